Source: an optimization exercise on an open RTL-to-GDS flow (aim: a short achievable clock period and few clock cycles). Production flows keep margins and buffers that such runs may drop.
Only simulation tests tie the RTL to the original design; equivalence was not proved.
Order is by start time. A run may have started before the one above it ended, and the first run may already hold edits.
Some runs may be left out. An edit can pass the tests and still lose a function that they never use.
Power figures rest on the tool's default switching activity, not on a simulated workload.

[flow/config.mk]
export PLATFORM = sky130hd
export DESIGN_NAME = CPU_RV32I
export DESIGN_NICKNAME = CPU_RV32I
export VERILOG_FILES = /design/flow/design.v
export SDC_FILE = /design/flow/constraint.sdc
export NUM_CORES = 4
export LEC_CHECK = 0
export CAP_MARGIN = 20
export CORE_MARGIN = 2
export CORE_UTILIZATION = 40
export SLEW_MARGIN = 20
[flow/run.sh]
#!/bin/bash
# synth_recipe.tcl (not shown) runs the flow's synth.tcl, then flattens the netlist and writes it again
# the make line also repeats each setting of config.mk as NAME=value (left out here)
make -C /OpenROAD-flow-scripts/flow DESIGN_CONFIG=/design/flow/config.mk WORK_HOME=/design/flow/orfs CLKGATE_MAP_FILE= SYNTH_SCRIPT=/design/flow/synth_recipe.tcl finish
[flow/constraint.sdc]
create_clock -name core_clock -period 8.0 [get_ports {clk}]
set_input_delay 1.6000 -clock core_clock [delete_from_list [all_inputs] [get_ports {clk}]]
set_output_delay 1.6000 -clock core_clock [all_outputs]
set_load 0.01 [all_outputs]
[flow/design.v]
`timescale 1ns / 1ps
module ControlUnit (
    input  logic        clk,
    input  logic        reset,
    input  logic [31:0] instrCode,
    output logic        PCEn,
    output logic        regFileWe,
    output logic [ 3:0] aluControl,
    output logic        aluSrcMuxSel,
    output logic        busWe,
    output logic [ 2:0] RFWDSrcMuxSel,
    output logic        branch,
    output logic        jal,
    output logic        jalr,
    output logic        transfer,
    input  logic        ready
);
    wire  [ 6:0] opcode = instrCode[6:0];
    wire  [ 3:0] operator = {instrCode[30], instrCode[14:12]};
    logic [10:0] signals;
    assign {PCEn, regFileWe, aluSrcMuxSel, busWe, RFWDSrcMuxSel, branch, jal, jalr, transfer} = signals;
    typedef enum {
        FETCH,
        DECODE,
        R_EXE,
        I_EXE,
        B_EXE,
        LU_EXE,
        AU_EXE,
        J_EXE,
        JL_EXE,
        S_EXE,
        S_MEM,
        L_EXE,
        L_MEM,
        L_WB
    } state_e;
    state_e state, next_state;
    always_ff @(posedge clk, posedge reset) begin
        if (reset) begin
            state <= FETCH;
        end else begin
            state <= next_state;
        end
    end
    always_comb begin
        next_state = state;
        case (state)
            FETCH:  next_state = DECODE;
            DECODE: begin
                case (opcode)
                    7'b0110011:  next_state = R_EXE;
                    7'b0010011:  next_state = I_EXE;
                    7'b1100011:  next_state = B_EXE;
                    7'b0110111: next_state = LU_EXE;
                    7'b0010111: next_state = AU_EXE;
                    7'b1101111:  next_state = J_EXE;
                    7'b1100111: next_state = JL_EXE;
                    7'b0100011:  next_state = S_EXE;
                    7'b0000011:  next_state = L_EXE;
                endcase
            end
            R_EXE:  next_state = FETCH;
            I_EXE:  next_state = FETCH;
            B_EXE:  next_state = FETCH;
            LU_EXE: next_state = FETCH;
            AU_EXE: next_state = FETCH;
            J_EXE:  next_state = FETCH;
            JL_EXE: next_state = FETCH;
            S_EXE:  next_state = S_MEM;
            S_MEM:  if (ready) next_state = FETCH;
            L_EXE:  next_state = L_MEM;
            L_MEM:  if (ready) next_state = L_WB;
            L_WB:   next_state = FETCH;
        endcase
    end
    always_comb begin
        signals = 11'b0;
        aluControl = 4'b0000;
        case (state)
            FETCH:  signals = 11'b1_0_0_0_000_0_0_0_0;
            DECODE: signals = 11'b0_0_0_0_000_0_0_0_0;
            R_EXE: begin
                signals = 11'b0_1_0_0_000_0_0_0_0;
                aluControl = operator;
            end
            I_EXE: begin
                signals = 11'b0_1_1_0_000_0_0_0_0;
                if (operator == 4'b1101) aluControl = operator;
                else aluControl = {1'b0, operator[2:0]};
            end
            B_EXE: begin
                signals = 11'b0_0_0_0_000_1_0_0_0;
                aluControl = operator;
            end
            LU_EXE: signals = 11'b0_1_0_0_010_0_0_0_0;
            AU_EXE: signals = 11'b0_1_0_0_011_0_0_0_0;
            J_EXE:  signals = 11'b0_1_0_0_100_0_1_0_0;
            JL_EXE: signals = 11'b0_1_0_0_100_0_1_1_0;
            S_EXE:  signals = 11'b0_0_1_0_000_0_0_0_0;
            S_MEM:  signals = 11'b0_0_1_1_000_0_0_0_1;
            L_EXE:  signals = 11'b0_0_1_0_001_0_0_0_0;
            L_MEM:  signals = 11'b0_0_1_0_001_0_0_0_1;
            L_WB:   signals = 11'b0_1_1_0_001_0_0_0_0;
        endcase
    end
endmodule
`timescale 1ns / 1ps
module DataPath (
    input  logic        clk,
    input  logic        reset,
    input  logic [31:0] instrCode,
    output logic [31:0] instrMemAddr,
    input  logic        PCEn,
    input  logic        regFileWe,
    input  logic [ 3:0] aluControl,
    input  logic        aluSrcMuxSel,
    input  logic [ 2:0] RFWDSrcMuxSel,
    input  logic        branch,
    input  logic        jal,
    input  logic        jalr,
    output logic [31:0] busAddr,
    output logic [31:0] busWData,
    input  logic [31:0] busRData
);
    logic [31:0] aluResult, ExeReg_aluResult;
    logic [31:0] RFData1, RFData2, DecReg_RFData1, DecReg_RFData2, ExeReg_RFData2;
    logic [31:0] PCSrcData, PCOutData, PC_Imm_AdderSrcMuxOut;
    logic [31:0] aluSrcMuxOut, immExt, DecReg_immExt, RFWDSrcMuxOut;
    logic [31:0] PC_4_AdderResult, PC_Imm_AdderResult, PCSrcMuxOut, ExeReg_PCSrcMuxOut;
    logic [31:0] MemAccReg_busRData;
    logic PCSrcMuxSel;
    logic btaken;
    assign instrMemAddr = PCOutData;
    assign busAddr = ExeReg_aluResult;
    assign busWData = ExeReg_RFData2;
    RegisterFile U_RegFile (
        .clk(clk),
        .we (regFileWe),
        .RA1(instrCode[19:15]),
        .RA2(instrCode[24:20]),
        .WA (instrCode[11:7]),
        .WD (RFWDSrcMuxOut),
        .RD1(RFData1),
        .RD2(RFData2)
    );
    register U_DecReg_RFRD1 (
        .clk  (clk),
        .reset(reset),
        .d    (RFData1),
        .q    (DecReg_RFData1)
    );
    register U_DecReg_RFRD2 (
        .clk  (clk),
        .reset(reset),
        .d    (RFData2),
        .q    (DecReg_RFData2)
    );
    register U_ExeReg_RFRD2 (
        .clk  (clk),
        .reset(reset),
        .d    (DecReg_RFData2),
        .q    (ExeReg_RFData2)
    );
    mux_2x1 U_AluSrcMux (
        .sel(aluSrcMuxSel),
        .x0 (DecReg_RFData2),
        .x1 (DecReg_immExt),
        .y  (aluSrcMuxOut)
    );
    register U_MemAccReg_ReadData (
        .clk  (clk),
        .reset(reset),
        .d    (busRData),
        .q    (MemAccReg_busRData)
    );
    mux_5x1 U_RFWDSrcMux (
        .sel(RFWDSrcMuxSel),
        .x0 (aluResult),
        .x1 (MemAccReg_busRData),
        .x2 (DecReg_immExt),
        .x3 (PC_Imm_AdderResult),
        .x4 (PC_4_AdderResult),
        .y  (RFWDSrcMuxOut)
    );
    alu U_ALU (
        .aluControl(aluControl),
        .a         (DecReg_RFData1),
        .b         (aluSrcMuxOut),
        .result    (aluResult),
        .btaken    (btaken)
    );
    register U_ExeReg_ALU (
        .clk  (clk),
        .reset(reset),
        .d    (aluResult),
        .q    (ExeReg_aluResult)
    );
    immExtend U_ImmExtend (
        .instrCode(instrCode),
        .immExt   (immExt)
    );
    register U_DecReg_ImmExtend (
        .clk  (clk),
        .reset(reset),
        .d    (immExt),
        .q    (DecReg_immExt)
    );
    mux_2x1 U_PC_Imm_AdderSrcMux (
        .sel(jalr),
        .x0 (PCOutData),
        .x1 (DecReg_RFData1),
        .y  (PC_Imm_AdderSrcMuxOut)
    );
    adder U_PC_Imm_Adder (
        .a(DecReg_immExt),
        .b(PC_Imm_AdderSrcMuxOut),
        .y(PC_Imm_AdderResult)
    );
    adder U_PC_4_Adder (
        .a(32'd4),
        .b(PCOutData),
        .y(PC_4_AdderResult)
    );
    assign PCSrcMuxSel = jal | (btaken & branch);
    mux_2x1 U_PCSrcMux (
        .sel(PCSrcMuxSel),
        .x0 (PC_4_AdderResult),
        .x1 (PC_Imm_AdderResult),
        .y  (PCSrcMuxOut)
    );
    register U_ExeReg_PCSrcMux (
        .clk  (clk),
        .reset(reset),
        .d    (PCSrcMuxOut),
        .q    (ExeReg_PCSrcMuxOut)
    );
    registerEn U_PC (
        .clk  (clk),
        .reset(reset),
        .en   (PCEn),
        .d    (ExeReg_PCSrcMuxOut),
        .q    (PCOutData)
    );
endmodule
module alu (
    input  logic [ 3:0] aluControl,
    input  logic [31:0] a,
    input  logic [31:0] b,
    output logic [31:0] result,
    output logic        btaken
);
    always_comb begin
        result = 32'bx;
        case (aluControl)
            4'b0000:  result = a + b;
            4'b1000:  result = a - b;
            4'b0001:  result = a << b[4:0];
            4'b0101:  result = a >> b[4:0];
            4'b1101:  result = $signed(a) >>> b[4:0];
            4'b0010:  result = ($signed(a) < $signed(b)) ? 1 : 0;
            4'b0011: result = (a < b) ? 1 : 0;
            4'b0100:  result = a ^ b;
            4'b0110:   result = a | b;
            4'b0111:  result = a & b;
        endcase
    end
    always_comb begin : branch
        btaken = 1'b0;
        case (aluControl[2:0])
            3'b000:  btaken = (a == b);
            3'b001:  btaken = (a != b);
            3'b100:  btaken = ($signed(a) < $signed(b));
            3'b101:  btaken = ($signed(a) >= $signed(b));
            3'b110: btaken = (a < b);
            3'b111: btaken = (a >= b);
        endcase
    end
endmodule
module RegisterFile (
    input  logic        clk,
    input  logic        we,
    input  logic [ 4:0] RA1,
    input  logic [ 4:0] RA2,
    input  logic [ 4:0] WA,
    input  logic [31:0] WD,
    output logic [31:0] RD1,
    output logic [31:0] RD2
);
    logic [31:0] mem[0:2**5-1];
    always_ff @(posedge clk) begin
        if (we) mem[WA] <= WD;
    end
    assign RD1 = (RA1 != 0) ? mem[RA1] : 32'b0;
    assign RD2 = (RA2 != 0) ? mem[RA2] : 32'b0;
endmodule
module registerEn (
    input  logic        clk,
    input  logic        reset,
    input  logic        en,
    input  logic [31:0] d,
    output logic [31:0] q
);
    always_ff @(posedge clk, posedge reset) begin
        if (reset) begin
            q <= 0;
        end else begin
            if (en) q <= d;
        end
    end
endmodule
module register (
    input  logic        clk,
    input  logic        reset,
    input  logic [31:0] d,
    output logic [31:0] q
);
    always_ff @(posedge clk, posedge reset) begin
        if (reset) begin
            q <= 0;
        end else begin
            q <= d;
        end
    end
endmodule
module adder (
    input  logic [31:0] a,
    input  logic [31:0] b,
    output logic [31:0] y
);
    assign y = a + b;
endmodule
module mux_2x1 (
    input  logic        sel,
    input  logic [31:0] x0,
    input  logic [31:0] x1,
    output logic [31:0] y
);
    always_comb begin
        y = 32'bx;
        case (sel)
            1'b0: y = x0;
            1'b1: y = x1;
        endcase
    end
endmodule
module mux_5x1 (
    input  logic [ 2:0] sel,
    input  logic [31:0] x0,
    input  logic [31:0] x1,
    input  logic [31:0] x2,
    input  logic [31:0] x3,
    input  logic [31:0] x4,
    output logic [31:0] y
);
    always_comb begin
        y = 32'bx;
        case (sel)
            3'b000: y = x0;
            3'b001: y = x1;
            3'b010: y = x2;
            3'b011: y = x3;
            3'b100: y = x4;
        endcase
    end
endmodule
module immExtend (
    input  logic [31:0] instrCode,
    output logic [31:0] immExt
);
    wire [6:0] opcode = instrCode[6:0];
    wire [2:0] func3 = instrCode[14:12];
    always_comb begin
        immExt = 32'bx;
        case (opcode)
            7'b0110011: immExt = 32'bx;   
            7'b0000011: immExt = {{20{instrCode[31]}}, instrCode[31:20]};
            7'b0100011:
            immExt = {
                {20{instrCode[31]}}, instrCode[31:25], instrCode[11:7]
            };   
            7'b0010011: begin
                case (func3)
                    3'b001:  immExt = {27'b0, instrCode[24:20]};   
                    3'b101:  immExt = {27'b0, instrCode[24:20]};   
                    3'b011:  immExt = {{20{instrCode[31]}}, instrCode[31:20]};   
                    default: immExt = {{20{instrCode[31]}}, instrCode[31:20]};
                endcase
            end
            7'b1100011:
            immExt = {
                {20{instrCode[31]}},
                instrCode[7],
                instrCode[30:25],
                instrCode[11:8],
                1'b0
            };
            7'b0110111: immExt = {instrCode[31:12], 12'b0};
            7'b0010111: immExt = {instrCode[31:12], 12'b0};
            7'b1101111:
            immExt = {
                {12{instrCode[31]}},
                instrCode[19:12],
                instrCode[20],
                instrCode[30:21],
                1'b0
            };
            7'b1100111: immExt = {{20{instrCode[31]}}, instrCode[31:20]};
        endcase
    end
endmodule
`timescale 1ns / 1ps
module CPU_RV32I (
    input  logic        clk,
    input  logic        reset,
    input  logic [31:0] instrCode,
    output logic [31:0] instrMemAddr,
    output logic        busWe,
    output logic [31:0] busAddr,
    output logic [31:0] busWData,
    input  logic [31:0] busRData,
    output logic        transfer,
    input  logic        ready
);
    logic       PCEn;
    logic       regFileWe;
    logic [3:0] aluControl;
    logic       aluSrcMuxSel;
    logic [2:0] RFWDSrcMuxSel;
    logic       branch;
    logic       jal;
    logic       jalr;
    ControlUnit U_ControlUnit (.*);
    DataPath U_DataPath (.*);
endmodule
==> results.sh, run 1 <==
export IMPL_status="finished clean"
export IMPL_crit_chain="nor2b_1, o32ai_1, or2_2, inv_2, fa_1, a21o_1, a21oi_1, o21ai_0, buf_4, a2111oi_1, buf_4, o211ai_1, a221oi_1, o21ai_0, o32ai_1, o2111ai_1, o21a_1"
export IMPL_die_w_um=417
export IMPL_wl_um=264000
export IMPL_yosysTopAreaCell="edfxtp_1"
export IMPL_fin_setup_tns_ns=0
export IMPL_drc=0
export IMPL_critPathTopFamily="compound AO/OA/AOI/OAI gates"
export IMPL_core_rowCount=151
export IMPL_cts_buffers=142
export IMPL_synth_common_cells="edfxtp_1 (1024), mux4_2 (640), nor2_1 (318)"
export IMPL_cp_num_buf_inv=3
export IMPL_grt_max_degree=120
export IMPL_timing_final_crit_share_pct=90.7
export IMPL_initial_core_util_pct=40.2
export IMPL_clock_sinks=1284
export IMPL_grt_pass1_vias=46500
export IMPL_clkSlewWorstSetupHoldPaths_ns=0.06
export IMPL_required_ns=8.37
export IMPL_relSlewSlack_pct=17.8
export IMPL_startpoint_type="flip-flop"
export IMPL_drive_gt1_share_pct=25.4
export IMPL_die_area_um2=174000
export IMPL_nFillCells=14800
export IMPL_rsz0062_at_grt="no"
export IMPL_worstSkewPairLatency_ns=0.82
export IMPL_holdCritStartpoint="U_DataPath.U_DecReg_RFRD2.q[4]"
export IMPL_die_y_um=417
export IMPL_synth_cell_type_count=98
export IMPL_grtUsageTotal_pct=30.2
export IMPL_worst_slew_pin_slew_ns=1.22
export IMPL_cts_root_buf="clkbuf_16"
export IMPL_synthCells=4557
export IMPL_reg2reg_from="U_ControlUnit.state[1]"
export IMPL_syn2layout_area_growth_pct=13.9
export IMPL_synth_top_area_share_pct=45.1
export IMPL_portBuffers=164
export IMPL_first_iter_violations=5624
export IMPL_synth_most_common_cell="edfxtp_1"
export IMPL_critPathArrivalTime_ns=7.62
export IMPL_setup_viol=0
export IMPL_pin_count=165
export IMPL_maxCapViolations=0
export IMPL_synthTopCellsByArea="edfxtp_1 (45%), mux4_2 (21%), dfrtp_1 (9.6%)"
export IMPL_grt_pass1_wl_um=367000
export IMPL_ir_drop_mv=0.178
export IMPL_drt_vias_per_instance=6.64
export IMPL_cts_htree_levels=4
export IMPL_ys_seq_area_share_pct=54.7
export IMPL_syn_num_nets=4748
export IMPL_fmax_ghz=0.138
export IMPL_crit_start="U_ControlUnit.state[1]"
export IMPL_ys_ff_latch=1284
export IMPL_dp_hpwl_um=176000
export IMPL_critPathSlowestCell="dfrtp_1"
export IMPL_stdcell_area_um2=77600
export IMPL_slowest_delay_ns=0.84
export IMPL_synth_edf_count=1024
export IMPL_syn_cell_area_um2=68100
export IMPL_cts_tree="yes"
export IMPL_yosys_most_used_dff="edfxtp_1"
export IMPL_period_needed_ns=7.25
export IMPL_slew_violations=0
export IMPL_place_congestion=1.02
export IMPL_wl_per_cell_um=37.5
export IMPL_post_cts_buffers=0
export IMPL_vias=46700
export IMPL_antenna_found_initial=7
export IMPL_layout_nets=4885
export IMPL_hp_class="reg2reg"
export IMPL_synthArstFlopShare_pct=20.2
export IMPL_hold_buffers=0
export IMPL_skew_ns=0.0453
export IMPL_overflow=0
export IMPL_postRouteAntennaNets=0
export IMPL_firstDrtPassIters=9
export IMPL_ys_warn_count=8
export IMPL_p_per_area_nw_per_um2=343
export IMPL_worstPathMaxFanout=32
export IMPL_clock_path_buffers=3
export IMPL_placed_area_um2=73000
export IMPL_syn_avg_cell_area_um2=14.9
export IMPL_core_um2=169000
export IMPL_crit_type="reg2reg"
export IMPL_p_leak_nw=26.5
export IMPL_cts_resized=0
export IMPL_timing_final_hold_violations=0
export IMPL_end_kind="flip-flop"
[state kept, by name (all words and copies together) (netlist names)]
signal	cells
U_DataPath.U_ExeReg_ALU.q	32
U_DataPath.U_DecReg_RFRD1.q	32
U_DataPath.U_DecReg_ImmExtend.q	32
U_DataPath.U_RegFile.mem	1024
U_ControlUnit.state	4
U_DataPath.U_PC.q	32
U_DataPath.U_MemAccReg_ReadData.q	32
U_DataPath.U_DecReg_RFRD2.q	32
U_DataPath.U_ExeReg_RFRD2.q	32
U_DataPath.U_ExeReg_PCSrcMux.q	32
[cell type report]
| class | count | area (µm²) | share of cell area, % |
|---|---|---|---|
| Timing Repair Buffer | 326 | 2990 | 3.86 |
| Clock buffer | 192 | 3950 | 5.09 |
| Multi-Input combinational cell | 2814 | 29500 | 38.0 |
| Inverter | 126 | 477 | 0.615 |
| Clock inverter | 69 | 624 | 0.805 |
| Antenna cell | 7 | 17.5 | 0.0226 |
| Sequential cell | 1284 | 37300 | 48.0 |
| Tap cell | 2218 | 2780 | 3.58 |
[logic make-up after synthesis]
kind of cell	Yosys count	share of synthesized area, %
AO/OA/AOI/OAI	933	9.26
XOR/XNOR	70	0.900
adder cells (fa/ha/maj)	124	2.30
buffers and inverters	459	2.63
flip-flops	1284	54.7
multiplexers	857	24.5
AND/OR/NAND/NOR	830	5.67
[path summary, 6_finish.rpt]
| path | to | slack, ns | cells after the start |
|---|---|---|---|
| min | U_DataPath.U_ExeReg_RFRD2.q[4] | 0.43 | 0 |
| min reg2reg | U_DataPath.U_ExeReg_RFRD2.q[4] | 0.43 | 0 |
| min in group asynchronous | U_DataPath.U_PC.q[21] | 1.04 | 2 |
| max reg2reg | U_DataPath.U_RegFile.mem[24][26] | 0.75 | 17 |
| max | U_DataPath.U_RegFile.mem[24][26] | 0.75 | 17 |
| max in group asynchronous | U_DataPath.U_DecReg_RFRD1.q[31] | 5.26 | 4 |
[per-stage QoR]
step / util (%) / std cells / total power, mW / worst slack, ns / hold slack, ns
after CTS: 45.8 / 7028 / 26.3 / 0.886 / 0.448
final: 45.8 / 7036 / 26.6 / 0.746 / 0.432
after detailed placement: 43.1 / 6767 / 19.9 / 0.944 / 0.429
after floorplan: - / 4557 / 15.3 / 1.21 / 0.349
after global placement: 43.1 / 6764 / 19.8 / 0.881 / 0.441
after global routing: 45.8 / 7029 / 27.4 / 0.516 / 0.457
[layer usage]
layer / vias up / track usage, % / share of wire, %
met5: - / 0 / 0.0030
met3: 628 / 5.24 / 7.8
met2: 2657 / 49.1 / 48
met1: 24600 / 37.6 / 37
met4: 2 / 18.6 / 7.3
li1: 18800 / - / -
[layout by cell type, fill, tap and decap left out, types with 60 or more instances in the layout]
cell	count
nand2_1	175
inv_1	118
buf_4	156
edfxtp_1	1024
nand3_1	92
a21oi_1	223
clkbuf_16	149
mux2_2	95
nor2_1	282
o211ai_1	62
ha_1	122
mux4_2	640
clkdlybuf4s50_1	154
mux2i_1	120
o21ai_0	186
dfrtp_1	260
a21o_1	60
[power by group]
group | switching, mW | internal (mW) | total, mW
clock network | 2.79 | 3.69 | 6.49
logic | 7.10 | 2.97 | 10.1
registers | 0.545 | 9.49 | 10.0
total | 10.4 | 16.1 | 26.6
Testbench counts, summed over its fixed seeds: cycles 151,838.
==> run 2, diff against run 1 <==
==> flow/design.v (replaced) <==
`timescale 1ns / 1ps
module CPU_RV32I (
    input  logic        clk,
    input  logic        reset,
    input  logic [31:0] instrCode,
    output logic [31:0] instrMemAddr,
    output logic        busWe,
    output logic [31:0] busAddr,
    output logic [31:0] busWData,
    input  logic [31:0] busRData,
    output logic        transfer,
    input  logic        ready
);
    logic [31:0] pc;                  
    logic        v_d;                 
    logic [31:0] ir, pc_d;
    logic        v_e;
    logic [31:0] a_e, b_e, sd_e, alt_e;
    logic [ 4:0] rd_e;
    logic        wr_e;                
    logic        ld_e, st_e, br_e, jalr_e, pred_e;
    logic [ 2:0] f3_e;
    logic        sub_e, arith_e;
    logic        r_sum, r_slt, r_sltu, r_xor, r_or, r_and, r_sll, r_sr, r_link;
    logic        v_w;
    logic [ 4:0] rd_w;
    logic [31:0] res_w;
    logic        q_v, q_we, q_rdv;
    logic [ 4:0] q_rd;
    logic [31:0] q_addr, q_wdata;
    logic        b_rdv;
    logic [ 4:0] b_rd;
    logic        ldv;
    logic [ 4:0] ld_rd;
    logic [31:0] ldr;
    assign instrMemAddr = pc;
    logic [31:0] rfv[0:31];
    assign rfv[0] = 32'b0;
    genvar gi;
    generate
        for (gi = 1; gi < 32; gi++) begin : g_rf
            logic [31:0] r;
            always_ff @(posedge clk) begin
                if (v_w && rd_w == gi) r <= res_w;
                else if (ldv && ld_rd == gi) r <= ldr;
            end
            assign rfv[gi] = r;
        end
    endgenerate
    wire [6:0] opc = ir[6:0];
    wire [4:0] rd = ir[11:7];
    wire [2:0] f3 = ir[14:12];
    wire [4:0] rs1 = ir[19:15];
    wire [4:0] rs2 = ir[24:20];
    wire is_r = (opc == 7'b0110011);
    wire is_i = (opc == 7'b0010011);
    wire is_l = (opc == 7'b0000011);
    wire is_s = (opc == 7'b0100011);
    wire is_b = (opc == 7'b1100011);
    wire is_lui = (opc == 7'b0110111);
    wire is_auipc = (opc == 7'b0010111);
    wire is_jal = (opc == 7'b1101111);
    wire is_jalr = (opc == 7'b1100111);
    wire use1 = (is_r | is_i | is_l | is_s | is_b | is_jalr) & (rs1 != 5'd0);
    wire use2 = (is_r | is_s | is_b) & (rs2 != 5'd0);
    wire wrd = (is_r | is_i | is_l | is_lui | is_auipc | is_jal | is_jalr) & (rd != 5'd0);
    wire [31:0] immI = {{20{ir[31]}}, ir[31:20]};
    wire [31:0] immS = {{20{ir[31]}}, ir[31:25], ir[11:7]};
    wire [31:0] immB = {{20{ir[31]}}, ir[7], ir[30:25], ir[11:8], 1'b0};
    wire [31:0] immU = {ir[31:12], 12'b0};
    wire [31:0] immJ = {{12{ir[31]}}, ir[19:12], ir[20], ir[30:21], 1'b0};
    wire [31:0] pc4_d = pc_d + 32'd4;
    wire [31:0] tgt_d = pc_d + (is_jal ? immJ : immB);
    wire        dpred = is_jal | (is_b & ir[31]);    
    wire pe_v = v_e & ld_e & wr_e;
    wire pq_v = q_v & q_rdv;
    wire pb_v = transfer & b_rdv;
    function automatic logic pend(input logic [4:0] x);
        pend = (pe_v && rd_e == x) || (pq_v && q_rd == x) || (pb_v && b_rd == x);
    endfunction
    wire hazard_d = v_d & ((use1 & pend(rs1)) | (use2 & pend(rs2)) | (wrd & pend(rd)));
    logic [31:0] alu_res;
    wire [31:0] bx = sub_e ? ~b_e : b_e;
    wire [32:0] sum33 = {1'b0, a_e} + {1'b0, bx} + {32'b0, sub_e};
    wire [31:0] sum = sum33[31:0];
    wire ltu = ~sum33[32];
    wire lt = (a_e[31] ^ b_e[31]) ? a_e[31] : sum[31];
    wire eq = (a_e == b_e);
    wire [31:0] sll = a_e << b_e[4:0];
    wire [31:0] srx = 32'($signed({arith_e & a_e[31], a_e}) >>> b_e[4:0]);
    assign alu_res = ({32{r_sum}} & sum) | ({32{r_xor}} & (a_e ^ b_e)) | ({32{r_or}} & (a_e | b_e)) |
                     ({32{r_and}} & (a_e & b_e)) | ({32{r_sll}} & sll) | ({32{r_sr}} & srx) |
                     {31'b0, (r_slt & lt) | (r_sltu & ltu)} | ({32{r_link}} & alt_e);
    logic taken;
    always_comb begin
        case (f3_e)
            3'b000:    taken = eq;
            3'b001:    taken = ~eq;
            3'b100:    taken = lt;
            3'b101:    taken = ~lt;
            3'b110:   taken = ltu;
            3'b111:   taken = ~ltu;
            default: taken = 1'b0;
        endcase
    end
    wire redir_e = v_e & ((br_e & (taken ^ pred_e)) | jalr_e);
    wire [31:0] redir_pc = jalr_e ? sum : alt_e;
    wire mem_e = v_e & (ld_e | st_e);
    wire stall_e = mem_e & q_v;
    wire e_mem_go = mem_e & ~q_v;
    wire ebyp_v = v_e & wr_e & ~ld_e;
    function automatic logic [31:0] rd_early(input logic [4:0] x);
        if (v_w && rd_w == x) rd_early = res_w;
        else if (ldv && ld_rd == x) rd_early = ldr;
        else rd_early = rfv[x];
    endfunction
    wire [31:0] r1_early = rd_early(rs1);
    wire [31:0] r2_early = rd_early(rs2);
    wire byp1 = ebyp_v & (rd_e == rs1);
    wire byp2 = ebyp_v & (rd_e == rs2);
    wire [31:0] a_early = is_lui ? 32'b0 : is_auipc ? pc_d : r1_early;
    wire selA_e = byp1 & ~is_lui & ~is_auipc;
    wire [31:0] b_early = (is_r | is_b) ? r2_early : is_s ? immS : (is_lui | is_auipc) ? immU : immI;
    wire selB_e = byp2 & (is_r | is_b);
    wire [31:0] a_next = selA_e ? alu_res : a_early;
    wire [31:0] b_next = selB_e ? alu_res : b_early;
    wire [31:0] sd_next = byp2 ? alu_res : r2_early;
    wire d_ok = v_d & ~hazard_d & ~stall_e;      
    wire f_take = ~v_d | d_ok;                   
    wire dredir = d_ok & dpred;
    always_ff @(posedge clk, posedge reset) begin
        if (reset) begin
            pc  <= 32'b0;
            v_d <= 1'b0;
        end else if (redir_e) begin
            pc  <= redir_pc;
            v_d <= 1'b0;
        end else if (f_take) begin
            if (dredir) begin
                pc  <= tgt_d;
                v_d <= 1'b0;
            end else begin
                pc  <= pc + 32'd4;
                v_d <= 1'b1;
            end
        end
    end
    always_ff @(posedge clk) begin
        if (f_take) begin
            ir   <= instrCode;
            pc_d <= pc;
        end
    end
    always_ff @(posedge clk, posedge reset) begin
        if (reset) v_e <= 1'b0;
        else if (!stall_e) v_e <= d_ok & ~redir_e;
    end
    always_ff @(posedge clk) begin
        if (!stall_e) begin
            a_e    <= a_next;
            b_e    <= b_next;
            sd_e   <= sd_next;
            alt_e  <= (is_b & ~ir[31]) ? tgt_d : pc4_d;
            rd_e   <= rd;
            wr_e   <= wrd;
            ld_e   <= is_l;
            st_e   <= is_s;
            br_e   <= is_b;
            jalr_e <= is_jalr;
            pred_e <= ir[31];
            f3_e   <= f3;
            sub_e  <= is_b | (is_r & ir[30] & f3 == 3'b000) | ((is_r | is_i) & (f3 == 3'b010 || f3 == 3'b011));
            arith_e <= ir[30];
            r_sum  <= ((is_r | is_i) & f3 == 3'b000) | is_lui | is_auipc | is_l | is_s;
            r_slt  <= (is_r | is_i) & f3 == 3'b010;
            r_sltu <= (is_r | is_i) & f3 == 3'b011;
            r_xor  <= (is_r | is_i) & f3 == 3'b100;
            r_or   <= (is_r | is_i) & f3 == 3'b110;
            r_and  <= (is_r | is_i) & f3 == 3'b111;
            r_sll  <= (is_r | is_i) & f3 == 3'b001;
            r_sr   <= (is_r | is_i) & f3 == 3'b101;
            r_link <= is_jal | is_jalr;
        end
    end
    always_ff @(posedge clk, posedge reset) begin
        if (reset) v_w <= 1'b0;
        else v_w <= v_e & wr_e & ~ld_e & ~st_e;
    end
    always_ff @(posedge clk) begin
        rd_w  <= rd_e;
        res_w <= alu_res;
    end
    wire bfree = ~transfer | ready;
    always_ff @(posedge clk, posedge reset) begin
        if (reset) begin
            transfer <= 1'b0;
            q_v      <= 1'b0;
            ldv      <= 1'b0;
        end else begin
            ldv <= transfer & ready & b_rdv;
            if (bfree) begin
                transfer <= q_v | e_mem_go;
                q_v      <= 1'b0;
            end else if (e_mem_go) begin
                q_v <= 1'b1;
            end
        end
    end
    always_ff @(posedge clk) begin
        ldr   <= busRData;
        ld_rd <= b_rd;
        if (!q_v) begin
            q_we    <= st_e;
            q_addr  <= sum;
            q_wdata <= sd_e;
            q_rd    <= rd_e;
            q_rdv   <= ld_e & wr_e;
        end
        if (bfree) begin
            if (q_v) begin
                busWe    <= q_we;
                busAddr  <= q_addr;
                busWData <= q_wdata;
                b_rd     <= q_rd;
                b_rdv    <= q_rdv;
            end else begin
                busWe    <= st_e;
                busAddr  <= sum;
                busWData <= sd_e;
                b_rd     <= rd_e;
                b_rdv    <= ld_e & wr_e;
            end
        end
    end
endmodule
==> run 2 against run 1 <==
  * Combinational power down 54%
  * Non-clock buffer count rose by 114
  * Cell count rose by 40%
  * Area after synthesis is 22% higher
  * Highest routed layer unchanged
  * Still clean on timing, DRC and antenna
  * Worst hold slack improved by 0.037 ns
  * Clock power grew 22%
  * Largest power group is now registers
  * Critical path depth fell by 6
  * Flip-flop and latch count increased by 179
==> results.sh, run 2 <==
export IMPL_core_rowCount=167
export IMPL_total_power_mw=22.7
export IMPL_wl_per_cell_um=44.7
export IMPL_antenna_found_initial=28
export IMPL_synthTopCellsByArea="edfxtp_1 (46%), mux2_2 (14%), a22oi_1 (7.5%)"
export IMPL_required_ns=8.55
export IMPL_fin_setup_tns_ns=0
export IMPL_wl_um=439000
export IMPL_grt_pass1_wl_um=582000
export IMPL_final_common_cell="edfxtp_1"
export IMPL_dp_hpwl_um=253000
export IMPL_worst_slew_pin_slew_ns=1.39
export IMPL_hold_buffers=0
export IMPL_syn_num_nets=7273
export IMPL_synthCells=7076
export IMPL_maxCapViolations=0
export IMPL_worstSkewPairLatency_ns=0.88
export IMPL_layout_nets=7149
export IMPL_setup_viol=0
export IMPL_fmax_ghz=0.160
export IMPL_p_leak_nw=33.0
export IMPL_end_kind="flip-flop"
export IMPL_top_register="g_rf.r"
export IMPL_cts_tree="yes"
export IMPL_cts_resized=0
export IMPL_grt_pass1_vias=67600
export IMPL_postRouteAntennaNets=0
export IMPL_syn_cell_area_um2=82800
export IMPL_fin_ws_ns=1.74
export IMPL_vias=73700
export IMPL_slew_violations=0
export IMPL_drt_vias_per_instance=7.50
export IMPL_yosys_most_used_dff="edfxtp_1"
export IMPL_ir_drop_mv=0.252
export IMPL_syn_avg_cell_area_um2=11.7
export IMPL_die_y_um=459
export IMPL_die_area_um2=211000
export IMPL_post_cts_buffers=0
export IMPL_ys_seq_area_share_pct=51.1
export IMPL_synth_common_cells="edfxtp_1 (1280), mux2_2 (1060), a22oi_1 (832)"
export IMPL_grtUsageTotal_pct=40.2
export IMPL_first_iter_violations=15400
export IMPL_hp_class="reg2reg"
export IMPL_place_inst=9485
export IMPL_ys_ff_latch=1463
export IMPL_ys_warn_count=2
export IMPL_synth_most_common_cell="edfxtp_1"
export IMPL_place_congestion=1.00
export IMPL_cts_buffers=165
export IMPL_crit_type="reg2reg"
export IMPL_timing_final_crit_share_pct=78.3
export IMPL_portBuffers=164
export IMPL_clock_sinks=1463
export IMPL_rsz0062_at_grt="no"
export IMPL_core_um2=206000
export IMPL_placed_area_um2=87900
export IMPL_critPathArrivalTime_ns=6.81
export IMPL_clkSlewWorstSetupHoldPaths_ns=0.06
export IMPL_grt_max_degree=85
export IMPL_p_per_area_nw_per_um2=242
export IMPL_cts_htree_levels=4
export IMPL_nFillCells=19000
export IMPL_overflow=0
export IMPL_fin_cells=9822
export IMPL_layout_common_cells="edfxtp_1 (1280), mux2_2 (1060), a22oi_1 (832), nand2_1 (465), nor2_1 (285)"
export IMPL_largest_register_ffs=992
export IMPL_firstDrtPassIters=14
export IMPL_syn2layout_area_growth_pct=12.9
export IMPL_post_place_ws_ns=2.64
export IMPL_synthArstFlopShare_pct=2.60
export IMPL_worstPathMaxFanout=32
export IMPL_drc=0
export IMPL_timing_final_hold_violations=0
export IMPL_relSlewSlack_pct=7.66
export IMPL_period_needed_ns=6.26
export IMPL_cts_root_buf="clkbuf_16"
export IMPL_stdcell_area_um2=93500
export IMPL_skew_ns=0.0918
export IMPL_die_w_um=459
export IMPL_finish_utilization_pct=45.3
export IMPL_startpoint_type="flip-flop"
export IMPL_clock_path_buffers=3
export IMPL_pin_count=165
export IMPL_synth_top_area_share_pct=46.4
export IMPL_drive_gt1_share_pct=26.0
export IMPL_synth_edf_count=1280
export IMPL_status="finished clean"
export IMPL_yosysTopAreaCell="edfxtp_1"
export IMPL_synth_cell_type_count=77
export IMPL_fin_hold_ws_ns=0.469
export IMPL_initial_core_util_pct=40.1
run 2: cell count changes after synthesis, moves of 61 or more:
cell / before / now
dfrtp_1: 260 / 38
dfxtp_1: 0 / 145
mux2_2: 95 / 1060
clkbuf_1: 216 / 665
a22o_1: 4 / 84
a22oi_1: 27 / 832
a222oi_1: 6 / 67
xor2_1: 31 / 97
edfxtp_1: 1024 / 1280
nor3_1: 60 / 125
nand2_1: 175 / 478
mux4_2: 640 / 53
run 2: worst paths after layout:
path	from	end	slack, ns	depth (start not counted)
max	ir[17]	a_e[1]	1.74	11
min	q_wdata[1]	q_wdata[1]	0.47	1
max reg2reg	ir[17]	a_e[1]	1.74	11
min reg2reg	q_wdata[1]	q_wdata[1]	0.47	1
max in group asynchronous	reset	q_v	5.98	2
min in group asynchronous	reset	v_d	1.31	2
run 2: kinds of logic after synthesis:
logic type / Yosys count / share of synthesized area, %
AOI/OAI and AO/OA: 1781 / 15.6
xor gates and xnor gates: 186 / 1.97
and+or+nand+nor: 1423 / 8.08
adders and majority gates: 130 / 1.98
muxes: 1239 / 17.4
DFF: 1463 / 51.1
buffers and inverters: 854 / 3.94
run 2: worst max-delay path, stage by stage (launching register included):
cell and delay [ns]:
edfxtp_1 0.93, xor2_1 0.15, nor4_1 0.31, and3_2 0.22, buf_4 0.50, inv_1 0.18, nand2_1 0.99, inv_2 0.46
a221oi_1 1.24, nor3_1 0.14, a31oi_1 0.60, a21oi_1 0.17
run 2: area by class of cell:
cell class	instances	area, µm²	area share [%]
inverters	123	463	0.495
flip-flops and latches	1463	42300	45.3
repair buffers	440	3760	4.02
diodes	26	65.1	0.0696
multi-input cells	4759	38000	40.7
well taps	2704	3380	3.62
clock inverters	82	863	0.924
clock buffers	225	4620	4.94
run 2: where the power goes:
group	total [mW]	internal, mW	switching (mW)
clock network	7.89	4.41	3.48
logic	4.66	1.85	2.80
registers	10.1	9.01	1.10
total	22.7	15.3	7.38
run 2: routing by layer:
metal  part of all wire (%)  wire length [µm]  track usage [%]
met1                     33            146000             47.7
met5                   0.16               709             2.55
met3                     17             73400             19.3
met4                     11             49000             32.7
met2                     39            170000             54.7
Testbench counts for the RTL of run 2, summed over its fixed seeds: cycles 54,767.
==> run 3, diff against run 2 <==
--- a/flow/config.mk
+++ b/flow/config.mk
@@ -5,7 +5,9 @@
 export SDC_FILE = /design/flow/constraint.sdc
 export NUM_CORES = 4
 export LEC_CHECK = 0
+export ABC_CLOCK_PERIOD_IN_PS = 3000
 export CAP_MARGIN = 20
 export CORE_MARGIN = 2
 export CORE_UTILIZATION = 40
+export SETUP_SLACK_MARGIN = 5
 export SLEW_MARGIN = 20
==> run 3 against run 2 <==
  * Worst hold slack hardly changed
  * Count of clock-buffer cells in the layout is 9 lower
  * Routed wire length is 5.1% higher
  * Utilization is 4.8 points higher
  * Via count is 5.8% higher
  * Global-route usage is 1.5 points higher
  * Area after synthesis stayed put
  * Critical path depth is 7 higher
  * Non-clock buffer count is 502 higher
==> results.sh, run 3 <==
export IMPL_period_needed_ns=3.97
export IMPL_m1WireLength_um=149000
export IMPL_synthCells=7076
export IMPL_clkSlewWorstSetupHoldPaths_ns=0.06
export IMPL_multi_input_area_um2=41900
export IMPL_slew_violations=0
export IMPL_yosysTopAreaCell="edfxtp_1"
export IMPL_reg2reg_from="sub_e"
export IMPL_die_y_um=459
export IMPL_status="finished clean"
export IMPL_p_leak_nw=37.2
export IMPL_timing_final_crit_share_pct=49.6
export IMPL_cts_root_buf="clkbuf_16"
export IMPL_cts_htree_levels=4
export IMPL_fin_cells=10300
export IMPL_synth_most_common_cell="edfxtp_1"
export IMPL_core_rowCount=167
export IMPL_final_common_cell="edfxtp_1"
export IMPL_grtUsageTotal_pct=41.7
export IMPL_register_area_um2=42300
export IMPL_r2r_slack_ns=4.03
export IMPL_portBuffers=164
export IMPL_grt_pass1_wl_um=605000
export IMPL_place_congestion=1.02
export IMPL_synth_top_area_share_pct=46.4
export IMPL_core_um2=206000
export IMPL_layout_common_cells="edfxtp_1 (1280), mux2_2 (1050), a22oi_1 (777), buf_4 (516), nand2_1 (424)"
export IMPL_grt_pass1_vias=70700
export IMPL_relSlewSlack_pct=8.66
export IMPL_die_w_um=459
export IMPL_vias=78000
export IMPL_ys_warn_count=2
export IMPL_wl_met2_um=180000
export IMPL_dp_hpwl_um=254000
export IMPL_clock_sinks=1463
export IMPL_critPathSlowestCell="edfxtp_1"
export IMPL_worstHoldPathCells=1
export IMPL_syn2layout_area_growth_pct=24.8
export IMPL_cp_num_buf_inv=6
export IMPL_crit_top_cell="buf_12"
export IMPL_top_layer_used="met5"
export IMPL_first_iter_violations=16600
export IMPL_worst_slew_pin_slew_ns=1.37
export IMPL_worstSkewPairLatency_ns=0.88
export IMPL_top_register="g_rf.r"
export IMPL_ff2ff_path_depth=18
export IMPL_synth_common_cells="edfxtp_1 (1280), mux2_2 (1060), a22oi_1 (832)"
export IMPL_syn_num_nets=7273
export IMPL_initial_core_util_pct=40.1
export IMPL_largest_register_ffs=992
export IMPL_postRouteAntennaNets=0
export IMPL_ys_seq_area_share_pct=51.1
export IMPL_crit_type="reg2reg"
export IMPL_syn_avg_cell_area_um2=11.7
export IMPL_synth_cell_type_count=77
export IMPL_skew_ns=0.0552
export IMPL_cts_tree="yes"
export IMPL_fin_setup_tns_ns=0
export IMPL_antenna_found_initial=36
export IMPL_hp_class="reg2reg"
export IMPL_hold_buffers=0
export IMPL_nFillCells=18000
export IMPL_fmax_ghz=0.252
export IMPL_wl_met3_um=77900
export IMPL_required_ns=8.68
export IMPL_place_inst=9486
export IMPL_firstDrtPassIters=13
export IMPL_min_to="q_wdata[0]"
export IMPL_die_area_um2=211000
export IMPL_layout_nets=7654
export IMPL_drt_vias_per_instance=7.54
export IMPL_setup_viol=0
export IMPL_synthTopCellsByArea="edfxtp_1 (46%), mux2_2 (14%), a22oi_1 (7.5%)"
export IMPL_synthArstFlopShare_pct=2.60
export IMPL_crit_cells=18
export IMPL_yosys_most_used_dff="edfxtp_1"
export IMPL_crit_chain="buf_12, buf_4, xor2_1, ha_1, nor2_1, a21oi_4, a211oi_2, o211ai_4, buf_12, a41o_1, a21o_1, a311oi_2, buf_4, o31a_1, o31ai_4, buf_12, buf_12, mux2i_1"
export IMPL_drc=0
export IMPL_clock_path_buffers=3
export IMPL_rsz0062_at_grt="yes"
export IMPL_critPathTopFamily="compound AO/OA/AOI/OAI gates"
export IMPL_ys_ff_latch=1463
export IMPL_pin_count=165
export IMPL_end_kind="flip-flop"
export IMPL_cts_buffers=163
export IMPL_timing_final_hold_violations=0
export IMPL_maxCapViolations=0
export IMPL_syn_cell_area_um2=82800
export IMPL_wl_um=462000
export IMPL_worstPathMaxFanout=11
export IMPL_holdCritStartpoint="q_wdata[0]"
export IMPL_wl_per_cell_um=44.7
export IMPL_total_power_mw=24.1
export IMPL_r2r_end="pc[30]"
export IMPL_slowest_delay_ns=0.42
export IMPL_p_per_area_nw_per_um2=234
export IMPL_stdcell_area_um2=103000
export IMPL_synth_edf_count=1280
export IMPL_startpoint_type="flip-flop"
export IMPL_ir_drop_mv=0.271
export IMPL_overflow=0
export IMPL_drive_gt1_share_pct=38.7
export IMPL_critPathArrivalTime_ns=4.65
export IMPL_grt_max_degree=85
export IMPL_placed_area_um2=88300
==> run 3: cell counts after synthesis <==
Identical to the previous run, type by type.
==> run 3: worst reg2reg max path: cells and delay by family (launching register included) <==
family / cells / cell delay, ns
compound gates: 8 / 1.64
buf+inv: 6 / 1.00
flops: 1 / 0.42
fa+ha+maj: 1 / 0.27
simple gates: 1 / 0.22
xor+xnor: 1 / 0.16
mux: 1 / 0.12
==> run 3: worst max path at each step <==
stage | from | to
floorplan | ldv | g_rf[5].r[0]
global placement | ir[19] | a_e[9]
detailed placement | ir[17] | a_e[9]
CTS | sub_e | pc[14]
global route | ir[5] | pc[28]
finish | sub_e | pc[30]
==> run 3: kinds of logic after synthesis <==
group | count (synthesis) | share of synthesized area, %
AOI/OAI and AO/OA | 1781 | 15.6
DFF | 1463 | 51.1
and+or+nand+nor | 1423 | 8.08
muxes | 1239 | 17.4
buffers and inverters | 854 | 3.94
xor gates and xnor gates | 186 | 1.97
adders and majority gates | 130 | 1.98
==> run 3: layer usage <==
metal	up-vias	GRT usage (%)
li1	28400	-
met1	37800	48.6
met2	8631	56.6
met3	3115	20.8
met4	54	34.7
met5	-	3.77
==> run 3: power breakdown <==
part,switching [mW],internal [mW]
Sequential,0.933,9.02
Clock,3.46,4.40
Combinational,3.59,2.75
Total,7.98,16.2
==> run 3: timing repair <==
item / CTS / global route
setup endpoints to repair: 1408 / 488
hold endpoints to repair: 0 / 0
resized for setup: 1145 / 327
buffers inserted: 327 / 149
pin swaps: 261 / 222
cloned: 19 / 14
==> run 3: final cells by class <==
| type | count | share of cell area, % |
|---|---|---|
| Sequential cell | 1463 | 41.0 |
| Clock inverter | 85 | 0.932 |
| Timing Repair inverter | 1 | 0.0157 |
| Multi-Input combinational cell | 4763 | 40.5 |
| Timing Repair Buffer | 942 | 9.41 |
| Antenna cell | 43 | 0.104 |
| Tap cell | 2704 | 3.27 |
| Clock buffer | 216 | 4.30 |
| Inverter | 123 | 0.493 |
==> run 3: through the flow <==
stage	hold WS (ns)	worst slack [ns]	utilization, %
detailed placement	0.456	2.43	42.8
global route	0.483	3.92	50.0
finish	0.470	4.03	50.1
global placement	0.453	2.00	42.8
CTS	0.472	4.06	48.6
floorplan	0.424	4.32	-
==> run 4, diff against run 3 <==
==> flow/design.v (replaced) <==
`timescale 1ns / 1ps
module CPU_RV32I (
    input  logic        clk,
    input  logic        reset,
    input  logic [31:0] instrCode,
    output logic [31:0] instrMemAddr,
    output logic        busWe,
    output logic [31:0] busAddr,
    output logic [31:0] busWData,
    input  logic [31:0] busRData,
    output logic        transfer,
    input  logic        ready
);
    localparam int QN = 4;            
    localparam int QW = 2;
    logic [31:0] pc;                  
    logic        btb_v;
    logic [31:2] btb_pc;
    logic [31:0] btb_tgt;
    logic        v_d;
    logic [31:0] ir, pc_d, pc4_d, immx_d, immbj_d;
    logic [31:1] s1_d, s2_d;          
    logic        pf_d, dpred_d, fjal_d;
    logic [31:12] phi_p1_d, phi_m1_d;  
    logic        r_d, i_d, l_d, s_d, b_d, lui_d, aui_d, jal_d, jalr_d;
    logic        v_e;
    logic [31:0] a_e, bx_e, sd_e, alt_e;
    logic [ 4:0] rd_e;
    logic        wr_e, ld_e, st_e, jalr_e, sub_e, arith_e;
    logic        c_eq, c_ne, c_lt, c_ge, c_ltu, c_geu;
    logic        r_sum, r_slt, r_sltu, r_xor, r_or, r_and, r_sll, r_sr, r_link;
    logic        v_w;
    logic [ 4:0] rd_w;
    logic [31:0] res_w;
    logic [QN-1:0]       qv, qwe, qrdv;
    logic [QN-1:0][4:0]  qrd;
    logic [QN-1:0][31:0] qaddr, qwdata;
    logic [QW-1:0]       qh, qt;
    logic [QW:0]         qc;
    logic                b_rdv;
    logic [ 4:0]         b_rd;
    logic        ldv;
    logic [ 4:0] ld_rd;
    logic [31:0] ldr;
    assign instrMemAddr = pc;
    logic [31:0] rfv[1:31];
    genvar gi;
    generate
        for (gi = 1; gi < 32; gi++) begin : g_rf
            logic [31:0] r;
            always_ff @(posedge clk) begin
                if (v_w && rd_w == gi) r <= res_w;
                else if (ldv && ld_rd == gi) r <= ldr;
            end
            assign rfv[gi] = r;
        end
    endgenerate
    wire [6:0] f_opc = instrCode[6:0];
    wire f_r = (f_opc == 7'b0110011);
    wire f_i = (f_opc == 7'b0010011);
    wire f_l = (f_opc == 7'b0000011);
    wire f_s = (f_opc == 7'b0100011);
    wire f_b = (f_opc == 7'b1100011);
    wire f_lui = (f_opc == 7'b0110111);
    wire f_aui = (f_opc == 7'b0010111);
    wire f_jal = (f_opc == 7'b1101111);
    wire f_jalr = (f_opc == 7'b1100111);
    wire [31:0] f_immI = {{20{instrCode[31]}}, instrCode[31:20]};
    wire [31:0] f_immS = {{20{instrCode[31]}}, instrCode[31:25], instrCode[11:7]};
    wire [31:0] f_immB = {{20{instrCode[31]}}, instrCode[7], instrCode[30:25], instrCode[11:8], 1'b0};
    wire [31:0] f_immU = {instrCode[31:12], 12'b0};
    wire [31:0] f_immJ = {{12{instrCode[31]}}, instrCode[19:12], instrCode[20], instrCode[30:21], 1'b0};
    logic [31:1] f_s1, f_s2;
    always_comb begin
        for (int i = 1; i < 32; i++) begin
            f_s1[i] = (instrCode[19:15] == i[4:0]);
            f_s2[i] = (instrCode[24:20] == i[4:0]);
        end
    end
    wire [31:0] pc4 = pc + 32'd4;
    wire f_jal_near = f_jal & (instrCode[31] ? &instrCode[19:12] : ~|instrCode[19:12]);
    wire [4:0] rd = ir[11:7];
    wire [2:0] f3 = ir[14:12];
    wire [4:0] rs1 = ir[19:15];
    wire [4:0] rs2 = ir[24:20];
    wire use1 = (r_d | i_d | l_d | s_d | b_d | jalr_d) & (rs1 != 5'd0);
    wire use2 = (r_d | s_d | b_d) & (rs2 != 5'd0);
    wire wrd = (r_d | i_d | l_d | lui_d | aui_d | jal_d | jalr_d) & (rd != 5'd0);
    wire mem_d = l_d | s_d;
    wire [12:0] tlo = {1'b0, pc_d[11:0]} + {1'b0, immbj_d[11:0]};
    wire [31:12] thi = immbj_d[31] ? (tlo[12] ? pc_d[31:12] : phi_m1_d) : (tlo[12] ? phi_p1_d : pc_d[31:12]);
    wire [31:0] tgt_d = {thi, tlo[11:0]};
    wire pe_v = v_e & ld_e & wr_e;
    wire pb_v = transfer & b_rdv;
    function automatic logic pend(input logic [4:0] x);
        pend = (pe_v && rd_e == x) || (pb_v && b_rd == x);
        for (int i = 0; i < QN; i++) if (qv[i] && qrdv[i] && qrd[i] == x) pend = 1'b1;
    endfunction
    wire qroom = ({1'b0, qc} + {{QW{1'b0}}, v_e & (ld_e | st_e)}) < QN;
    wire hold_d = v_d & ((use1 & pend(rs1)) | (use2 & pend(rs2)) | (wrd & pend(rd)) | (mem_d & ~qroom));
    wire [32:0] sum33 = {1'b0, a_e} + {1'b0, bx_e} + {32'b0, sub_e};
    wire [31:0] sum = sum33[31:0];
    wire ltu = ~sum33[32];
    wire lt = (a_e[31] == bx_e[31]) ? a_e[31] : sum[31];
    wire eq = &(a_e ^ bx_e);
    wire [31:0] sll = a_e << bx_e[4:0];
    wire [31:0] srx = 32'($signed({arith_e & a_e[31], a_e}) >>> bx_e[4:0]);
    wire [31:0] res_other = ({32{r_xor}} & (a_e ^ bx_e)) | ({32{r_or}} & (a_e | bx_e)) |
                            ({32{r_and}} & (a_e & bx_e)) | ({32{r_sll}} & sll) | ({32{r_sr}} & srx) |
                            ({32{r_link}} & alt_e) | {31'b0, (r_slt & lt) | (r_sltu & ltu)};
    wire [31:0] alu_res = r_sum ? sum : res_other;
    wire redir_br = (c_eq & eq) | (c_ne & ~eq) | (c_lt & lt) | (c_ge & ~lt) | (c_ltu & ltu) | (c_geu & ~ltu);
    wire redir_jr = v_e & jalr_e;        
    wire redir_e = redir_br | redir_jr;
    wire mem_e = v_e & (ld_e | st_e);
    wire ebyp = v_e & wr_e & ~ld_e;
    wire wb1 = v_w & (rd_w == rs1);
    wire wb2 = v_w & (rd_w == rs2);
    wire lb1 = ldv & (ld_rd == rs1);
    wire lb2 = ldv & (ld_rd == rs2);
    logic [31:0] rf1, rf2;
    always_comb begin
        rf1 = 32'b0;
        rf2 = 32'b0;
        for (int i = 1; i < 32; i++) begin
            rf1 = rf1 | ({32{s1_d[i]}} & rfv[i]);
            rf2 = rf2 | ({32{s2_d[i]}} & rfv[i]);
        end
    end
    wire [31:0] r1_early = wb1 ? res_w : lb1 ? ldr : rf1;
    wire [31:0] r2_early = wb2 ? res_w : lb2 ? ldr : rf2;
    wire byp1 = ebyp & (rd_e == rs1);
    wire byp2 = ebyp & (rd_e == rs2);
    wire sub_d = b_d | (r_d & ir[30] & f3 == 3'b000) | ((r_d | i_d) & (f3 == 3'b010 || f3 == 3'b011));
    wire b_rs2 = r_d | b_d;
    wire [31:0] a_early = lui_d ? 32'b0 : (aui_d | fjal_d) ? pc_d : r1_early;
    wire [31:0] b_early = b_rs2 ? r2_early : fjal_d ? immbj_d : immx_d;
    wire selA_e = byp1 & ~lui_d & ~aui_d & ~fjal_d;
    wire selB_e = byp2 & b_rs2;
    wire [31:0] a_next = selA_e ? alu_res : a_early;
    wire [31:0] bx_next = (selB_e ? alu_res : b_early) ^ {32{sub_d}};
    wire [31:0] sd_next = byp2 ? alu_res : r2_early;
    wire d_go = v_d & ~hold_d;                   
    wire f_take = ~v_d | d_go;                   
    wire dredir = d_go & (dpred_d ^ pf_d);
    wire [31:0] dredir_pc = pf_d ? pc4_d : tgt_d;
    wire btb_hit = btb_v & (btb_pc == pc[31:2]);
    always_ff @(posedge clk, posedge reset) begin
        if (reset) begin
            pc  <= 32'b0;
            v_d <= 1'b0;
        end else if (redir_e) begin
            pc  <= redir_jr ? sum : alt_e;
            v_d <= 1'b0;
        end else if (f_take) begin
            if (dredir) begin
                pc  <= dredir_pc;
                v_d <= 1'b0;
            end else begin
                pc  <= btb_hit ? btb_tgt : pc4;
                v_d <= 1'b1;
            end
        end
    end
    always_ff @(posedge clk, posedge reset) begin
        if (reset) btb_v <= 1'b0;
        else if (v_d && dpred_d && !pf_d) btb_v <= 1'b1;
    end
    always_ff @(posedge clk) begin
        if (f_take) begin
            ir      <= instrCode;
            pc_d    <= pc;
            pc4_d   <= pc4;
            pf_d    <= btb_hit;
            s1_d    <= f_s1;
            s2_d    <= f_s2;
            immx_d  <= f_s ? f_immS : (f_lui | f_aui) ? f_immU : f_immI;
            immbj_d <= f_jal ? f_immJ : f_immB;
            dpred_d <= f_jal_near | (f_b & instrCode[31]);
            fjal_d  <= f_jal & ~f_jal_near;
            phi_p1_d <= pc[31:12] + 20'd1;
            phi_m1_d <= pc[31:12] - 20'd1;
            r_d     <= f_r;
            i_d     <= f_i;
            l_d     <= f_l;
            s_d     <= f_s;
            b_d     <= f_b;
            lui_d   <= f_lui;
            aui_d   <= f_aui;
            jal_d   <= f_jal;
            jalr_d  <= f_jalr;
        end
        if (v_d && dpred_d && !pf_d) begin
            btb_pc  <= pc_d[31:2];
            btb_tgt <= tgt_d;
        end
    end
    wire e_in = d_go & ~redir_e;
    always_ff @(posedge clk, posedge reset) begin
        if (reset) v_e <= 1'b0;
        else v_e <= e_in;
    end
    always_ff @(posedge clk) begin
        a_e     <= a_next;
        bx_e    <= bx_next;
        sd_e    <= sd_next;
        alt_e   <= (b_d & ~ir[31]) ? tgt_d : pc4_d;
        rd_e    <= rd;
        wr_e    <= wrd;
        ld_e    <= l_d;
        st_e    <= s_d;
        jalr_e  <= jalr_d | fjal_d;
        c_eq    <= e_in & b_d & ((f3 == 3'b000 && !ir[31]) || (f3 == 3'b001 && ir[31]));
        c_ne    <= e_in & b_d & ((f3 == 3'b001 && !ir[31]) || (f3 == 3'b000 && ir[31]));
        c_lt    <= e_in & b_d & ((f3 == 3'b100 && !ir[31]) || (f3 == 3'b101 && ir[31]));
        c_ge    <= e_in & b_d & ((f3 == 3'b101 && !ir[31]) || (f3 == 3'b100 && ir[31]));
        c_ltu   <= e_in & b_d & ((f3 == 3'b110 && !ir[31]) || (f3 == 3'b111 && ir[31]));
        c_geu   <= e_in & b_d & ((f3 == 3'b111 && !ir[31]) || (f3 == 3'b110 && ir[31]));
        sub_e   <= sub_d;
        arith_e <= ir[30];
        r_sum   <= ((r_d | i_d) & f3 == 3'b000) | lui_d | aui_d | l_d | s_d;
        r_slt   <= (r_d | i_d) & f3 == 3'b010;
        r_sltu  <= (r_d | i_d) & f3 == 3'b011;
        r_xor   <= (r_d | i_d) & f3 == 3'b100;
        r_or    <= (r_d | i_d) & f3 == 3'b110;
        r_and   <= (r_d | i_d) & f3 == 3'b111;
        r_sll   <= (r_d | i_d) & f3 == 3'b001;
        r_sr    <= (r_d | i_d) & f3 == 3'b101;
        r_link  <= jal_d | jalr_d;
    end
    always_ff @(posedge clk, posedge reset) begin
        if (reset) v_w <= 1'b0;
        else v_w <= v_e & wr_e & ~ld_e;
    end
    always_ff @(posedge clk) begin
        rd_w  <= rd_e;
        res_w <= alu_res;
    end
    wire q_empty = (qc == '0);
    wire bfree = ~transfer | ready;
    wire pop = bfree & ~q_empty;
    wire push = mem_e & ~(bfree & q_empty);
    always_ff @(posedge clk, posedge reset) begin
        if (reset) begin
            transfer <= 1'b0;
            ldv      <= 1'b0;
            qv       <= '0;
            qh       <= '0;
            qt       <= '0;
            qc       <= '0;
        end else begin
            ldv <= transfer & ready & b_rdv;
            if (bfree) transfer <= ~q_empty | mem_e;
            if (pop) begin
                qv[qh] <= 1'b0;
                qh     <= qh + 1'b1;
            end
            if (push) begin
                qv[qt] <= 1'b1;
                qt     <= qt + 1'b1;
            end
            qc <= qc + {{QW{1'b0}}, push} - {{QW{1'b0}}, pop};
        end
    end
    always_ff @(posedge clk) begin
        ldr   <= busRData;
        ld_rd <= b_rd;
        for (int i = 0; i < QN; i++) begin
            if (qt == i[QW-1:0] && !qv[i]) begin
                qwe[i]    <= st_e;
                qaddr[i]  <= sum;
                qwdata[i] <= sd_e;
                qrd[i]    <= rd_e;
                qrdv[i]   <= ld_e & wr_e;
            end
        end
        if (bfree) begin
            if (!q_empty) begin
                busWe    <= qwe[qh];
                busAddr  <= qaddr[qh];
                busWData <= qwdata[qh];
                b_rd     <= qrd[qh];
                b_rdv    <= qrdv[qh];
            end else begin
                busWe    <= st_e;
                busAddr  <= sum;
                busWData <= sd_e;
                b_rd     <= rd_e;
                b_rdv    <= ld_e & wr_e;
            end
        end
    end
endmodule
==> flow/config.mk (replaced) <==
export PLATFORM = sky130hd
export DESIGN_NAME = CPU_RV32I
export DESIGN_NICKNAME = CPU_RV32I
export VERILOG_FILES = /design/flow/design.v
export SDC_FILE = /design/flow/constraint.sdc
export NUM_CORES = 4
export LEC_CHECK = 0
export CAP_MARGIN = 20
export CORE_MARGIN = 2
export CORE_UTILIZATION = 30
export PLACE_DENSITY = 0.5
export SETUP_SLACK_MARGIN = 4.5
export SLEW_MARGIN = 20
==> run 4 against run 3 <==
  * Global-route usage fell by 11 points
  * Fmax rose by 2.9%
  * Sequential power rose by 58%
  * Combinational power rose by 110%
  * Register-to-register slack improved by 0.11 ns
  * Routed wire length rose by 16%
  * Power rose by 66%
  * Clock skew rose by 0.058 ns
  * Die area rose by 61%
  * Count of clock-buffer cells in the layout rose by 70
  * Utilization fell by 15 points
  * Clock power rose by 35%
==> results.sh, run 4 <==
export IMPL_largest_register_ffs=992
export IMPL_initial_core_util_pct=30.1
export IMPL_pin_count=165
export IMPL_ir_drop_mv=0.212
export IMPL_stdcell_area_um2=118000
export IMPL_rsz0062_at_grt="yes"
export IMPL_ys_ff_latch=1930
export IMPL_worst_slew_pin_slew_ns=1.35
export IMPL_yosysTopAreaCell="edfxtp_1"
export IMPL_die_y_um=582
export IMPL_drt_vias_per_instance=6.63
export IMPL_syn_cell_area_um2=100000
export IMPL_reg_top3="g_rf.r x992, qaddr x128, qwdata x128"
export IMPL_core_um2=333000
export IMPL_clock_sinks=1930
export IMPL_slowest_delay_ns=0.81
export IMPL_clkSlewWorstSetupHoldPaths_ns=0.06
export IMPL_dp_hpwl_um=310000
export IMPL_worstSkewPairLatency_ns=0.96
export IMPL_firstDrtPassIters=14
export IMPL_syn_num_nets=7991
export IMPL_grt_max_degree=73
export IMPL_drive_gt1_share_pct=29.6
export IMPL_ys_warn_count=2
export IMPL_top_register="g_rf.r"
export IMPL_synth_most_common_cell="edfxtp_1"
export IMPL_critPathArrivalTime_ns=4.75
export IMPL_hp_class="reg2reg"
export IMPL_first_iter_violations=15700
export IMPL_place_inst=12000
export IMPL_timing_final_crit_share_pct=48.2
export IMPL_synth_top_area_share_pct=49.6
export IMPL_status="finished clean"
export IMPL_vias=83000
export IMPL_clock_path_buffers=4
export IMPL_syn_avg_cell_area_um2=12.8
export IMPL_final_common_cell="edfxtp_1"
export IMPL_crit_cells=10
export IMPL_required_ns=8.90
export IMPL_fin_setup_tns_ns=0
export IMPL_crit_start="s1_d[16]"
export IMPL_cts_root_buf="clkbuf_16"
export IMPL_die_w_um=582
export IMPL_grtUsageTotal_pct=30.3
export IMPL_grt_pass1_vias=77800
export IMPL_overflow=0
export IMPL_holdCritStartpoint="l_d"
export IMPL_relSlewSlack_pct=9.98
export IMPL_synthSimpleGateAreaFrac_pct=6.95
export IMPL_finish_utilization_pct=35.4
export IMPL_synthTopCellsByArea="edfxtp_1 (50%), mux2_2 (11%), dfxtp_1 (4.6%)"
export IMPL_setup_viol=0
export IMPL_end_kind="flip-flop"
export IMPL_synth_edf_count=1653
export IMPL_fin_cells=12500
export IMPL_timing_final_hold_violations=0
export IMPL_period_needed_ns=3.86
export IMPL_layout_common_cells="edfxtp_1 (1653), mux2_2 (1019), buf_4 (422), nand2_1 (411), a22o_1 (369)"
export IMPL_wl_per_cell_um=42.6
export IMPL_synth_common_cells="edfxtp_1 (1653), mux2_2 (1019), clkbuf_1 (608)"
export IMPL_synth_compound_area_share_pct=13.6
export IMPL_layout_nets=8102
export IMPL_critPathTopFamily="compound AO/OA/AOI/OAI gates"
export IMPL_p_leak_nw=40.8
export IMPL_synth_mux_area_share_pct=16.7
export IMPL_synth_cell_type_count=106
export IMPL_worstPathMaxFanout=15
export IMPL_place_congestion=0.966
export IMPL_r2r_slack_ns=4.14
export IMPL_cts_htree_levels=4
export IMPL_total_power_mw=40.0
export IMPL_ys_seq_area_share_pct=55.4
export IMPL_synthCells=7828
export IMPL_cts_buffers=220
export IMPL_reg2reg_from="s1_d[16]"
export IMPL_p_per_area_nw_per_um2=340
export IMPL_ff2ff_path_depth=10
export IMPL_worstHoldPathCells=0
export IMPL_cts_tree="yes"
export IMPL_crit_chain="buf_4, buf_4, a22o_1, a221oi_1, nand3_1, nor3_1, a211oi_1, a21oi_1, o21ai_0, a22o_1"
export IMPL_core_rowCount=212
export IMPL_r2r_end="a_e[31]"
export IMPL_synth_top_family_by_area="multiplexers"
export IMPL_postRouteAntennaNets=0
export IMPL_grt_pass1_wl_um=702000
export IMPL_slew_violations=0
export IMPL_placed_area_um2=107000
export IMPL_synthAdderAreaFrac_pct=1.23
export IMPL_yosys_most_used_dff="edfxtp_1"
export IMPL_synth_xor_area_share_pct=2.31
export IMPL_drc=0
export IMPL_critPathSlowestCell="edfxtp_1"
export IMPL_cp_num_buf_inv=2
export IMPL_crit_type="reg2reg"
export IMPL_synthArstFlopShare_pct=2.54
export IMPL_wl_um=534000
export IMPL_die_area_um2=338000
export IMPL_worstSetupEndpoint="a_e[31]"
export IMPL_antenna_found_initial=38
export IMPL_skew_ns=0.113
export IMPL_maxCapViolations=0
export IMPL_syn2layout_area_growth_pct=17.6
export IMPL_fmax_ghz=0.259
export IMPL_startpoint_type="flip-flop"
export IMPL_portBuffers=164
[run 4: cell count changes after synthesis, sizes merged, moves of 82 or more]
| cell | previous run | this run |
|---|---|---|
| dfxtp | 145 | 228 |
| a22oi | 832 | 216 |
| mux4 | 53 | 142 |
| nand4 | 74 | 168 |
| edfxtp | 1280 | 1653 |
| a221oi | 76 | 363 |
| buf | 66 | 148 |
| a22o | 84 | 370 |
[run 4: cell families after synthesis]
kind of cell               Yosys count
muxes                             1369
and+or+nand+nor                   1458
adders and majority gates           96
DFF                               1930
xor gates and xnor gates           264
buffers and inverters              950
AOI/OAI and AO/OA                 1761
[run 4: worst min path at each step]
stage	to	slack, ns
finish	ld_e	0.44
detailed placement	ld_e	0.44
global route	ld_e	0.45
floorplan	rd_e[1]	0.34
CTS	ld_e	0.44
global placement	r_link	0.44
[run 4: metal layers]
layer / GRT usage [%] / up-vias / part of all wire, %
li1: - / 31100 / -
met1: 37.1 / 41700 / 36
met2: 44.0 / 7748 / 42
met3: 11.3 / 2431 / 14
met4: 20.7 / 46 / 9.0
met5: 0.978 / - / 0.13
[run 4: area by class of cell]
cell class / count / area (µm²)
Fill cell: 32200 / 215000
Sequential cell: 1930 / 55600
Multi-Input combinational cell: 4951 / 42700
Clock buffer: 286 / 6180
Timing Repair Buffer: 647 / 5780
Tap cell: 4387 / 5490
Clock inverter: 115 / 1200
Inverter: 188 / 738
Antenna cell: 20 / 50.0
Timing Repair inverter: 1 / 8.76
[run 4: repair_timing]
item	in CTS	in global routing
endpoints found under the setup margin	791	326
resized for setup	304	127
cloned	6	3
pin swaps	31	20
buffers inserted	108	33
hold buffers	0	0
[run 4: through the flow]
step           setup WS, ns  hold WS [ns]
6_report               4.14         0.444
3_5_place_dp           2.95         0.437
3_3_place_gp           2.91         0.441
2_1_floorplan          4.38         0.343
5_1_grt                4.34         0.451
4_1_cts                4.37         0.444
[run 4: worst reg2reg max path, cell delays in order, from the launching register on]
cell	delay (ns)
edfxtp_1	0.81
buf_4	0.63
buf_4	0.50
a22o_1	0.27
a221oi_1	0.07
nand3_1	0.12
nor3_1	0.09
a211oi_1	0.64
a21oi_1	0.17
o21ai_0	0.33
a22o_1	0.18
[run 4: power breakdown]
part	internal, mW	switching, mW
clock network	6.14	4.47
registers	13.7	2.09
logic	4.83	8.81
Testbench counts for the RTL of run 4, summed over its fixed seeds: cycles 51,353.
==> run 5, diff against run 4 <==
--- a/flow/design.v
+++ b/flow/design.v
@@ -21,6 +21,8 @@
     logic [31:0] ir, pc_d, pc4_d, immx_d, immbj_d;
     logic [31:1] s1_d, s2_d;          
     logic        pf_d, dpred_d, fjal_d;
+    logic        jr_pend;             
+    logic [31:0] jt;
     logic [31:12] phi_p1_d, phi_m1_d;  
     logic        r_d, i_d, l_d, s_d, b_d, lui_d, aui_d, jal_d, jalr_d;
     logic        v_e;
@@ -70,13 +72,6 @@
     wire [31:0] f_immB = {{20{instrCode[31]}}, instrCode[7], instrCode[30:25], instrCode[11:8], 1'b0};
     wire [31:0] f_immU = {instrCode[31:12], 12'b0};
     wire [31:0] f_immJ = {{12{instrCode[31]}}, instrCode[19:12], instrCode[20], instrCode[30:21], 1'b0};
-    logic [31:1] f_s1, f_s2;
-    always_comb begin
-        for (int i = 1; i < 32; i++) begin
-            f_s1[i] = (instrCode[19:15] == i[4:0]);
-            f_s2[i] = (instrCode[24:20] == i[4:0]);
-        end
-    end
     wire [31:0] pc4 = pc + 32'd4;
     wire f_jal_near = f_jal & (instrCode[31] ? &instrCode[19:12] : ~|instrCode[19:12]);
     wire [4:0] rd = ir[11:7];
@@ -100,8 +95,35 @@
     wire hold_d = v_d & ((use1 & pend(rs1)) | (use2 & pend(rs2)) | (wrd & pend(rd)) | (mem_d & ~qroom));
     wire [32:0] sum33 = {1'b0, a_e} + {1'b0, bx_e} + {32'b0, sub_e};
     wire [31:0] sum = sum33[31:0];
-    wire ltu = ~sum33[32];
-    wire lt = (a_e[31] == bx_e[31]) ? a_e[31] : sum[31];
+    wire [31:0] cb = ~bx_e;
+    logic ltu;
+    always_comb begin
+        logic [31:0] l0, e0;
+        logic [15:0] l1, e1;
+        logic [7:0] l2, e2;
+        logic [3:0] l3, e3;
+        logic [1:0] l4, e4;
+        l0 = ~a_e & cb;
+        e0 = ~(a_e ^ cb);
+        for (int i = 0; i < 16; i++) begin
+            l1[i] = l0[2*i+1] | (e0[2*i+1] & l0[2*i]);
+            e1[i] = e0[2*i+1] & e0[2*i];
+        end
+        for (int i = 0; i < 8; i++) begin
+            l2[i] = l1[2*i+1] | (e1[2*i+1] & l1[2*i]);
+            e2[i] = e1[2*i+1] & e1[2*i];
+        end
+        for (int i = 0; i < 4; i++) begin
+            l3[i] = l2[2*i+1] | (e2[2*i+1] & l2[2*i]);
+            e3[i] = e2[2*i+1] & e2[2*i];
+        end
+        for (int i = 0; i < 2; i++) begin
+            l4[i] = l3[2*i+1] | (e3[2*i+1] & l3[2*i]);
+            e4[i] = e3[2*i+1] & e3[2*i];
+        end
+        ltu = l4[1] | (e4[1] & l4[0]);
+    end
+    wire lt = (a_e[31] != cb[31]) ? a_e[31] : ltu;
     wire eq = &(a_e ^ bx_e);
     wire [31:0] sll = a_e << bx_e[4:0];
     wire [31:0] srx = 32'($signed({arith_e & a_e[31], a_e}) >>> bx_e[4:0]);
@@ -109,8 +131,8 @@
                             ({32{r_and}} & (a_e & bx_e)) | ({32{r_sll}} & sll) | ({32{r_sr}} & srx) |
                             ({32{r_link}} & alt_e) | {31'b0, (r_slt & lt) | (r_sltu & ltu)};
     wire [31:0] alu_res = r_sum ? sum : res_other;
-    wire redir_br = (c_eq & eq) | (c_ne & ~eq) | (c_lt & lt) | (c_ge & ~lt) | (c_ltu & ltu) | (c_geu & ~ltu);
-    wire redir_jr = v_e & jalr_e;        
+    wire redir_br = v_e & ((c_eq & eq) | (c_ne & ~eq) | (c_lt & lt) | (c_ge & ~lt) | (c_ltu & ltu) | (c_geu & ~ltu));
+    wire redir_jr = v_e & jalr_e;
     wire redir_e = redir_br | redir_jr;
     wire mem_e = v_e & (ld_e | st_e);
     wire ebyp = v_e & wr_e & ~ld_e;
@@ -143,14 +165,28 @@
     wire d_go = v_d & ~hold_d;                   
     wire f_take = ~v_d | d_go;                   
     wire dredir = d_go & (dpred_d ^ pf_d);
+    wire [4:0] n_rs1 = f_take ? instrCode[19:15] : ir[19:15];
+    wire [4:0] n_rs2 = f_take ? instrCode[24:20] : ir[24:20];
+    logic [31:1] f_s1, f_s2;
+    always_comb begin
+        for (int i = 1; i < 32; i++) begin
+            f_s1[i] = (n_rs1 == i[4:0]);
+            f_s2[i] = (n_rs2 == i[4:0]);
+        end
+    end
     wire [31:0] dredir_pc = pf_d ? pc4_d : tgt_d;
     wire btb_hit = btb_v & (btb_pc == pc[31:2]);
     always_ff @(posedge clk, posedge reset) begin
         if (reset) begin
             pc  <= 32'b0;
             v_d <= 1'b0;
-        end else if (redir_e) begin
-            pc  <= redir_jr ? sum : alt_e;
+        end else if (redir_br) begin
+            pc  <= alt_e;
+            v_d <= 1'b0;
+        end else if (jr_pend) begin
+            pc  <= jt;
+            v_d <= 1'b0;
+        end else if (redir_jr) begin
             v_d <= 1'b0;
         end else if (f_take) begin
             if (dredir) begin
@@ -163,17 +199,22 @@
         end
     end
     always_ff @(posedge clk, posedge reset) begin
+        if (reset) jr_pend <= 1'b0;
+        else jr_pend <= redir_jr;
+    end
+    always_ff @(posedge clk) jt <= sum;
+    always_ff @(posedge clk, posedge reset) begin
         if (reset) btb_v <= 1'b0;
         else if (v_d && dpred_d && !pf_d) btb_v <= 1'b1;
     end
     always_ff @(posedge clk) begin
+        s1_d <= f_s1;
+        s2_d <= f_s2;
         if (f_take) begin
             ir      <= instrCode;
             pc_d    <= pc;
             pc4_d   <= pc4;
             pf_d    <= btb_hit;
-            s1_d    <= f_s1;
-            s2_d    <= f_s2;
             immx_d  <= f_s ? f_immS : (f_lui | f_aui) ? f_immU : f_immI;
             immbj_d <= f_jal ? f_immJ : f_immB;
             dpred_d <= f_jal_near | (f_b & instrCode[31]);
@@ -210,12 +251,12 @@
         ld_e    <= l_d;
         st_e    <= s_d;
         jalr_e  <= jalr_d | fjal_d;
-        c_eq    <= e_in & b_d & ((f3 == 3'b000 && !ir[31]) || (f3 == 3'b001 && ir[31]));
-        c_ne    <= e_in & b_d & ((f3 == 3'b001 && !ir[31]) || (f3 == 3'b000 && ir[31]));
-        c_lt    <= e_in & b_d & ((f3 == 3'b100 && !ir[31]) || (f3 == 3'b101 && ir[31]));
-        c_ge    <= e_in & b_d & ((f3 == 3'b101 && !ir[31]) || (f3 == 3'b100 && ir[31]));
-        c_ltu   <= e_in & b_d & ((f3 == 3'b110 && !ir[31]) || (f3 == 3'b111 && ir[31]));
-        c_geu   <= e_in & b_d & ((f3 == 3'b111 && !ir[31]) || (f3 == 3'b110 && ir[31]));
+        c_eq    <= d_go & b_d & ((f3 == 3'b000 && !ir[31]) || (f3 == 3'b001 && ir[31]));
+        c_ne    <= d_go & b_d & ((f3 == 3'b001 && !ir[31]) || (f3 == 3'b000 && ir[31]));
+        c_lt    <= d_go & b_d & ((f3 == 3'b100 && !ir[31]) || (f3 == 3'b101 && ir[31]));
+        c_ge    <= d_go & b_d & ((f3 == 3'b101 && !ir[31]) || (f3 == 3'b100 && ir[31]));
+        c_ltu   <= d_go & b_d & ((f3 == 3'b110 && !ir[31]) || (f3 == 3'b111 && ir[31]));
+        c_geu   <= d_go & b_d & ((f3 == 3'b111 && !ir[31]) || (f3 == 3'b110 && ir[31]));
         sub_e   <= sub_d;
         arith_e <= ir[30];
         r_sum   <= ((r_d | i_d) & f3 == 3'b000) | lui_d | aui_d | l_d | s_d;
==> run 5 against run 4 <==
  * Still clean on timing, DRC and antenna
  * Power is 7.1% lower
  * Utilization is 0.16 points higher
  * Cell count rose by 1.2%
  * Design area increased by 0.60%
  * Flip-flop and latch count increased by 33
  * Worst setup slack better by 0.018 ns
  * Clock skew fell by 0.048 ns
  * First-iteration DRC count rose by 0.41%
  * Sequential share of layout area decreased by 0.17 points
  * Combinational power is 21% lower
  * Count of clock-buffer cells in the layout increased by 1
  * Non-clock buffer count shrank 13
  * Critical endpoint is now a_e[26]
  * Largest power group unchanged
==> results.sh, run 5 <==
export IMPL_status="finished clean"
export IMPL_r2r_end="a_e[26]"
export IMPL_place_congestion=1.01
export IMPL_clock_path_buffers=4
export IMPL_startpoint_type="flip-flop"
export IMPL_synth_common_cells="edfxtp_1 (1591), mux2_2 (1037), clkbuf_1 (607)"
export IMPL_use_met1_pct=38.8
export IMPL_p_leak_nw=41.1
export IMPL_antenna_found_initial=50
export IMPL_worst_slew_pin_slew_ns=1.36
export IMPL_vias=84400
export IMPL_clkSlewWorstSetupHoldPaths_ns=0.06
export IMPL_synthArstFlopShare_pct=2.55
export IMPL_synth_top_family_by_area="multiplexers"
export IMPL_stdcell_area_um2=118000
export IMPL_cts_root_buf="clkbuf_16"
export IMPL_fmax_ghz=0.260
export IMPL_end_kind="flip-flop"
export IMPL_synth_cell_type_count=87
export IMPL_die_area_um2=340000
export IMPL_drive_gt1_share_pct=29.7
export IMPL_clock_sinks=1963
export IMPL_cts_htree_levels=4
export IMPL_synth_mux_area_share_pct=16.7
export IMPL_synth_edf_count=1591
export IMPL_dp_hpwl_um=327000
export IMPL_nFillCells=32300
export IMPL_synth_top_area_share_pct=47.5
export IMPL_layout_nets=8226
export IMPL_wl_um=547000
export IMPL_place_inst=12100
export IMPL_synth_most_common_cell="edfxtp_1"
export IMPL_wl_per_cell_um=43.1
export IMPL_finish_utilization_pct=35.5
export IMPL_yosysTopAreaCell="edfxtp_1"
export IMPL_top_register="g_rf.r"
export IMPL_crit_type="reg2reg"
export IMPL_largest_register_ffs=992
export IMPL_placed_area_um2=108000
export IMPL_overflow=0
export IMPL_maxCapViolations=0
export IMPL_grt_pass1_wl_um=719000
export IMPL_postRouteAntennaNets=0
export IMPL_ys_seq_area_share_pct=55.2
export IMPL_synthTopCellsByArea="edfxtp_1 (48%), mux2_2 (12%), dfxtp_1 (6.4%)"
export IMPL_core_um2=333000
export IMPL_initial_core_util_pct=30.2
export IMPL_drt_vias_per_instance=6.66
export IMPL_critPathArrivalTime_ns=4.64
export IMPL_ff2ff_path_depth=10
export IMPL_drc=0
export IMPL_p_per_area_nw_per_um2=314
export IMPL_required_ns=8.80
export IMPL_hold_buffers=0
export IMPL_die_y_um=583
export IMPL_grtUsageTotal_pct=30.9
export IMPL_post_place_ws_ns=2.91
export IMPL_reg_top3="g_rf.r x992, qaddr x128, qwdata x128"
export IMPL_slew_violations=0
export IMPL_grt_util_met2_pct=44.4
export IMPL_worstPathMaxFanout=18
export IMPL_r2r_slack_ns=4.16
export IMPL_synthCells=7981
export IMPL_layout_common_cells="edfxtp_1 (1591), mux2_2 (1037), buf_4 (414), nand2_1 (412), a22o_1 (373)"
export IMPL_syn_cell_area_um2=101000
export IMPL_synth_xor_area_share_pct=2.25
export IMPL_relSlewSlack_pct=9.40
export IMPL_crit_start="s1_d[7]"
export IMPL_total_power_mw=37.2
export IMPL_syn2layout_area_growth_pct=17.8
export IMPL_fin_setup_tns_ns=0
export IMPL_grt_busiest_layer="met2"
export IMPL_synthAdderAreaFrac_pct=1.22
export IMPL_ir_drop_mv=0.191
export IMPL_die_w_um=583
export IMPL_worstSetupEndpoint="a_e[26]"
export IMPL_portBuffers=164
export IMPL_grtUsageMet3_pct=11.4
export IMPL_cts_buffers=223
export IMPL_multi_input_area_um2=43100
export IMPL_rsz0062_at_grt="yes"
export IMPL_synth_compound_area_share_pct=14.0
export IMPL_fin_cells=12700
export IMPL_timing_final_hold_violations=0
export IMPL_grt_pass1_vias=78600
export IMPL_pin_count=165
export IMPL_fin_hold_ws_ns=0.431
export IMPL_syn_avg_cell_area_um2=12.6
export IMPL_skew_ns=0.0642
export IMPL_setup_viol=0
export IMPL_register_area_um2=55700
export IMPL_syn_num_nets=8144
export IMPL_core_rowCount=212
export IMPL_grt_max_degree=104
export IMPL_yosys_most_used_dff="edfxtp_1"
export IMPL_synthSimpleGateAreaFrac_pct=6.90
export IMPL_hp_class="reg2reg"
export IMPL_period_needed_ns=3.84
export IMPL_first_iter_violations=15700
export IMPL_timing_final_crit_share_pct=48.0
export IMPL_cts_tree="yes"
export IMPL_ys_warn_count=2
export IMPL_reg2reg_from="s1_d[7]"
export IMPL_firstDrtPassIters=11
export IMPL_fin_ws_ns=4.16
export IMPL_worstSkewPairLatency_ns=0.94
export IMPL_ys_ff_latch=1963
export IMPL_final_common_cell="edfxtp_1"
==> run 5: cell types whose count changed after synthesis, sizes merged, moves of 24 or more <==
cell / delta
xnor2: -25
or3: -27
buf: +24
o21ai: +35
edfxtp: -62
dfxtp: +94
==> run 5: layout make-up <==
type | instances | share of cell area (%)
Antenna cell | 39 | 0.0824
Clock buffer | 287 | 5.18
Clock inverter | 122 | 1.19
Inverter | 209 | 0.676
Multi-Input combinational cell | 5031 | 36.3
Sequential cell | 1963 | 47.0
Tap cell | 4387 | 4.63
Timing Repair Buffer | 634 | 4.85
Timing Repair inverter | 1 | 0.00634
==> run 5: where the power goes <==
group	total, mW	internal, mW	switching [mW]
registers	15.5	13.6	1.95
clock network	10.9	6.32	4.58
logic	10.8	3.97	6.79
==> run 5: routing by layer <==
layer	wire length (µm)	vias up
met4	45000	45
met1	199000	42400
met2	225000	8028
met5	863	-
li1	-	31600
met3	76700	2338
==> run 5: kinds of logic (layout without fill, tap and decap cells) <==
group           Yosys count  count (layout)
compound gates         1842            1842
xor+xnor                258             258
fa+ha+maj                96              96
buf+inv                 988            1253
flops                  1963            1963
mux                    1377            1377
other cells               0              39
simple gates           1457            1458
==> run 5: worst max-delay path, stage by stage, from the launching register on <==
cell,delay [ns]
dfxtp_2,1.13
buf_4,0.70
a22o_1,0.25
a221oi_1,0.05
nand3_1,0.15
nor3_1,0.07
a211oi_2,0.47
a21oi_1,0.13
nor2_1,0.45
a21oi_1,0.14
o22ai_1,0.16
==> run 5: worst min-delay path by stage <==
| stage | from | endpoint | slack, ns | depth (start not counted) |
|---|---|---|---|---|
| 5_1_grt | l_d | ld_e | 0.45 | 0 |
| 3_3_place_gp | l_d | ld_e | 0.42 | 0 |
| 4_1_cts | jal_d | r_link | 0.42 | 2 |
| 6_report | l_d | ld_e | 0.43 | 0 |
| 3_5_place_dp | l_d | ld_e | 0.40 | 0 |
| 2_1_floorplan | ir[7] | rd_e[0] | 0.34 | 0 |
==> run 5: what timing repair did <==
| item | CTS | global route |
|---|---|---|
| pin swaps | 21 | 27 |
| endpoints found under the setup margin | 820 | 356 |
| resized for setup | 264 | 150 |
| buffers inserted | 97 | 33 |
| hold endpoints to repair | 0 | 0 |
| cloned | 5 | 7 |
Testbench counts for the RTL of run 5, summed over its fixed seeds: cycles 51,571.
==> run 6, diff against run 5 <==
--- a/flow/design.v
+++ b/flow/design.v
@@ -149,19 +149,33 @@
             rf2 = rf2 | ({32{s2_d[i]}} & rfv[i]);
         end
     end
-    wire [31:0] r1_early = wb1 ? res_w : lb1 ? ldr : rf1;
-    wire [31:0] r2_early = wb2 ? res_w : lb2 ? ldr : rf2;
     wire byp1 = ebyp & (rd_e == rs1);
     wire byp2 = ebyp & (rd_e == rs2);
     wire sub_d = b_d | (r_d & ir[30] & f3 == 3'b000) | ((r_d | i_d) & (f3 == 3'b010 || f3 == 3'b011));
     wire b_rs2 = r_d | b_d;
-    wire [31:0] a_early = lui_d ? 32'b0 : (aui_d | fjal_d) ? pc_d : r1_early;
-    wire [31:0] b_early = b_rs2 ? r2_early : fjal_d ? immbj_d : immx_d;
-    wire selA_e = byp1 & ~lui_d & ~aui_d & ~fjal_d;
-    wire selB_e = byp2 & b_rs2;
-    wire [31:0] a_next = selA_e ? alu_res : a_early;
-    wire [31:0] bx_next = (selB_e ? alu_res : b_early) ^ {32{sub_d}};
-    wire [31:0] sd_next = byp2 ? alu_res : r2_early;
+    wire a_rs = ~lui_d & ~aui_d & ~fjal_d;
+    wire sA_E = a_rs & byp1;
+    wire sA_W = a_rs & ~byp1 & wb1;
+    wire sA_L = a_rs & ~byp1 & ~wb1 & lb1;
+    wire sA_R = a_rs & ~byp1 & ~wb1 & ~lb1;
+    wire sA_P = aui_d | fjal_d;
+    wire sB_E = b_rs2 & byp2;
+    wire sB_W = b_rs2 & ~byp2 & wb2;
+    wire sB_L = b_rs2 & ~byp2 & ~wb2 & lb2;
+    wire sB_R = b_rs2 & ~byp2 & ~wb2 & ~lb2;
+    wire sB_I = ~b_rs2 & ~fjal_d;
+    wire sB_J = fjal_d;
+    wire sS_E = byp2;
+    wire sS_W = ~byp2 & wb2;
+    wire sS_L = ~byp2 & ~wb2 & lb2;
+    wire sS_R = ~byp2 & ~wb2 & ~lb2;
+    wire [31:0] a_next = ({32{sA_E}} & alu_res) | ({32{sA_W}} & res_w) | ({32{sA_L}} & ldr) |
+                         ({32{sA_R}} & rf1) | ({32{sA_P}} & pc_d);
+    wire [31:0] b_pre = ({32{sB_E}} & alu_res) | ({32{sB_W}} & res_w) | ({32{sB_L}} & ldr) |
+                        ({32{sB_R}} & rf2) | ({32{sB_I}} & immx_d) | ({32{sB_J}} & immbj_d);
+    wire [31:0] bx_next = b_pre ^ {32{sub_d}};
+    wire [31:0] sd_next = ({32{sS_E}} & alu_res) | ({32{sS_W}} & res_w) | ({32{sS_L}} & ldr) |
+                          ({32{sS_R}} & rf2);
     wire d_go = v_d & ~hold_d;                   
     wire f_take = ~v_d | d_go;                   
     wire dredir = d_go & (dpred_d ^ pf_d);
==> run 6 against run 5 <==
  * Worst hold slack worse by 0.0052 ns
  * Register-to-register slack improved by 0.14 ns
  * Die area shrank 0.40%
  * Critical endpoint is now bx_e[14]
==> results.sh, run 6 <==
export IMPL_ys_warn_count=2
export IMPL_yosysTopAreaCell="edfxtp_1"
export IMPL_period_needed_ns=3.70
export IMPL_top_layer_used="met5"
export IMPL_overflow=0
export IMPL_cts_buffers=222
export IMPL_m1WireLength_um=191000
export IMPL_fmax_ghz=0.270
export IMPL_p_per_area_nw_per_um2=316
export IMPL_clkSlewWorstSetupHoldPaths_ns=0.06
export IMPL_timing_final_hold_violations=0
export IMPL_fin_setup_tns_ns=0
export IMPL_maxCapViolations=0
export IMPL_pin_count=165
export IMPL_cts_tree="yes"
export IMPL_die_area_um2=338000
export IMPL_grtUsageTotal_pct=29.6
export IMPL_worstPathMaxFanout=23
export IMPL_synth_edf_count=1591
export IMPL_top_register="g_rf.r"
export IMPL_required_ns=8.87
export IMPL_synth_top_family_by_area="multiplexers"
export IMPL_wl_met2_um=223000
export IMPL_drt_vias_per_instance=6.63
export IMPL_crit_cells=11
export IMPL_hp_class="reg2reg"
export IMPL_yosys_most_used_dff="edfxtp_1"
export IMPL_ys_seq_area_share_pct=55.4
export IMPL_wl_per_cell_um=42.1
export IMPL_grt_pass1_wl_um=692000
export IMPL_synthCells=7799
export IMPL_fin_hold_ws_ns=0.426
export IMPL_grt_max_degree=119
export IMPL_status="finished clean"
export IMPL_place_inst=11900
export IMPL_ys_ff_latch=1963
export IMPL_cts_htree_levels=4
export IMPL_cp_num_buf_inv=2
export IMPL_nFillCells=32200
export IMPL_timing_final_crit_share_pct=46.3
export IMPL_initial_core_util_pct=30.1
export IMPL_syn2layout_area_growth_pct=17.6
export IMPL_synth_cell_type_count=98
export IMPL_crit_chain="buf_4, a22o_1, a221oi_1, nand4_1, nor3_1, buf_4, nor3_1, a211oi_1, a21oi_4, a221oi_2, xnor2_1"
export IMPL_first_iter_violations=15300
export IMPL_reg_top3="g_rf.r x992, qaddr x128, qwdata x128"
export IMPL_startpoint_type="flip-flop"
export IMPL_syn_num_nets=7962
export IMPL_layout_nets=8004
export IMPL_slowest_delay_ns=0.54
export IMPL_wl_met3_um=70200
export IMPL_syn_avg_cell_area_um2=12.8
export IMPL_critPathSlowestCell="nor3_1"
export IMPL_r2r_end="bx_e[14]"
export IMPL_worstSkewPairLatency_ns=0.99
export IMPL_dp_hpwl_um=305000
export IMPL_end_kind="flip-flop"
export IMPL_ir_drop_mv=0.253
export IMPL_slew_violations=0
export IMPL_place_congestion=0.975
export IMPL_critPathArrivalTime_ns=4.57
export IMPL_register_area_um2=55800
export IMPL_die_y_um=582
export IMPL_synth_common_cells="edfxtp_1 (1591), mux2_2 (1023), clkbuf_1 (624)"
export IMPL_portBuffers=164
export IMPL_drc=0
export IMPL_fin_ws_ns=4.30
export IMPL_grt_pass1_vias=77400
export IMPL_layout_common_cells="edfxtp_1 (1591), mux2_2 (1023), nand2_1 (407), a22o_1 (393), a221oi_1 (391)"
export IMPL_synthSimpleGateAreaFrac_pct=6.60
export IMPL_firstDrtPassIters=12
export IMPL_synthArstFlopShare_pct=2.55
export IMPL_hold_buffers=0
export IMPL_r2r_slack_ns=4.30
export IMPL_core_rowCount=212
export IMPL_clock_path_buffers=4
export IMPL_synthTopCellsByArea="edfxtp_1 (48%), mux2_2 (12%), dfxtp_1 (6.4%)"
export IMPL_rsz0062_at_grt="yes"
export IMPL_synth_xor_area_share_pct=2.41
export IMPL_setup_viol=0
export IMPL_cts_root_buf="clkbuf_16"
export IMPL_worstSetupEndpoint="bx_e[14]"
export IMPL_synth_mux_area_share_pct=16.3
export IMPL_fin_cells=12400
export IMPL_synthAdderAreaFrac_pct=1.23
export IMPL_postRouteAntennaNets=0
export IMPL_multi_input_area_um2=42600
export IMPL_ff2ff_path_depth=11
export IMPL_crit_start="s2_d[10]"
export IMPL_critPathTopFamily="compound AO/OA/AOI/OAI gates"
export IMPL_antenna_found_initial=46
export IMPL_p_leak_nw=40.7
export IMPL_synth_top_area_share_pct=47.7
export IMPL_post_place_ws_ns=2.84
export IMPL_wl_um=523000
export IMPL_synth_compound_area_share_pct=14.3
export IMPL_skew_ns=0.113
export IMPL_vias=82400
export IMPL_die_w_um=582
export IMPL_synth_most_common_cell="edfxtp_1"
export IMPL_final_common_cell="edfxtp_1"
export IMPL_relSlewSlack_pct=11.9
export IMPL_largest_register_ffs=992
export IMPL_drive_gt1_share_pct=29.4
export IMPL_syn_cell_area_um2=100000
export IMPL_core_um2=333000
export IMPL_reg2reg_from="s2_d[10]"
export IMPL_clock_sinks=1963
export IMPL_worst_slew_pin_slew_ns=1.32
export IMPL_crit_type="reg2reg"
-- run 6: worst reg2reg max path, cell delays in order, from the launching register on --
cell and delay [ns]:
dfxtp_2 0.52, buf_4 0.52, a22o_1 0.35, a221oi_1 0.25
nand4_1 0.15, nor3_1 0.54, buf_4 0.30, nor3_1 0.07
a211oi_1 0.41, a21oi_4 0.10, a221oi_2 0.27, xnor2_1 0.15
-- run 6: cell type report --
class                   count  area share, %
inverters                 186          0.633
clock buffers             303           5.28
flip-flops and latches   1963           47.3
repair buffers            595           4.66
clock inverters           108           1.17
well taps                4387           4.66
repair inverters            1         0.0138
multi-input cells        4872           36.2
diodes                     23         0.0489
-- run 6: logic make-up (layout without fill, tap and decap cells) --
family,count (synthesis),in the layout
compound gates,1811,1813
xor+xnor,275,275
fa+ha+maj,96,96
buf+inv,966,1193
flops,1963,1963
mux,1318,1318
other cells,0,23
simple gates,1370,1370
-- run 6: timing repair --
item / CTS / global route
setup buffers: 98 / 38
resized for setup: 306 / 130
setup endpoints to repair: 759 / 306
pin swaps: 27 / 17
cloned: 9 / 4
-- run 6: power by group --
part           leakage [nW]  switching, mW  internal, mW  total [mW]
clock network          3.69           4.60          6.29        10.9
registers              18.2           1.88          13.6        15.5
logic                  18.9           6.86          4.01        10.9
-- run 6: worst min-delay path by stage --
stage	from	to	slack, ns	depth (start not counted)
6_report	pc4_d[18]	alt_e[18]	0.43	2
5_1_grt	l_d	ld_e	0.47	0
4_1_cts	pc4_d[18]	alt_e[18]	0.44	2
3_5_place_dp	l_d	ld_e	0.44	0
3_3_place_gp	jal_d	r_link	0.42	2
2_1_floorplan	ir[8]	rd_e[1]	0.34	0
-- run 6: per-stage QoR --
stage | util (%) | power [mW] | area [µm²]
finish | 35.4 | 37.2 | 118000
global placement | 32.2 | 25.3 | 107000
floorplan | - | 20.4 | 100000
global route | 35.4 | 38.3 | 118000
detailed placement | 32.2 | 25.4 | 107000
CTS | 35.1 | 36.7 | 117000
-- run 6: per-layer routing --
layer	global-route usage, %	vias to the layer above
met1	36.8	41800
li1	-	31000
met5	0.638	-
met2	44.2	7447
met3	10.7	2172
met4	16.8	44
Testbench counts for the RTL of run 6, summed over its fixed seeds: cycles 51,571.
==> run 7, diff against run 6 <==
--- a/flow/design.v
+++ b/flow/design.v
@@ -27,6 +27,7 @@
     logic        r_d, i_d, l_d, s_d, b_d, lui_d, aui_d, jal_d, jalr_d;
     logic        v_e;
     logic [31:0] a_e, bx_e, sd_e, alt_e;
+    logic [31:0] ax_e, bxx_e;         
     logic [ 4:0] rd_e;
     logic        wr_e, ld_e, st_e, jalr_e, sub_e, arith_e;
     logic        c_eq, c_ne, c_lt, c_ge, c_ltu, c_geu;
@@ -46,13 +47,14 @@
     logic [31:0] ldr;
     assign instrMemAddr = pc;
     logic [31:0] rfv[1:31];
+    logic [31:1] wsel, lsel;          
     genvar gi;
     generate
         for (gi = 1; gi < 32; gi++) begin : g_rf
             logic [31:0] r;
             always_ff @(posedge clk) begin
-                if (v_w && rd_w == gi) r <= res_w;
-                else if (ldv && ld_rd == gi) r <= ldr;
+                if (wsel[gi]) r <= res_w;
+                else if (lsel[gi]) r <= ldr;
             end
             assign rfv[gi] = r;
         end
@@ -93,9 +95,9 @@
     endfunction
     wire qroom = ({1'b0, qc} + {{QW{1'b0}}, v_e & (ld_e | st_e)}) < QN;
     wire hold_d = v_d & ((use1 & pend(rs1)) | (use2 & pend(rs2)) | (wrd & pend(rd)) | (mem_d & ~qroom));
-    wire [32:0] sum33 = {1'b0, a_e} + {1'b0, bx_e} + {32'b0, sub_e};
-    wire [31:0] sum = sum33[31:0];
-    wire [31:0] cb = ~bx_e;
+    wire [32:0] sum33 = {a_e, 1'b1} + {bx_e, sub_e};
+    wire [31:0] sum = sum33[32:1];
+    wire [31:0] cb = ~bxx_e;
     logic ltu;
     always_comb begin
         logic [31:0] l0, e0;
@@ -103,8 +105,8 @@
         logic [7:0] l2, e2;
         logic [3:0] l3, e3;
         logic [1:0] l4, e4;
-        l0 = ~a_e & cb;
-        e0 = ~(a_e ^ cb);
+        l0 = ~ax_e & cb;
+        e0 = ~(ax_e ^ cb);
         for (int i = 0; i < 16; i++) begin
             l1[i] = l0[2*i+1] | (e0[2*i+1] & l0[2*i]);
             e1[i] = e0[2*i+1] & e0[2*i];
@@ -123,12 +125,12 @@
         end
         ltu = l4[1] | (e4[1] & l4[0]);
     end
-    wire lt = (a_e[31] != cb[31]) ? a_e[31] : ltu;
-    wire eq = &(a_e ^ bx_e);
-    wire [31:0] sll = a_e << bx_e[4:0];
-    wire [31:0] srx = 32'($signed({arith_e & a_e[31], a_e}) >>> bx_e[4:0]);
-    wire [31:0] res_other = ({32{r_xor}} & (a_e ^ bx_e)) | ({32{r_or}} & (a_e | bx_e)) |
-                            ({32{r_and}} & (a_e & bx_e)) | ({32{r_sll}} & sll) | ({32{r_sr}} & srx) |
+    wire lt = (ax_e[31] != cb[31]) ? ax_e[31] : ltu;
+    wire eq = &(ax_e ^ bxx_e);
+    wire [31:0] sll = ax_e << bxx_e[4:0];
+    wire [31:0] srx = 32'($signed({arith_e & ax_e[31], ax_e}) >>> bxx_e[4:0]);
+    wire [31:0] res_other = ({32{r_xor}} & (ax_e ^ bxx_e)) | ({32{r_or}} & (ax_e | bxx_e)) |
+                            ({32{r_and}} & (ax_e & bxx_e)) | ({32{r_sll}} & sll) | ({32{r_sr}} & srx) |
                             ({32{r_link}} & alt_e) | {31'b0, (r_slt & lt) | (r_sltu & ltu)};
     wire [31:0] alu_res = r_sum ? sum : res_other;
     wire redir_br = v_e & ((c_eq & eq) | (c_ne & ~eq) | (c_lt & lt) | (c_ge & ~lt) | (c_ltu & ltu) | (c_geu & ~ltu));
@@ -169,12 +171,13 @@
     wire sS_W = ~byp2 & wb2;
     wire sS_L = ~byp2 & ~wb2 & lb2;
     wire sS_R = ~byp2 & ~wb2 & ~lb2;
-    wire [31:0] a_next = ({32{sA_E}} & alu_res) | ({32{sA_W}} & res_w) | ({32{sA_L}} & ldr) |
+    wire [31:0] a_next = ({32{sA_E & r_sum}} & sum) | ({32{sA_E & ~r_sum}} & res_other) | ({32{sA_W}} & res_w) | ({32{sA_L}} & ldr) |
                          ({32{sA_R}} & rf1) | ({32{sA_P}} & pc_d);
-    wire [31:0] b_pre = ({32{sB_E}} & alu_res) | ({32{sB_W}} & res_w) | ({32{sB_L}} & ldr) |
+    wire [31:0] b_pre = ({32{sB_E & r_sum}} & sum) | ({32{sB_E & ~r_sum}} & res_other) | ({32{sB_W}} & res_w) | ({32{sB_L}} & ldr) |
                         ({32{sB_R}} & rf2) | ({32{sB_I}} & immx_d) | ({32{sB_J}} & immbj_d);
     wire [31:0] bx_next = b_pre ^ {32{sub_d}};
-    wire [31:0] sd_next = ({32{sS_E}} & alu_res) | ({32{sS_W}} & res_w) | ({32{sS_L}} & ldr) |
+    wire aux_d = b_d | ((r_d | i_d) & (f3 != 3'b000));
+    wire [31:0] sd_next = ({32{sS_E & r_sum}} & sum) | ({32{sS_E & ~r_sum}} & res_other) | ({32{sS_W}} & res_w) | ({32{sS_L}} & ldr) |
                           ({32{sS_R}} & rf2);
     wire d_go = v_d & ~hold_d;                   
     wire f_take = ~v_d | d_go;                   
@@ -258,6 +261,8 @@
     always_ff @(posedge clk) begin
         a_e     <= a_next;
         bx_e    <= bx_next;
+        ax_e    <= a_next & {32{aux_d}};
+        bxx_e   <= bx_next & {32{aux_d}};
         sd_e    <= sd_next;
         alt_e   <= (b_d & ~ir[31]) ? tgt_d : pc4_d;
         rd_e    <= rd;
@@ -291,6 +296,17 @@
         rd_w  <= rd_e;
         res_w <= alu_res;
     end
+    always_ff @(posedge clk, posedge reset) begin
+        if (reset) begin
+            wsel <= '0;
+            lsel <= '0;
+        end else begin
+            for (int i = 1; i < 32; i++) begin
+                wsel[i] <= v_e & wr_e & ~ld_e & (rd_e == i[4:0]);
+                lsel[i] <= transfer & ready & b_rdv & (b_rd == i[4:0]);
+            end
+        end
+    end
     wire q_empty = (qc == '0);
     wire bfree = ~transfer | ready;
     wire pop = bfree & ~q_empty;
==> run 7 against run 6 <==
  * Worst setup slack better by 0.0060 ns
  * Area after synthesis up 3.6%
  * Design area up 3.7%
  * Via count up 3.7%
  * Die area up 3.6%
  * Sequential share of layout area up 0.70 points
  * Flip-flop and latch count up 126
  * Clock skew up 0.0027 ns
  * Fmax up 0.16%
  * Non-clock buffer count up 66
==> results.sh, run 7 <==
export IMPL_total_power_mw=36.8
export IMPL_required_ns=8.76
export IMPL_syn_num_nets=8359
export IMPL_worstPathMaxFanout=20
export IMPL_final_common_cell="edfxtp_1"
export IMPL_p_per_area_nw_per_um2=302
export IMPL_status="finished clean"
export IMPL_grt_pass1_vias=79500
export IMPL_cts_buffers=235
export IMPL_slew_violations=0
export IMPL_antenna_found_initial=37
export IMPL_synthCells=8166
export IMPL_clkSlewWorstSetupHoldPaths_ns=0.06
export IMPL_hp_class="reg2reg"
export IMPL_ir_drop_mv=0.201
export IMPL_wl_per_cell_um=42.2
export IMPL_core_um2=344000
export IMPL_yosys_most_used_dff="edfxtp_1"
export IMPL_syn_avg_cell_area_um2=12.7
export IMPL_firstDrtPassIters=14
export IMPL_fin_cells=13100
export IMPL_slowest_delay_ns=0.82
export IMPL_layout_common_cells="edfxtp_1 (1591), mux2_2 (1030), nand2_1 (470), buf_4 (433), a22oi_1 (397)"
export IMPL_grt_max_degree=85
export IMPL_cts_root_buf="clkbuf_16"
export IMPL_rsz0062_at_grt="yes"
export IMPL_relSlewSlack_pct=8.09
export IMPL_synth_top_area_share_pct=46.0
export IMPL_holdCritStartpoint="l_d"
export IMPL_ys_ff_latch=2089
export IMPL_ys_seq_area_share_pct=56.2
export IMPL_crit_start="s2_d[10]"
export IMPL_maxCapViolations=0
export IMPL_finish_utilization_pct=35.5
export IMPL_clock_path_buffers=4
export IMPL_initial_core_util_pct=30.2
export IMPL_critPathArrivalTime_ns=4.45
export IMPL_worst_slew_pin_slew_ns=1.38
export IMPL_cts_htree_levels=4
export IMPL_place_congestion=0.985
export IMPL_ff2ff_path_depth=11
export IMPL_r2r_slack_ns=4.30
export IMPL_dp_hpwl_um=327000
export IMPL_largest_register_ffs=992
export IMPL_postRouteAntennaNets=0
export IMPL_nFillCells=33300
export IMPL_worstSkewPairLatency_ns=1.00
export IMPL_synth_cell_type_count=92
export IMPL_drive_gt1_share_pct=29.5
export IMPL_critPathSlowestCell="dfxtp_2"
export IMPL_timing_final_crit_share_pct=46.2
export IMPL_r2r_end="bx_e[3]"
export IMPL_die_y_um=592
export IMPL_crit_chain="buf_4, a221oi_1, nand3_1, nor3_1, buf_4, a211oi_1, a21oi_1, mux2i_4, nand2_1, o211ai_1, xnor2_2"
export IMPL_die_w_um=592
export IMPL_drt_vias_per_instance=6.54
export IMPL_critPathTopFamily="buffers and inverters"
export IMPL_min_to="ld_e"
export IMPL_grtUsageMet3_pct=10.5
export IMPL_hold_buffers=0
export IMPL_die_area_um2=351000
export IMPL_reg_top3="g_rf.r x992, qaddr x128, qwdata x128"
export IMPL_worstHoldPathCells=0
export IMPL_clock_sinks=2089
export IMPL_grtUsageTotal_pct=30.3
export IMPL_p_leak_nw=42.2
export IMPL_use_met1_pct=36.8
export IMPL_cp_num_buf_inv=2
export IMPL_syn_cell_area_um2=104000
export IMPL_crit_type="reg2reg"
export IMPL_place_inst=12400
export IMPL_skew_ns=0.116
export IMPL_end_kind="flip-flop"
export IMPL_wl_um=552000
export IMPL_fin_setup_tns_ns=0
export IMPL_timing_final_hold_violations=0
export IMPL_synthArstFlopShare_pct=5.36
export IMPL_cts_tree="yes"
export IMPL_syn2layout_area_growth_pct=17.6
export IMPL_grt_busiest_layer="met2"
export IMPL_register_area_um2=58600
export IMPL_grt_util_met2_pct=45.1
export IMPL_yosysTopAreaCell="edfxtp_1"
export IMPL_pin_count=165
export IMPL_drc=0
export IMPL_portBuffers=164
export IMPL_reg2reg_from="s2_d[10]"
export IMPL_synth_common_cells="edfxtp_1 (1591), mux2_2 (1032), clkbuf_1 (662)"
export IMPL_ys_warn_count=2
export IMPL_multi_input_area_um2=43000
export IMPL_synth_edf_count=1591
export IMPL_vias=85400
export IMPL_fmax_ghz=0.271
export IMPL_top_register="g_rf.r"
export IMPL_first_iter_violations=15500
export IMPL_fin_hold_ws_ns=0.420
export IMPL_synthTopCellsByArea="edfxtp_1 (46%), mux2_2 (11%), dfxtp_1 (7.4%)"
export IMPL_startpoint_type="flip-flop"
export IMPL_overflow=0
export IMPL_grt_pass1_wl_um=725000
export IMPL_layout_nets=8469
export IMPL_setup_viol=0
export IMPL_synth_most_common_cell="edfxtp_1"
export IMPL_crit_top_cell="buf_4"
export IMPL_period_needed_ns=3.70
export IMPL_core_rowCount=215
==> run 7: area by class of cell <==
class | instances | share of cell area [%]
clock buffers | 291 | 5.17
inverters | 185 | 0.609
well taps | 4557 | 4.67
repair buffers | 661 | 4.97
multi-input cells | 5104 | 35.2
flip-flops and latches | 2089 | 48.0
diodes | 37 | 0.0758
clock inverters | 149 | 1.23
==> run 7: power by group <==
group | leakage (nW) | switching, mW | internal [mW]
Clock | 3.84 | 4.91 | 6.34
Combinational | 18.9 | 6.15 | 3.39
Sequential | 19.5 | 1.87 | 14.2
==> run 7: kinds of logic (layout without fill, tap and decap cells) <==
kind of cell	count (synthesis)	count (layout)	synth area share, %
AOI/OAI and AO/OA	1808	1808	13.4
xor gates and xnor gates	273	273	2.32
adders and majority gates	126	126	1.54
buffers and inverters	974	1286	3.66
DFF	2089	2089	56.2
muxes	1313	1313	15.6
other	0	37	0
and+or+nand+nor	1583	1584	7.30
==> run 7: metal layers <==
metal,share of wire (%),vias to the layer above
met5,0.065,-
met4,8.7,24
met2,42,7790
met3,13,2375
li1,-,32100
met1,36,43100
==> run 7: timing repair <==
item,CTS,global route
gates cloned,7,5
pin swaps,33,39
buffers inserted,141,38
gates resized for setup,332,139
endpoints found under the setup margin,553,257
endpoints found under the hold margin,0,0
==> run 7: worst max-delay path by stage <==
stage               end  slack (ns)  depth (start not counted)
2_1_floorplan  s2_d[30]        3.01                         12
4_1_cts         bx_e[3]        4.39                         12
5_1_grt        ax_e[30]        4.41                         12
3_3_place_gp    bx_e[3]        2.88                         11
6_report        bx_e[3]        4.30                         11
3_5_place_dp    bx_e[3]        2.85                         11
==> run 7: per-stage QoR <==
stage	cell area, µm²	setup WS, ns
floorplan	104000	3.01
global placement	111000	2.88
detailed placement	111000	2.85
global route	122000	4.41
finish	122000	4.30
CTS	121000	4.39
Testbench counts for the RTL of run 7, summed over its fixed seeds: cycles 51,571.
==> run 8, diff against run 7 <==
--- a/flow/config.mk
+++ b/flow/config.mk
@@ -9,5 +9,5 @@
 export CORE_MARGIN = 2
 export CORE_UTILIZATION = 30
 export PLACE_DENSITY = 0.5
-export SETUP_SLACK_MARGIN = 4.5
+export SETUP_SLACK_MARGIN = 5
 export SLEW_MARGIN = 20
==> run 8 against run 7 <==
  * Still clean on timing, DRC and antenna
  * Count of clock-buffer cells in the layout is 21 higher
  * Sequential power is essentially flat
  * Synthesized cell count did not move
  * Register-to-register slack better by 0.12 ns
  * Sequential share of layout area shrank 2.3 points
  * Combinational power up 13%
  * Utilization rose by 1.8 points
  * Non-clock buffer count increased by 307
  * Fmax up 3.3%
==> results.sh, run 8 <==
export IMPL_place_congestion=0.996
export IMPL_p_comb_share_pct=28.4
export IMPL_required_ns=8.77
export IMPL_grtUsageTotal_pct=31.0
export IMPL_fmax_ghz=0.279
export IMPL_synth_top_area_share_pct=46.0
export IMPL_clock_sinks=2089
export IMPL_vias=87200
export IMPL_end_kind="flip-flop"
export IMPL_core_rowCount=215
export IMPL_synth_most_common_cell="edfxtp_1"
export IMPL_portBuffers=164
export IMPL_cts_buffers=233
export IMPL_overflow=0
export IMPL_layout_common_cells="edfxtp_1 (1591), mux2_2 (1021), buf_4 (544), nand2_1 (443), a22oi_1 (393)"
export IMPL_worstPathMaxFanout=19
export IMPL_power_internal_mw=24.8
export IMPL_syn_num_nets=8359
export IMPL_syn_cell_area_um2=104000
export IMPL_syn2layout_area_growth_pct=23.7
export IMPL_initial_core_util_pct=30.2
export IMPL_critPathSlowestCell="nor3_2"
export IMPL_timing_final_hold_violations=0
export IMPL_final_common_cell="edfxtp_1"
export IMPL_layout_nets=8777
export IMPL_top_register="g_rf.r"
export IMPL_antenna_found_initial=44
export IMPL_ys_warn_count=2
export IMPL_largest_register_ffs=992
export IMPL_ir_drop_mv=0.186
export IMPL_yosys_most_used_dff="edfxtp_1"
export IMPL_period_needed_ns=3.58
export IMPL_cts_htree_levels=4
export IMPL_cts_tree="yes"
export IMPL_drive_gt1_share_pct=37.4
export IMPL_die_area_um2=351000
export IMPL_rsz0062_at_grt="yes"
export IMPL_power_switching_mw=13.4
export IMPL_pin_count=165
export IMPL_worst_slew_pin_slew_ns=1.33
export IMPL_fin_setup_tns_ns=0
export IMPL_maxCapViolations=0
export IMPL_core_um2=344000
export IMPL_total_power_mw=38.1
export IMPL_clock_path_buffers=4
export IMPL_setup_viol=0
export IMPL_synth_cell_type_count=92
export IMPL_swShare_pct=35.1
export IMPL_firstDrtPassIters=11
export IMPL_nFillCells=33000
export IMPL_cts_root_buf="clkbuf_16"
export IMPL_crit_top_cell="buf_4"
export IMPL_crit_type="reg2reg"
export IMPL_relSlewSlack_pct=11.6
export IMPL_ys_ff_latch=2089
export IMPL_reg_top3="g_rf.r x992, qaddr x128, qwdata x128"
export IMPL_grt_pass1_vias=81500
export IMPL_grt_pass1_wl_um=742000
export IMPL_synthTopCellsByArea="edfxtp_1 (46%), mux2_2 (11%), dfxtp_1 (7.4%)"
export IMPL_synthCells=8166
export IMPL_first_iter_violations=16200
export IMPL_skew_ns=0.0823
export IMPL_synth_edf_count=1591
export IMPL_status="finished clean"
export IMPL_wl_um=566000
export IMPL_cp_num_buf_inv=2
export IMPL_synthArstFlopShare_pct=5.36
export IMPL_worstSkewPairLatency_ns=0.97
export IMPL_hp_class="reg2reg"
export IMPL_die_y_um=592
export IMPL_yosysTopAreaCell="edfxtp_1"
export IMPL_wl_per_cell_um=42.3
export IMPL_drt_vias_per_instance=6.52
export IMPL_critPathTopFamily="compound AO/OA/AOI/OAI gates"
export IMPL_critPathArrivalTime_ns=4.35
export IMPL_clkSlewWorstSetupHoldPaths_ns=0.07
export IMPL_postRouteAntennaNets=0
export IMPL_dp_hpwl_um=335000
export IMPL_crit_cells=11
export IMPL_drc=0
export IMPL_fin_hold_ws_ns=0.406
export IMPL_synth_common_cells="edfxtp_1 (1591), mux2_2 (1032), clkbuf_1 (662)"
export IMPL_p_leak_nw=44.6
export IMPL_p_per_area_nw_per_um2=297
export IMPL_grt_max_degree=62
export IMPL_pwr_share_seq_pct=42.0
export IMPL_r2r_slack_ns=4.42
export IMPL_syn_avg_cell_area_um2=12.7
export IMPL_timing_final_crit_share_pct=44.7
export IMPL_ff2ff_path_depth=11
export IMPL_startpoint_type="flip-flop"
export IMPL_crit_chain="buf_4, buf_4, a22o_1, a221oi_1, nand4_1, nor3_2, nor2_1, a211o_1, a221oi_4, xnor2_2, nor2b_1"
export IMPL_slew_violations=0
export IMPL_worstHoldPathCells=0
export IMPL_slowest_delay_ns=0.68
export IMPL_ys_seq_area_share_pct=56.2
export IMPL_p_clk_share_pct=29.5
export IMPL_die_w_um=592
-- run 8: cell counts after synthesis --
No cell type changed its count.
-- run 8: what timing repair did --
| item | 4_1_cts | 5_1_grt |
|---|---|---|
| hold endpoints to repair | 0 | 0 |
| hold buffers | 0 | 0 |
| buffers inserted | 304 | 147 |
| setup endpoints to repair | 776 | 586 |
| gates cloned | 20 | 19 |
| resized for setup | 1227 | 445 |
| pin swaps | 157 | 179 |
-- run 8: path summary, 6_finish.rpt --
kind / endpoint / start
max: bxx_e[13] / s2_d[23]
min: ld_e / l_d
max reg2reg: bxx_e[13] / s2_d[23]
min reg2reg: ld_e / l_d
max in group asynchronous: pc[4] / reset
min in group asynchronous: wsel[18] / reset
-- run 8: power groups by stage --
stage	sequential (mW)	clock (mW)	combinational [mW]
2_1_floorplan	15.1	0	5.00
3_3_place_gp	16.4	0	8.38
3_5_place_dp	16.5	0	8.43
4_1_cts	16.0	11.3	9.96
5_1_grt	16.1	11.7	11.3
6_report	16.0	11.3	10.8
-- run 8: final cells by class --
type	instances	area (µm²)	share of cell area, %
Antenna cell	39	97.6	0.0760
Timing Repair Buffer	968	9530	7.42
Sequential cell	2089	58700	45.7
Clock buffer	312	6550	5.10
Tap cell	4557	5700	4.44
Multi-Input combinational cell	5106	45800	35.6
Clock inverter	124	1290	1.00
Timing Repair inverter	1	8.76	0.00682
Inverter	185	739	0.576
-- run 8: metal layers --
layer / vias up / GRT usage [%] / routed length [µm]
li1: 32800 / - / -
met5: - / 0.135 / 312
met4: 26 / 23.7 / 56700
met1: 43800 / 37.1 / 199000
met2: 7888 / 45.6 / 237000
met3: 2666 / 10.9 / 74000
-- run 8: kinds of logic (layout without fill, tap and decap cells) --
family | after synthesis | after routing | synth area share, %
buf+inv | 974 | 1590 | 3.66
compound gates | 1808 | 1808 | 13.4
flops | 2089 | 2089 | 56.2
mux | 1313 | 1313 | 15.6
xor+xnor | 273 | 273 | 2.32
simple gates | 1583 | 1586 | 7.30
fa+ha+maj | 126 | 126 | 1.54
other cells | 0 | 39 | 0
-- run 8: stage by stage --
stage	instance area [µm²]	setup WS, ns	util, %	std cells
finish	128000	4.42	37.4	13400
global route	128000	4.48	37.3	13400
CTS	125000	4.48	36.3	13200
detailed placement	111000	2.75	32.3	12400
global placement	111000	2.73	32.3	12400
floorplan	104000	3.01	-	8166
==> run 9, diff against run 8 <==
--- a/flow/design.v
+++ b/flow/design.v
@@ -177,6 +177,13 @@
                         ({32{sB_R}} & rf2) | ({32{sB_I}} & immx_d) | ({32{sB_J}} & immbj_d);
     wire [31:0] bx_next = b_pre ^ {32{sub_d}};
     wire aux_d = b_d | ((r_d | i_d) & (f3 != 3'b000));
+    wire [31:0] ax_next = ({32{sA_E & r_sum & aux_d}} & sum) | ({32{sA_E & ~r_sum & aux_d}} & res_other) |
+                          ({32{sA_W & aux_d}} & res_w) | ({32{sA_L & aux_d}} & ldr) |
+                          ({32{sA_R & aux_d}} & rf1) | ({32{sA_P & aux_d}} & pc_d);
+    wire [31:0] bxx_next = (({32{sB_E & r_sum & aux_d}} & sum) | ({32{sB_E & ~r_sum & aux_d}} & res_other) |
+                            ({32{sB_W & aux_d}} & res_w) | ({32{sB_L & aux_d}} & ldr) |
+                            ({32{sB_R & aux_d}} & rf2) | ({32{sB_I & aux_d}} & immx_d) |
+                            ({32{sB_J & aux_d}} & immbj_d)) ^ {32{sub_d & aux_d}};
     wire [31:0] sd_next = ({32{sS_E & r_sum}} & sum) | ({32{sS_E & ~r_sum}} & res_other) | ({32{sS_W}} & res_w) | ({32{sS_L}} & ldr) |
                           ({32{sS_R}} & rf2);
     wire d_go = v_d & ~hold_d;                   
@@ -261,8 +268,8 @@
     always_ff @(posedge clk) begin
         a_e     <= a_next;
         bx_e    <= bx_next;
-        ax_e    <= a_next & {32{aux_d}};
-        bxx_e   <= bx_next & {32{aux_d}};
+        ax_e    <= ax_next;
+        bxx_e   <= bxx_next;
         sd_e    <= sd_next;
         alt_e   <= (b_d & ~ir[31]) ? tgt_d : pc4_d;
         rd_e    <= rd;
==> run 9 against run 8 <==
  * Critical endpoint is now ax_e[4]
  * Worst setup slack better by 0.16 ns
  * Critical path type unchanged
  * Area after synthesis is 0.63% higher
  * Worst hold slack better by 0.0045 ns
  * Design area is 2.3% higher
  * Global-route usage is 0.054 points higher
  * Die area is 0.63% higher
  * Via count is 1.5% higher
  * Critical path depth is 3 lower
  * Flip-flop and latch count stayed put
  * Non-clock buffer count is 130 higher
  * Clock skew is 0.010 ns higher
==> results.sh, run 9 <==
export IMPL_status="finished clean"
export IMPL_timing_final_hold_violations=0
export IMPL_syn_cell_area_um2=104000
export IMPL_cts_buffers=234
export IMPL_cts_htree_levels=4
export IMPL_drive_gt1_share_pct=38.7
export IMPL_place_congestion=0.996
export IMPL_core_rowCount=216
export IMPL_p_per_area_nw_per_um2=303
export IMPL_yosysTopAreaCell="edfxtp_1"
export IMPL_syn_num_nets=8455
export IMPL_synthTopCellsByArea="edfxtp_1 (46%), mux2_2 (11%), dfxtp_1 (7.4%)"
export IMPL_portBuffers=164
export IMPL_rsz0062_at_grt="yes"
export IMPL_die_w_um=594
export IMPL_power_internal_mw=25.6
export IMPL_cts_tree="yes"
export IMPL_synth_most_common_cell="edfxtp_1"
export IMPL_grt_util_met2_pct=46.0
export IMPL_dp_hpwl_um=340000
export IMPL_postRouteAntennaNets=0
export IMPL_grt_max_degree=65
export IMPL_use_met1_pct=37.5
export IMPL_stdcell_area_um2=131000
export IMPL_pin_count=165
export IMPL_wl_um=576000
export IMPL_placed_area_um2=112000
export IMPL_synth_cell_type_count=95
export IMPL_swShare_pct=35.7
export IMPL_critPathArrivalTime_ns=4.26
export IMPL_synthCells=8262
export IMPL_firstDrtPassIters=11
export IMPL_maxCapViolations=0
export IMPL_synth_top_area_share_pct=45.7
export IMPL_relSlewSlack_pct=12.8
export IMPL_required_ns=8.85
export IMPL_synthArstFlopShare_pct=5.36
export IMPL_die_area_um2=353000
export IMPL_core_um2=346000
export IMPL_crit_type="reg2reg"
export IMPL_ys_seq_area_share_pct=55.8
export IMPL_grt_pass1_vias=84000
export IMPL_ir_drop_mv=0.207
export IMPL_overflow=0
export IMPL_synth_edf_count=1591
export IMPL_syn_avg_cell_area_um2=12.6
export IMPL_clkSlewWorstSetupHoldPaths_ns=0.07
export IMPL_worstSkewPairLatency_ns=0.97
export IMPL_ys_warn_count=2
export IMPL_grt_busiest_layer="met2"
export IMPL_ff2ff_path_depth=8
export IMPL_layout_nets=8990
export IMPL_setup_viol=0
export IMPL_syn2layout_area_growth_pct=25.7
export IMPL_worstPathMaxFanout=19
export IMPL_post_place_ws_ns=3.15
export IMPL_yosys_most_used_dff="edfxtp_1"
export IMPL_p_clk_share_pct=29.0
export IMPL_clock_path_buffers=4
export IMPL_fin_ws_ns=4.58
export IMPL_grtUsageTotal_pct=31.1
export IMPL_nFillCells=33100
export IMPL_wl_per_cell_um=42.4
export IMPL_end_kind="flip-flop"
export IMPL_initial_core_util_pct=30.1
export IMPL_period_needed_ns=3.42
export IMPL_reg_top3="g_rf.r x992, qaddr x128, qwdata x128"
export IMPL_p_leak_nw=46.0
export IMPL_vias=88600
export IMPL_power_switching_mw=14.2
export IMPL_largest_register_ffs=992
export IMPL_skew_ns=0.0927
export IMPL_fmax_ghz=0.293
export IMPL_grtUsageMet3_pct=11.2
export IMPL_final_common_cell="edfxtp_1"
export IMPL_timing_final_crit_share_pct=42.7
export IMPL_antenna_found_initial=36
export IMPL_die_y_um=594
export IMPL_synth_common_cells="edfxtp_1 (1591), mux2_2 (1041), clkbuf_1 (665)"
export IMPL_startpoint_type="flip-flop"
export IMPL_drt_vias_per_instance=6.51
export IMPL_ys_ff_latch=2089
export IMPL_hp_class="reg2reg"
export IMPL_fin_setup_tns_ns=0
export IMPL_p_comb_share_pct=30.1
export IMPL_pwr_share_seq_pct=40.9
export IMPL_slew_violations=0
export IMPL_layout_common_cells="edfxtp_1 (1591), mux2_2 (1015), buf_4 (646), nand2_1 (465), a22o_1 (347)"
export IMPL_top_register="g_rf.r"
export IMPL_worstHoldPathCells=0
export IMPL_worst_slew_pin_slew_ns=1.31
export IMPL_clock_sinks=2089
export IMPL_grt_pass1_wl_um=755000
export IMPL_cts_root_buf="clkbuf_16"
export IMPL_drc=0
export IMPL_first_iter_violations=15800
==> run 9: path summary, 6_finish.rpt <==
kind	startpoint	end	slack, ns
setup reg to reg	r_sll	ax_e[4]	4.58
min in group asynchronous	reset	lsel[20]	1.03
hold / removal	l_d	ld_e	0.41
hold reg to reg	l_d	ld_e	0.41
max in group asynchronous	reset	pc[21]	5.52
setup / recovery	r_sll	ax_e[4]	4.58
==> run 9: cell families after synthesis <==
logic type / Yosys count / synth area share, %
adders and majority gates: 126 / 1.53
muxes: 1324 / 15.6
buffers and inverters: 984 / 3.71
AOI/OAI and AO/OA: 1869 / 13.7
and+or+nand+nor: 1567 / 7.11
DFF: 2089 / 55.8
xor gates and xnor gates: 303 / 2.55
==> run 9: final cells by class <==
cell class / instances / area (µm²) / share of cell area, %
sequential: 2089 / 58700 / 44.7
multi-input combinational: 5196 / 47000 / 35.8
timing repair buffer: 1098 / 10900 / 8.33
clock buffer: 294 / 6350 / 4.84
tap: 4578 / 5730 / 4.36
clock inverter: 145 / 1670 / 1.27
inverter: 172 / 747 / 0.569
timing repair inverter: 6 / 128 / 0.0972
antenna: 25 / 62.6 / 0.0476
==> run 9: what timing repair did <==
action | in CTS | in global routing
gates cloned | 31 | 12
pin swaps | 260 | 229
hold buffers | 0 | 0
setup buffers | 391 | 186
gates resized for setup | 1445 | 432
endpoints found under the setup margin | 827 | 562
==> run 9: power groups by stage <==
stage	Clock [mW]	Sequential, mW	Combinational [mW]
6_report	11.5	16.3	12.0
5_1_grt	12.0	16.4	12.4
4_1_cts	11.6	16.2	10.9
3_5_place_dp	0	16.7	8.83
3_3_place_gp	0	16.7	8.80
2_1_floorplan	0	15.2	5.21
==> run 9: metal layers <==
| layer | wire [µm] | up-vias |
|---|---|---|
| met5 | 426 | - |
| met4 | 51600 | 22 |
| met3 | 78400 | 2483 |
| met2 | 242000 | 7917 |
| met1 | 204000 | 44700 |
| li1 | - | 33400 |
==> run 9: through the flow <==
step / instances / utilization (%) / hold slack (ns) / total power, mW
finish: 13600 / 37.9 / 0.411 / 39.8
floorplan: 8262 / - / 0.343 / 20.4
global route: 13600 / 37.9 / 0.431 / 40.8
CTS: 13400 / 36.7 / 0.409 / 38.7
detailed placement: 12500 / 32.2 / 0.392 / 25.6
global placement: 12500 / 32.2 / 0.383 / 25.5
==> run 9: critical path, stage by stage, from the launching register on <==
cell	delay, ns
dfxtp_1	0.32
buf_4	0.37
nand2_1	0.58
nor2_2	0.69
a221o_2	0.41
o21ai_4	0.10
buf_6	0.15
o211ai_1	0.44
and2_1	0.22
Testbench counts for the RTL of run 9, summed over its fixed seeds: cycles 51,571.

afterwards: timing with drivers on the ports:
In the flow no input, the clock included, has a driving cell. The finished layouts below were timed again as built, in two steps. Step 1 (the two cells are an assumption about what drives the block):
set clk [get_ports {clk}]
set_driving_cell -lib_cell sky130_fd_sc_hd__clkbuf_16 $clk
set_driving_cell -lib_cell sky130_fd_sc_hd__buf_2 [delete_from_list [all_inputs] $clk]
Step 2 times the ports against the registers' clock, not the clock port: input delays grow and output delays shrink by t, the midpoint of the rising clock arrivals with the driver on. a / b / c = no drivers / after step 1 / after step 2; a / b = the first two.
| run | shift t [ns] | slack for setup (ns) | latest minus earliest clock arrival (ns) | worst register clock-pin slew, ns |
|---|---|---|---|---|
| run 1 | 0.879 | 0.746 / 0.746 / 0.746 | 0.045 / 0.045 | 0.08 / 0.08 |
| run 2 | 0.921 | 1.740 / 1.740 / 1.740 | 0.096 / 0.095 | 0.07 / 0.07 |
| run 3 | 0.943 | 4.029 / 4.029 / 4.029 | 0.062 / 0.062 | 0.07 / 0.07 |
| run 4 | 1.016 | 4.142 / 4.142 / 3.765 | 0.119 / 0.119 | 0.07 / 0.07 |
| run 5 | 1.006 | 4.160 / 4.160 / 3.704 | 0.071 / 0.072 | 0.08 / 0.08 |
| run 6 | 1.019 | 4.298 / 4.298 / 3.738 | 0.138 / 0.138 | 0.07 / 0.07 |
| run 7 | 1.056 | 4.304 / 4.304 / 3.683 | 0.123 / 0.124 | 0.08 / 0.08 |
| run 8 | 1.030 | 4.421 / 4.421 / 4.002 | 0.087 / 0.087 | 0.07 / 0.07 |
| run 9 | 1.037 | 4.583 / 4.583 / 3.936 | 0.096 / 0.096 | 0.07 / 0.07 |
After both steps setup and hold are still met in every run listed. For run 9, which loses most, drivers alone change the setup slack by 0.000 ns; drivers and shift together by -0.647 ns.
